This is an optimization exercise on Yosys and OpenROAD, whose aim is small area, not a production implementation.
Only simulation tests tie the RTL to the original design; equivalence was not proved.
The runs stand in the order in which they began. Some may have run side by side, so a run need not build on the results above it, and the first need not be the original design.
The series may have gaps, and a smaller design here may also do less where the tests do not look.

===== flow/config.mk =====
export PLATFORM = sky130hd
export DESIGN_NAME = Neuron
export DESIGN_NICKNAME = Neuron
export VERILOG_FILES = /design/flow/design.v
export SDC_FILE = /design/flow/constraint.sdc
export NUM_CORES = 4
export LEC_CHECK = 0
export CAP_MARGIN = 20
export CORE_MARGIN = 2
export CORE_UTILIZATION = 40
export SLEW_MARGIN = 20

===== flow/constraint.sdc =====
create_clock -name core_clock -period 22.0 [get_ports {CLOCK_50}]
set_input_delay 4.4000 -clock core_clock [delete_from_list [all_inputs] [get_ports {CLOCK_50}]]
set_output_delay 4.4000 -clock core_clock [all_outputs]
set_load 0.01 [all_outputs]

===== flow/design.v =====
module Neuron(
	input CLOCK_50, 
	input [1:0] KEY, 
	input [3:0] SW,  
	input [3:0] GPIO_0, 
	output [7:0] LED,
	output [3:0] GPIO_1,
	output [17:0] V_OUT,
	output [17:0] W_OUT,
	output [17:0] SPIKE_COUNT
);
	reg signed [17:0] v1, v2;  
	reg [5:0] count; 
	reg signed [17:0] w1,w2,c1, c2, c3, c4; 
	reg signed [17:0] v1new, w1new,w2new,v2new,v12,v13,v22,v23; 
	reg signed	[35:0]	temp_mult_out_v12,temp_mult_out_v22; 
	reg signed	[35:0]	temp_mult_out_v13,temp_mult_out_v23; 
	reg [17:0] spike_counter;  
	reg v2_active;
	reg [3:0] led_sw;
	reg [1:0] led_lo;
	reg gpio1_r;
	assign V_OUT = v1;
	assign W_OUT = w1;
	assign SPIKE_COUNT = spike_counter;
	assign LED = {1'b0, led_sw, 1'b0, led_lo};
	assign GPIO_1 = {3'b000, gpio1_r};
always @ (posedge CLOCK_50) 
begin 
	count <= count + 1; 
	if (KEY[0]==0)  
		begin 
			count <= 1;
			led_sw <= SW[3:0];
			spike_counter <= 0;
			v1 = 18'h3_2148 ;  
			w1 = 18'h3_C9BB ;  
			v2 = 0 ;  
			v1new=0;
			w1new=0;
			v2new=0;
			v12=0;
			v13=0;
			v22=0;
			v23=0;
			if(SW[0]==1)
				begin
					c1<=18'h0_1000;
				end
			else
				begin
					c1<=0;
				end
			if(SW[1]==1)
				begin
					c2<=18'h0_1000;
				end
			else
				begin
					c2<=0;
				end
			if(SW[2]==1)
				begin
					c3<=18'h0_2000;
				end
			else
				begin
					c3<=0;
				end
			if(SW[3]==1)
				begin
					c4<=18'h0_2000;
				end
			else
				begin
					c4<=0;
				end
		end
	else if(count==0) 
		begin
		if(GPIO_0[0]==1) 
			begin
				v2=18'h0_1000;
				led_lo[1] <= 1;
			end
		else 
			begin
					v2=0;	
					led_lo[1] <= 0;	
			end
		temp_mult_out_v12=v1*(v1>>>1); 
		v12 = {temp_mult_out_v12[35], temp_mult_out_v12[32:16]}; 
		temp_mult_out_v13=v12*(v1>>>1); 
		v13 = {temp_mult_out_v13[35], temp_mult_out_v13[32:16]}; 
		v1new = v1 + (((v1>>>2)-v13-(w1>>>2)+(c1>>>2)-(c2>>>2)+(c3>>>2)+(c4>>>2)-(v2>>>2))>>>4);  
		w1new = w1 + (((v1>>>1)-(w1>>>1)) >>>9);  
		v1 = v1new ;
		w1 = w1new ;
		led_lo[0] <= spike_counter[17];
		if(v1[17]==0 & v1[16]==0 & v1[15]==1)
			begin
			 spike_counter <= spike_counter+1;
			gpio1_r <= 1;
			end
		else
			begin
			gpio1_r <= 0;
			end
		end
end
endmodule

===== flow/run.sh =====
#!/bin/bash
# synth_recipe.tcl (not shown) runs the flow's synth.tcl, then flattens the netlist and writes it again
# the make line also repeats each setting of config.mk as NAME=value (left out here)
make -C /OpenROAD-flow-scripts/flow DESIGN_CONFIG=/design/flow/config.mk WORK_HOME=/design/flow/orfs CLKGATE_MAP_FILE= SYNTH_SCRIPT=/design/flow/synth_recipe.tcl finish

==> summary.txt, run 1 <==
DRT Wirelength=62710 µm; H-Tree Depth=3; CTS max path bufs=2; Post-CTS Resized=0; Slew Viols, Final=0; Synth Area in Adders=59.01%; share of cells above drive strength 1=3.491%; drt first pass iters=5; antenna violations before repair=0; Crit-path slowest cell=a2111oi_0; register bit total from synthesis=67; largest net degree at the start of global routing=51; worst slew pin tran=1057 ps; Worst Hold Class=flip-flop to flip-flop; mux share of post-synthesis cell area=0.3462%; TritonCTS Buffers=9; Die Width=264.3 µm; Synth cell types=74; # hold bufs at CTS=0; Ant. Diodes=0; Critical Path Most Common Cell=fa_1; simple-gate share of the synthesized area=13.00%; Most used DFF post-synth=dfxtp_1; Critical Path Start Type=flip-flop; clk sink count=67; site row count=95; Setup crit end kind=flip-flop; Synth Instances=2953; drt first-iter violations=789; Synth Area per Inst=9.178 µm²; Post-synth EDFFs=7; main combinational cell family by area after synthesis=adder cells; All-Layer GR Usage=19.09%; clk root buf=clkbuf_16; setup TNS=0 ps; postcts setup bufs=0; Reg clk slew, reported paths=70 ps; synth warn=1; WL per Instance=16.28 µm; sequential area share after synthesis=5.207%; clk_skew=11.86 ps; max incr delay on CP=730 ps; PnR worst setup slack=1997 ps; CP Max Fanout=22; DRC errors left=0; r2r startpoint=v1[3]; fin nets=3884; Final Cycle Share=90.92%; first-pass GRT wire length=106400 µm; area leader, netlist=fa_1; WP data required=22250 ps; Crit path buffers/inverters=9; share of the synthesized area in the top cell type=46.68%; Initial Util=40.36%; Post-DP HPWL=52010 µm; Critical path origin=v1[3]; CTS tree=done; final hold vios=0; core area=67160 µm²; XOR/XNOR Fraction of Synth Area=3.933%; RD Place Congestion=0.8128; pre-CTS setup slack=1880 ps; Die Y-Extent=264.3 µm; final setup vio count=0; complex-gate fraction of the synthesized area=6.241%; GRT overflow=0; Max Cap Viol=0; Max Clk Rate=49.99 MHz; port buffer count=67; top post-synthesis cells by area=fa_1 (47%), ha_1 (12%), inv_1 (11%), and2_1 (4.6%), dfxtp_1 (4.4%); ANT nets after route=0; critical path class=flip-flop to flip-flop; I/O pins=77; Final Critical Period=20000 ps; Die ar.=69860 µm²; status=timing/DRC/antenna clean; Vias/cell=4.834; Area growth syn-to-layout=7.511%; Max-slew headroom=29.29%; vias=18620; Post-Syn Area=27100 µm²; later-pin clock latency in the skew report=340 ps; Critical Path AT=20250 ps; Async SR Flop Fraction=0%; vias in the first global route=20010; crit-path leading delay family=adder cells; worst hold start=count[0]; RSZ-0062 raised after global routing=false
==> layout make-up <==
| cell class | instances | area (µm²) |
|---|---|---|
| Fill cell | 6615 | 38020 |
| Multi-Input combinational cell | 2014 | 22420 |
| Inverter | 769 | 2887 |
| Sequential cell | 67 | 1428 |
| Tap cell | 873 | 1092 |
| Timing Repair Buffer | 113 | 1016 |
| Clock buffer | 9 | 225.2 |
| Clock inverter | 7 | 76.32 |
==> layer usage <==
metal | up-vias | wire, µm | global-route usage [%]
li1 | 8810 | - | -
met1 | 9522 | 28750 | 26.55
met2 | 244 | 31550 | 33.51
met3 | 46 | 1726 | 1.398
met4 | 0 | 690 | 2.457
met5 | - | 0 | 0
==> Yosys cell counts, drive strengths merged (27+ instances only) <==
cell type / instances
fa: 632
nand2: 291
nand3: 28
xnor2: 78
nor3: 27
inv: 767
o21ai: 41
dfxtp: 60
clkbuf: 98
and2: 200
ha: 267
xor2: 38
a21oi: 82
a21o: 41
nor2: 111
==> kinds of logic after synthesis <==
kind of cell,count (synthesis)
xor gates and xnor gates,117
and+or+nand+nor,730
DFF,67
other,1
muxes,9
AOI/OAI and AO/OA,254
buffers and inverters,876
adders and majority gates,899
==> state kept, by name, summed over array words and instances, names as in the netlist <==
name           cells
gpio1_r            1
led_sw             4
led_lo             2
count              6
v1                18
spike_counter     18
w1                18
==> cell usage in the layout (no fill, tap or decap), types with 11 or more instances in the layout <==
cell             Yosys  layout
a21o_1              41      41
a21oi_1             82      82
o21ai_0             35      35
nor2b_1             11      11
o21a_1              15      15
and2_1             200     200
fa_1               632     632
dfxtp_2              0      13
buf_4                6      46
nand2b_1            15      15
o211ai_1            11      11
dfxtp_1             60      47
o21bai_1            11      11
nand3_1             27      26
or3_1               19      19
xor2_1              38      36
xnor2_1             76      75
clkdlybuf4s50_1      0      67
ha_1               267     267
nand2_1            291     291
nor3_1              26      26
nor2_1             111     111
inv_1              767     767
==> per-stage QoR <==
stage	hold slack (ps)	instances	instance area, µm²	util [%]
floorplan	388.2	2957	27120	-
global placement	408.0	3836	28840	42.94
detailed placement	410.6	3836	28840	42.94
CTS	427.6	3852	29140	43.39
global route	463.3	3852	29140	43.39
finish	429.6	3852	29140	43.39
==> final timing paths <==
check | to | slack, ps | cells after the start
setup / recovery | spike_counter[10] | 2000 | 67
hold / removal | count[0] | 430 | 1
setup reg to reg | spike_counter[10] | 2000 | 67
hold reg to reg | count[0] | 430 | 1
Power of run 1 is left out: the tool's default activity adds up to more than one toggle a clock period on the data nets, which glitch-free logic cannot reach.
==> run 2, diff against run 1 <==
==> flow/design.v (replaced) <==
module Neuron(
	input CLOCK_50,
	input [1:0] KEY,
	input [3:0] SW,
	input [3:0] GPIO_0,
	output [7:0] LED,
	output [3:0] GPIO_1,
	output [17:0] V_OUT,
	output [17:0] W_OUT,
	output [17:0] SPIKE_COUNT
);
	reg signed [17:0] v, w;
	reg [17:0] spike_counter;
	reg [5:0] count;
	reg [3:0] led_sw;
	reg [1:0] led_lo;
	reg gpio1_r;
	reg [17:0] acc;      
	reg [16:0] qr;       
	reg wrap;            
	assign V_OUT = v;
	assign W_OUT = w;
	assign SPIKE_COUNT = spike_counter;
	assign LED = {1'b0, led_sw, 1'b0, led_lo};
	assign GPIO_1 = {3'b000, gpio1_r};
	wire rst = ~KEY[0];
	wire g = GPIO_0[0];
	wire [17:0] h = {v[17], v[17:1]};           
	wire signed [17:0] I = (led_sw[0] ? 18'sh00400 : 18'sh0) - (led_sw[1] ? 18'sh00400 : 18'sh0)
	                     + (led_sw[2] ? 18'sh00800 : 18'sh0) + (led_sw[3] ? 18'sh00800 : 18'sh0);
	reg b1;
	always @* begin
		case (count[4:0])
			5'd1: b1 = v[0];   5'd2: b1 = v[1];   5'd3: b1 = v[2];   5'd4: b1 = v[3];
			5'd5: b1 = v[4];   5'd6: b1 = v[5];   5'd7: b1 = v[6];   5'd8: b1 = v[7];
			5'd9: b1 = v[8];   5'd10: b1 = v[9];  5'd11: b1 = v[10]; 5'd12: b1 = v[11];
			5'd13: b1 = v[12]; 5'd14: b1 = v[13]; 5'd15: b1 = v[14]; 5'd16: b1 = v[15];
			5'd17: b1 = v[16];
			default: b1 = v[17];
		endcase
	end
	reg [1:0] bsel;    
	reg m;             
	reg m0mask;        
	reg inv, cin, shift;
	always @* begin
		bsel = 2'd0; m = 1'b0; m0mask = 1'b0; inv = 1'b0; cin = 1'b0; shift = 1'b0;
		if (count >= 6'd1 && count <= 6'd16) begin
			m = b1; shift = 1'b1;
		end else if (count == 6'd17) begin
			m = b1;
		end else if (count == 6'd18 || count == 6'd19) begin
			m = b1; inv = 1'b1; cin = 1'b1;
		end else if (count >= 6'd20 && count <= 6'd34) begin
			m = qr[0]; inv = 1'b1; cin = 1'b1; shift = 1'b1;
		end else if (count == 6'd35) begin
			m = ~qr[0]; m0mask = 1'b1; inv = qr[0]; cin = qr[0] & ~v[1]; shift = 1'b1;
		end else if (count == 6'd36) begin
			m = qr[0]; inv = 1'b1; cin = 1'b1;
		end else if (count == 6'd37) begin
			bsel = 2'd1; inv = 1'b1; cin = 1'b1;
		end else if (count == 6'd38) begin
			bsel = 2'd2;
		end else if (count >= 6'd39 && count <= 6'd42) begin
			shift = 1'b1;
		end else if (count == 6'd43) begin
			bsel = 2'd3;
		end
	end
	reg [17:0] bsrc;
	always @* begin
		case (bsel)
			2'd0: bsrc = {h[17:1] & {17{m}}, h[0] & m & ~m0mask};
			2'd1: bsrc = {{2{w[17]}}, w[17:2]};
			2'd2: bsrc = I;
			default: bsrc = v;
		endcase
	end
	wire [17:0] bx = bsrc ^ {18{inv}};
	wire [18:0] S = {acc[17], acc} + {bx[17], bx} + {18'd0, cin};
	wire [17:0] vnew = acc + ({18{g}} & (wrap ? 18'h03FC0 : 18'h3FFC0));
	wire [17:0] dw = h - {w[17], w[17:1]};
	wire [17:0] wnew = w + {{9{dw[17]}}, dw[17:9]};
	wire spk = (vnew[17:15] == 3'b001);
	always @(posedge CLOCK_50) begin
		count <= count + 6'd1;
		if (rst) begin
			count <= 6'd1;
			led_sw <= SW;
			spike_counter <= 18'd0;
			v <= 18'h32148;
			w <= 18'h3C9BB;
		end else if (count == 6'd0) begin
			v <= vnew;
			w <= wnew;
			led_lo[1] <= g;
			led_lo[0] <= spike_counter[17];
			gpio1_r <= spk;
			if (spk) spike_counter <= spike_counter + 18'd1;
		end
	end
	always @(posedge CLOCK_50) begin
		if (rst || count == 6'd0)
			acc <= 18'd0;
		else if (count == 6'd19)
			acc <= 18'h0FFFF;
		else if (shift)
			acc <= S[18:1];
		else
			acc <= S[17:0];
		if (count == 6'd19)
			qr <= S[16:0];
		else
			qr <= {1'b0, qr[16:1]};
		if (count == 6'd43)
			wrap <= (acc[13:6] == 8'h80);
	end
endmodule
==> run 2 against run 1 <==
  * Maximum frequency increased to 2.6 times the previous value
  * First-iteration DRC count down 48%
  * Clock skew shrank 1.7 ps
  * Wire length decreased by 67%
  * Core utilization is 3.0 points higher
  * Sequential share of layout area grew 19 points
  * Register-to-register slack better by 14000 ps
  * Design area fell by 69%
  * Still clean on timing, DRC and antenna
  * Synthesized cell count decreased by 67%
  * Cell count shrank 67%
  * Critical endpoint is now spike_counter[4]
==> summary.txt, run 2 <==
first-pass GRT wire length=33700 µm; WL per Instance=16.49 µm; Slew Viols, Final=0; Reg clk slew, reported paths=80 ps; max incr delay on CP=770 ps; Post-synth top cells=nand2_1 (117), dfxtp_1 (95), a21oi_1 (83); Synth cell types=79; largest net degree at the start of global routing=61; RSZ-0062 raised after global routing=false; clk sink count=103; All-Layer GR Usage=20.50%; Die ar.=20600 µm²; most common cell after layout, fill and taps aside=nand2_1; ANT nets after route=0; Final Critical Period=7800 ps; clk root buf=clkbuf_16; register bit total from synthesis=103; Most used DFF post-synth=dfxtp_1; top sig layer=met4; synth warn=1; RD Place Congestion=0.8555; vias=7123; core area=19270 µm²; CP Cell Sequence=clkdlybuf4s50_1 -> ha_1 -> inv_1 -> fa_1 -> nor2b_1 -> o21ai_1 -> a31oi_1 -> o2111a_1 -> o31ai_1 -> a21o_1 -> or4_1 -> a21oi_1; Area growth syn-to-layout=14.83%; Max Clk Rate=128.2 MHz; Synth Area per Inst=8.112 µm²; area leader, netlist=dfxtp_1; DRC errors left=0; antenna violations before repair=0; Synth Instances=960; # hold bufs at CTS=0; Critical Path Start Type=input port; status=timing/DRC/antenna clean; Worst Hold Class=flip-flop to flip-flop; met3 routed WL=869 µm; I/O pins=77; M1 WL=10500 µm; Vias/cell=5.600; share of cells above drive strength 1=5.462%; top post-synthesis cells by area=dfxtp_1 (24%), ha_1 (11%), nand2_1 (5.6%), a21oi_1 (5.3%), xnor2_1 (4.4%); DRT Wirelength=20980 µm; WP data required=22290 ps; Max-slew headroom=37.77%; site row count=51; Ant. Diodes=0; WL met2=9328 µm; most frequent cells in the layout=nand2_1 (117), dfxtp_1 (95), a21oi_1 (83); sequential area share after synthesis=27.51%; Async SR Flop Fraction=0%; later-pin clock latency in the skew report=360 ps; H-Tree Depth=3; drt first-iter violations=407; Post-CTS Resized=0; CTS tree=done; critical path class=input port to flip-flop; Post-DP HPWL=14950 µm; GRT overflow=0; TritonCTS Buffers=9; drt first pass iters=5; CP Max Fanout=27; Post-synth EDFFs=8; worst slew pin tran=920.5 ps; Die Y-Extent=143.5 µm; final instance area=8942 µm²; most numerous cell in the Yosys netlist=nand2_1; Initial Util=40.41%; clk_skew=10.17 ps; postcts setup bufs=0; final setup vio count=0; port buffer count=67; Placed Area=8652 µm²; vias in the first global route=6387; Critical Path AT=8090 ps; share of the synthesized area in the top cell type=24.42%; Die Width=143.5 µm; CTS max path bufs=2; setup TNS=0 ps; Final Cycle Share=35.45%; Max Cap Viol=0; final hold vios=0; Setup crit end kind=flip-flop; fin nets=1089; Crit-path slowest cell=clkdlybuf4s50_1; Post-Syn Area=7787 µm²
## run 2: cell count changes after synthesis, sizes merged, moves of 39 or more
| cell | previous run | this run |
|---|---|---|
| inv | 767 | 47 |
| fa | 632 | 5 |
| ha | 267 | 71 |
| and2 | 200 | 6 |
| nand2 | 291 | 117 |
| clkbuf | 98 | 30 |
| nor2 | 111 | 59 |
| xnor2 | 78 | 39 |
## run 2: path summary, 6_finish.rpt
kind	start	to	slack [ps]	cells after the start
worst min-delay path	qr[1]	qr[0]	440	2
worst max register to register	count[0]	acc[16]	15980	20
worst min register to register	qr[1]	qr[0]	440	2
worst max-delay path	GPIO_0[0]	spike_counter[4]	14200	12
## run 2: area by class of cell
| cell class | count | area (µm²) |
|---|---|---|
| Clock buffer | 10 | 239.0 |
| Fill cell | 1973 | 10330 |
| Clock inverter | 6 | 51.30 |
| Inverter | 48 | 180.2 |
| Multi-Input combinational cell | 764 | 5260 |
| Sequential cell | 103 | 2142 |
| Timing Repair Buffer | 76 | 738.2 |
| Tap cell | 265 | 331.6 |
## run 2: critical path, delay by kind of cell
kind / cells / cell delay, ps
buffers and inverters: 2 / 820
adder cells (fa/ha/maj): 2 / 630
AND/OR/NAND/NOR: 2 / 740
AO/OA/AOI/OAI: 6 / 1470
## run 2: per-layer routing
| metal | vias up | global-route usage (%) |
|---|---|---|
| met5 | - | 0 |
| met4 | 0 | 4.283 |
| met3 | 17 | 2.832 |
| met2 | 171 | 32.43 |
| met1 | 3354 | 29.78 |
| li1 | 3581 | - |
## run 2: stage by stage
stage	hold WS, ps	utilization, %	setup slack (ps)	instances
after floorplan	401.4	-	15260	964
after global placement	414.5	44.90	13850	1256
after detailed placement	417.6	44.90	13850	1256
after CTS	444.1	46.40	14200	1272
after global routing	469.8	46.40	13850	1272
final	436.0	46.40	14200	1272
## run 2: cell families (layout without fill, tap and decap cells)
group | count (synthesis) | after routing | synth area share, %
fa+ha+maj | 76 | 76 | 12.69
compound gates | 290 | 290 | 25.06
buf+inv | 97 | 140 | 5.206
simple gates | 316 | 316 | 20.36
mux | 18 | 18 | 2.490
xor+xnor | 59 | 59 | 6.636
flops | 103 | 103 | 27.51
other cells | 1 | 5 | 0.04815
Power of run 2 is not shown: the default activity estimate is doubtful for this run.
==> run 3, diff against run 2 <==
==> flow/design.v (replaced) <==
module Neuron(
	input CLOCK_50,
	input [1:0] KEY,
	input [3:0] SW,
	input [3:0] GPIO_0,
	output [7:0] LED,
	output [3:0] GPIO_1,
	output [17:0] V_OUT,
	output [17:0] W_OUT,
	output [17:0] SPIKE_COUNT
);
	reg [17:0] v, w;
	reg [17:0] spike_counter;
	reg [5:0] count;
	reg [3:0] led_sw;
	reg [1:0] led_lo;
	reg gpio1_r;
	reg [17:0] acc;      
	reg [17:0] qr;       
	reg wrap;            
	assign V_OUT = v;
	assign W_OUT = w;
	assign SPIKE_COUNT = spike_counter;
	assign LED = {1'b0, led_sw, 1'b0, led_lo};
	assign GPIO_1 = {3'b000, gpio1_r};
	wire rst = ~KEY[0];
	wire upd = (count == 6'd0);
	wire g = GPIO_0[0];
	wire [17:0] h = {v[17], v[17:1]};           
	wire [17:0] I = (led_sw[0] ? 18'h00400 : 18'h0) - (led_sw[1] ? 18'h00400 : 18'h0)
	              + (led_sw[2] ? 18'h00800 : 18'h0) + (led_sw[3] ? 18'h00800 : 18'h0);
	reg b1;
	always @* begin
		case (count[4:0])
			5'd1: b1 = v[0];   5'd2: b1 = v[1];   5'd3: b1 = v[2];   5'd4: b1 = v[3];
			5'd5: b1 = v[4];   5'd6: b1 = v[5];   5'd7: b1 = v[6];   5'd8: b1 = v[7];
			5'd9: b1 = v[8];   5'd10: b1 = v[9];  5'd11: b1 = v[10]; 5'd12: b1 = v[11];
			5'd13: b1 = v[12]; 5'd14: b1 = v[13]; 5'd15: b1 = v[14]; 5'd16: b1 = v[15];
			5'd17: b1 = v[16];
			default: b1 = v[17];
		endcase
	end
	wire q15 = qr[17];
	reg [1:0] bsel;    
	reg m;             
	reg m0mask;        
	reg inv, cin, shift;
	always @* begin
		bsel = 2'd0; m = 1'b0; m0mask = 1'b0; inv = 1'b0; cin = 1'b0; shift = 1'b0;
		case (count)
			6'd1, 6'd2, 6'd3, 6'd4, 6'd5, 6'd6, 6'd7, 6'd8,
			6'd9, 6'd10, 6'd11, 6'd12, 6'd13, 6'd14, 6'd15, 6'd16: begin
				m = b1; shift = 1'b1;
			end
			6'd17: m = b1;
			6'd18, 6'd19: begin m = b1; inv = 1'b1; cin = 1'b1; end
			6'd20, 6'd21, 6'd22, 6'd23, 6'd24, 6'd25, 6'd26,
			6'd27, 6'd28, 6'd29, 6'd30, 6'd31, 6'd32, 6'd33: begin
				m = qr[0]; inv = 1'b1; cin = 1'b1; shift = 1'b1;
			end
			6'd34: begin m = qr[0]; inv = 1'b1; cin = 1'b1; end
			6'd35: begin bsel = 2'd1; m0mask = 1'b1; inv = 1'b1; cin = 1'b1; shift = 1'b1; end
			6'd36: begin
				m = ~q15; m0mask = 1'b1; inv = q15 & v[1] & ~w[1];
				cin = w[1] & ~(q15 & v[1]); shift = 1'b1;
			end
			6'd37: begin m = q15; inv = 1'b1; cin = 1'b1; end
			6'd38: bsel = 2'd2;
			6'd39, 6'd40, 6'd41, 6'd42: shift = 1'b1;
			6'd44: begin m = 1'b1; cin = v[0]; end
			6'd45: m = 1'b1;
			6'd46, 6'd47: m = 1'b1;
			6'd48: begin bsel = 2'd1; m0mask = 1'b1; inv = 1'b1; cin = 1'b1; shift = 1'b1; end
			6'd49, 6'd50, 6'd51, 6'd52, 6'd53, 6'd54, 6'd55, 6'd56, 6'd57: shift = 1'b1;
			6'd58: bsel = 2'd1;
			default: ;
		endcase
	end
	reg [17:0] bsrc;
	always @* begin
		case (bsel)
			2'd0: bsrc = {h[17:1] & {17{m}}, h[0] & m & ~m0mask};
			2'd1: bsrc = {w[17:1], w[0] & ~m0mask};
			default: bsrc = I;
		endcase
	end
	wire [17:0] bx = bsrc ^ {18{inv}};
	wire [18:0] S;
	wire [18:0] cy;
	genvar gi;
	generate for (gi = 0; gi < 18; gi = gi + 1) begin : add
		wire ci = (gi == 0) ? cin : cy[gi-1];
		assign S[gi] = acc[gi] ^ bx[gi] ^ ci;
		assign cy[gi] = (acc[gi] & bx[gi]) | (ci & (acc[gi] ^ bx[gi]));
	end endgenerate
	assign S[18] = acc[17] ^ bx[17] ^ cy[17];
	function [17:0] inc18(input [17:0] a, input c);
		integer i;
		reg cc;
		begin
			cc = c;
			for (i = 0; i < 18; i = i + 1) begin
				inc18[i] = a[i] ^ cc;
				cc = a[i] & cc;
			end
		end
	endfunction
	wire [7:0] lo = qr[13:6];
	wire [7:0] lo_new;
	wire [8:0] bw;
	assign bw[0] = g;
	generate for (gi = 0; gi < 8; gi = gi + 1) begin : dec
		assign lo_new[gi] = lo[gi] ^ bw[gi];
		assign bw[gi+1] = bw[gi] & ~lo[gi];
	end endgenerate
	wire up = g & wrap & ~bw[8];
	wire dn = bw[8] & ~(g & wrap);
	wire [3:0] hi = qr[17:14];
	wire [3:0] hi_new = hi + {{3{dn}}, up | dn};
	wire [17:0] vnew = {hi_new, lo_new, qr[5:0]};
	wire spk = (vnew[17:15] == 3'b001);
	wire [17:0] count_inc = inc18({12'd0, count}, 1'b1);
	always @(posedge CLOCK_50) begin
		count <= count_inc[5:0];
		spike_counter <= inc18(spike_counter, upd & spk) & {18{~rst}};
		if (rst) begin
			count <= 6'd1;
			led_sw <= SW;
			v <= 18'h32148;
			w <= 18'h3C9BB;
		end else if (upd) begin
			v <= vnew;
			w <= acc;
			led_lo[1] <= g;
			led_lo[0] <= spike_counter[17];
			gpio1_r <= spk;
		end
	end
	always @(posedge CLOCK_50) begin
		if (rst || upd || count == 6'd45)
			acc <= 18'd0;
		else if (count == 6'd19)
			acc <= 18'h0FFFF;
		else if (shift)
			acc <= S[18:1];
		else
			acc <= S[17:0];
		if (count == 6'd19 || count == 6'd45)
			qr <= S[17:0];
		else
			qr <= {qr[0], qr[17:1]};
		if (count == 6'd44)
			wrap <= (acc[13:6] == 8'h80);
	end
endmodule
==> run 3 against run 2 <==
  * Still clean
  * Clock skew up 1.1 ps
  * Maximum frequency down 28%
  * Cell count is 33% lower
  * Synthesized cell count decreased by 35%
  * Design area down 24%
  * Setup slack lost 3100 ps
  * First-iteration DRC count is 11% lower
  * Sequential cell count increased by 1
  * Critical endpoint is now spike_counter[16]
  * Largest cell class unchanged
==> summary.txt, run 3 <==
CP Max Fanout=3; hold path endpoint=count[0]; Ant. Diodes=0; met2 Resource Use GR=32.66%; Hold Path Cell Cnt=1; Vias/cell=5.590; setup TNS=0 ps; drt first pass iters=6; GRT overflow=0; DRC errors left=0; Slew Viols, Final=0; register bit total from synthesis=104; r2r startpoint=count[0]; Post-CTS Resized=0; Post-synth top cells=dfxtp_1 (96), nand2_1 (63), a21oi_1 (55); Critical Path Most Common Cell=ha_1; final hold vios=0; share of cells above drive strength 1=5.232%; Most used DFF post-synth=dfxtp_1; DRT Wirelength=15340 µm; top post-synthesis cells by area=dfxtp_1 (33%), ha_1 (8.2%), fa_1 (7.2%), a21oi_1 (4.7%), edfxtp_1 (4.1%); M3 GR Usage=3.737%; clk sink count=104; CTS tree=done; core area=14370 µm²; most numerous cell in the Yosys netlist=dfxtp_1; multi-input logic area=3269 µm²; Post-Syn Area=5802 µm²; Final Cycle Share=49.45%; TritonCTS Buffers=9; Crit-path slowest cell=clkdlybuf4s50_1; Final Critical Period=10880 ps; drt first-iter violations=361; area leader, netlist=dfxtp_1; later-pin clock latency in the skew report=360 ps; Critical Path AT=11130 ps; All-Layer GR Usage=20.06%; Critical Path Start Type=input port; sequential area share after synthesis=37.27%; ANT nets after route=0; fin nets=734; Synth Area per Inst=9.313 µm²; FF/Latch Area=2162 µm²; site row count=44; Max Clk Rate=91.92 MHz; Async SR Flop Fraction=0%; largest net degree at the start of global routing=49; RSZ-0062 raised after global routing=false; R2R setup slack=11450 ps; synth warn=1; share of the synthesized area in the top cell type=33.12%; I/O pins=77; met1 Use GR=25.83%; WL per Instance=17.98 µm; H-Tree Depth=3; critical path class=input port to flip-flop; Worst R2R End=acc[16]; Reg2Reg Depth=30; WP data required=22250 ps; Post-DP HPWL=10630 µm; Setup crit end kind=flip-flop; Initial Util=40.38%; Die ar.=15480 µm²; most common cell after layout, fill and taps aside=dfxtp_1; Reg clk slew, reported paths=70 ps; first-pass GRT wire length=24670 µm; port buffer count=67; postcts setup bufs=0; number of fill cells=1375; Area growth syn-to-layout=17.73%; most frequent cells in the layout=dfxtp_1 (96), clkdlybuf4s50_1 (67), nand2_1 (63); worst slew pin tran=1078 ps; Post-synth EDFFs=8; final setup vio count=0; max incr delay on CP=550 ps; RD Place Congestion=0.9492; status=timing/DRC/antenna clean; Max-slew headroom=27.95%; Synth Instances=623; gr busiest metal=met2; clk_skew=11.30 ps; Die Y-Extent=124.4 µm; Max Cap Viol=0; antenna violations before repair=0; Worst Hold Class=flip-flop to flip-flop; Critical path origin=GPIO_0[0]; Die Width=124.4 µm; vias in the first global route=4654; clk root buf=clkbuf_16; vias=4768; worst hold start=count[0]; CTS max path bufs=2; Synth cell types=68; # hold bufs at CTS=0
==> run 3: worst max path at each step <==
stage | to | slack, ps | cells past startpoint
3_3_place_gp | spike_counter[16] | 10800 | 34
3_5_place_dp | spike_counter[16] | 10700 | 34
2_1_floorplan | spike_counter[16] | 11790 | 33
6_report | spike_counter[16] | 11120 | 34
4_1_cts | spike_counter[16] | 11080 | 34
5_1_grt | spike_counter[16] | 10790 | 34
==> run 3: cell families (layout without fill, tap and decap cells) <==
logic type	after synthesis	count (layout)	synth area share, %
simple gates	186	186	16.17
fa+ha+maj	59	59	15.44
compound gates	139	139	16.71
flops	104	104	37.27
other cells	1	5	0.06463
buf+inv	89	131	6.750
xor+xnor	24	24	3.623
mux	21	21	3.968
==> run 3: per-layer routing <==
| metal | up-vias | routed length (µm) |
|---|---|---|
| li1 | 2242 | - |
| met1 | 2312 | 6494 |
| met2 | 178 | 7380 |
| met3 | 36 | 915 |
| met4 | 0 | 544 |
| met5 | - | 0 |
==> run 3: layout make-up <==
cell class / instances / share of cell area (%)
Clock buffer: 12 / 3.920
Multi-Input combinational cell: 434 / 47.87
Timing Repair Buffer: 73 / 10.48
Clock inverter: 4 / 0.4030
Inverter: 42 / 2.308
Tap cell: 184 / 3.371
Sequential cell: 104 / 31.65
==> run 3: critical path, delay by kind of cell <==
| kind | cells | cell delay (ps) |
|---|---|---|
| buf+inv | 3 | 670 |
| fa+ha+maj | 28 | 5590 |
| xor+xnor | 1 | 250 |
| simple gates | 2 | 250 |
==> run 3: metrics by stage <==
stage               util [%]  area (µm²)  hold slack [ps]  worst slack (ps)  instances
CTS                    47.53        6829            438.0             11080        853
detailed placement     45.47        6534            424.8             10700        837
floorplan                  -        5817            391.8             11790        627
global placement       45.47        6534            398.4             10800        837
global route           47.54        6830            477.4             10790        853
finish                 47.54        6830            431.6             11120        853
Power of run 3 is not shown: the default activity estimate is doubtful for this run.
==> run 4, diff against run 3 <==
--- a/flow/design.v
+++ b/flow/design.v
@@ -30,16 +30,6 @@
 	wire [17:0] I = (led_sw[0] ? 18'h00400 : 18'h0) - (led_sw[1] ? 18'h00400 : 18'h0)
 	              + (led_sw[2] ? 18'h00800 : 18'h0) + (led_sw[3] ? 18'h00800 : 18'h0);
-	reg b1;
-	always @* begin
-		case (count[4:0])
-			5'd1: b1 = v[0];   5'd2: b1 = v[1];   5'd3: b1 = v[2];   5'd4: b1 = v[3];
-			5'd5: b1 = v[4];   5'd6: b1 = v[5];   5'd7: b1 = v[6];   5'd8: b1 = v[7];
-			5'd9: b1 = v[8];   5'd10: b1 = v[9];  5'd11: b1 = v[10]; 5'd12: b1 = v[11];
-			5'd13: b1 = v[12]; 5'd14: b1 = v[13]; 5'd15: b1 = v[14]; 5'd16: b1 = v[15];
-			5'd17: b1 = v[16];
-			default: b1 = v[17];
-		endcase
-	end
 	wire q15 = qr[17];
+	wire b1 = (count == 6'd19) ? qr[17] : qr[0];    
 	reg [1:0] bsel;    
 	reg m;             
@@ -68,10 +58,11 @@
 			6'd38: bsel = 2'd2;
 			6'd39, 6'd40, 6'd41, 6'd42: shift = 1'b1;
-			6'd44: begin m = 1'b1; cin = v[0]; end
-			6'd45: m = 1'b1;
-			6'd46, 6'd47: m = 1'b1;
-			6'd48: begin bsel = 2'd1; m0mask = 1'b1; inv = 1'b1; cin = 1'b1; shift = 1'b1; end
-			6'd49, 6'd50, 6'd51, 6'd52, 6'd53, 6'd54, 6'd55, 6'd56, 6'd57: shift = 1'b1;
-			6'd58: bsel = 2'd1;
+			6'd43: begin m = 1'b1; cin = v[0]; end
+			6'd44: m = 1'b1;
+			6'd45, 6'd46: m = 1'b1;
+			6'd47: begin bsel = 2'd1; m0mask = 1'b1; inv = 1'b1; cin = 1'b1; shift = 1'b1; end
+			6'd48, 6'd49, 6'd50, 6'd51, 6'd52, 6'd53, 6'd54, 6'd55, 6'd56: shift = 1'b1;
+			6'd57: bsel = 2'd1;
+			6'd0: bsel = 2'd3;
 			default: ;
 		endcase
@@ -82,5 +73,6 @@
 			2'd0: bsrc = {h[17:1] & {17{m}}, h[0] & m & ~m0mask};
 			2'd1: bsrc = {w[17:1], w[0] & ~m0mask};
-			default: bsrc = I;
+			2'd2: bsrc = I;
+			default: bsrc = {{4{g & ~wrap}}, {8{g}}, 6'd0};
 		endcase
 	end
@@ -106,17 +98,5 @@
 		end
 	endfunction
-	wire [7:0] lo = qr[13:6];
-	wire [7:0] lo_new;
-	wire [8:0] bw;
-	assign bw[0] = g;
-	generate for (gi = 0; gi < 8; gi = gi + 1) begin : dec
-		assign lo_new[gi] = lo[gi] ^ bw[gi];
-		assign bw[gi+1] = bw[gi] & ~lo[gi];
-	end endgenerate
-	wire up = g & wrap & ~bw[8];
-	wire dn = bw[8] & ~(g & wrap);
-	wire [3:0] hi = qr[17:14];
-	wire [3:0] hi_new = hi + {{3{dn}}, up | dn};
-	wire [17:0] vnew = {hi_new, lo_new, qr[5:0]};
+	wire [17:0] vnew = S[17:0];
 	wire spk = (vnew[17:15] == 3'b001);
 	wire [17:0] count_inc = inc18({12'd0, count}, 1'b1);
@@ -131,5 +111,5 @@
 		end else if (upd) begin
 			v <= vnew;
-			w <= acc;
+			w <= qr;
 			led_lo[1] <= g;
 			led_lo[0] <= spike_counter[17];
@@ -138,6 +118,8 @@
 	end
 	always @(posedge CLOCK_50) begin
-		if (rst || upd || count == 6'd45)
+		if (rst || upd || count == 6'd44)
 			acc <= 18'd0;
+		else if (count == 6'd63)
+			acc <= qr;
 		else if (count == 6'd19)
 			acc <= 18'h0FFFF;
@@ -146,9 +128,11 @@
 		else
 			acc <= S[17:0];
-		if (count == 6'd19 || count == 6'd45)
+		if (rst)
+			qr <= 18'h32148;
+		else if (upd || count == 6'd19 || count == 6'd44 || count == 6'd63)
 			qr <= S[17:0];
 		else
 			qr <= {qr[0], qr[17:1]};
-		if (count == 6'd44)
+		if (count == 6'd43)
 			wrap <= (acc[13:6] == 8'h80);
 	end
==> flow/flow/run.sh (new file) <==
#!/bin/bash
# Standard ORFS layout (standard.sh, standard synthesis unchanged), with
# two placement/CTS options changed:
#  - port buffers use sky130_fd_sc_hd__buf_1 instead of the resizer's default pick
#    (every input and output port still gets its own buffer);
#  - clock tree built from clkbuf_8 cells, without dummy loads.
set -euo pipefail
export BUFFER_PORTS_ARGS="-buffer_cell sky130_fd_sc_hd__buf_1"
export CTS_ARGS="-sink_clustering_enable -repair_clock_nets -dont_use_dummy_load -buf_list sky130_fd_sc_hd__clkbuf_8"
bash standard.sh finish > flow_make.log 2>&1
==> flow/standard.sh (new file) <==
#!/bin/bash
# synth_recipe.tcl (not shown) runs the flow's synth.tcl, then flattens the netlist and writes it again
# the make line also repeats each setting of config.mk as NAME=value (left out here)
make -C /OpenROAD-flow-scripts/flow DESIGN_CONFIG=/design/flow/config.mk WORK_HOME=/design/flow/orfs CLKGATE_MAP_FILE= SYNTH_SCRIPT=/design/flow/synth_recipe.tcl "${@:-finish}"
removed: flow/run.sh
==> run 4 against run 3 <==
  * Sequential share of layout area increased by 5.0 points
  * Design area decreased by 14%
  * Clock skew increased by 9.8 ps
  * Sequential cell count unchanged
  * Synthesized cell count decreased by 7.1%
  * Critical path depth increased by 14
  * Via count decreased by 9.9%
  * Area after synthesis decreased by 5.7%
  * Die area decreased by 5.5%
  * Non-clock buffer count increased by 2
  * Cell count decreased by 7.0%
  * Hold slack improved by 11 ps
  * Critical endpoint is now spike_counter[17]
  * Highest routed layer unchanged
==> summary.txt, run 4 <==
synth warn=1; # hold bufs at CTS=0; CTS max path bufs=2; critical path class=flip-flop to flip-flop; clk root buf=clkbuf_8; antenna violations before repair=0; clk_skew=21.11 ps; share of cells above drive strength 1=7.618%; WP data required=22270 ps; Max-slew headroom=30.13%; M3 GR Usage=3.148%; largest net degree at the start of global routing=53; Crit-path slowest cell=or4b_2; share of the synthesized area in the top cell type=35.12%; Crit path buffers/inverters=3; most frequent cells in the layout=dfxtp_1 (96), nand2_1 (69), buf_1 (66); Initial Util=41.16%; Async SR Flop Fraction=0%; Vias/cell=5.417; fin nets=676; clk sink count=104; Synth Instances=579; Die ar.=14630 µm²; ANT nets after route=0; number of fill cells=1336; Max Cap Viol=0; multi-input logic area=2945 µm²; vias in the first global route=4119; Worst Hold Class=flip-flop to flip-flop; final hold vios=0; Die Width=121.0 µm; area leader, netlist=dfxtp_1; most numerous cell in the Yosys netlist=dfxtp_1; first-pass GRT wire length=21700 µm; drt first pass iters=5; FF/Latch Area=2162 µm²; met1 Use GR=26.24%; top post-synthesis cells by area=dfxtp_1 (35%), fa_1 (7.3%), ha_1 (5.9%), nand2_1 (4.7%), edfxtp_1 (4.4%); setup TNS=0 ps; DRC errors left=0; gr busiest metal=met2; CP Max Fanout=20; max incr delay on CP=650 ps; drt first-iter violations=357; Post-Syn Area=5473 µm²; Max Clk Rate=72.72 MHz; port buffer count=67; Reg clk slew, reported paths=90 ps; Final Critical Period=13750 ps; Die Y-Extent=121.0 µm; Synth cell types=62; Most used DFF post-synth=dfxtp_1; GRT overflow=0; Post-DP HPWL=8766 µm; Critical Path Start Type=flip-flop; RD Place Congestion=0.8638; I/O pins=77; Worst R2R End=spike_counter[17]; All-Layer GR Usage=19.13%; Critical Path AT=14020 ps; sequential area share after synthesis=39.51%; final setup vio count=0; R2R setup slack=8250 ps; status=timing/DRC/antenna clean; Synth Area per Inst=9.452 µm²; Hold Path Cell Cnt=1; Post-CTS Resized=0; worst hold start=count[0]; hold path endpoint=count[0]; Post-synth top cells=dfxtp_1 (96), nand2_1 (69), inv_1 (33); later-pin clock latency in the skew report=390 ps; RSZ-0062 raised after global routing=false; Ant. Diodes=0; TritonCTS Buffers=9; met2 Resource Use GR=29.95%; postcts setup bufs=0; H-Tree Depth=3; most common cell after layout, fill and taps aside=dfxtp_1; r2r startpoint=count[0]; DRT Wirelength=13390 µm; Final Cycle Share=62.51%; register bit total from synthesis=104; vias=4296; WL per Instance=16.89 µm; site row count=42; Slew Viols, Final=0; Setup crit end kind=flip-flop; Area growth syn-to-layout=7.659%; CTS tree=done; crit-path leading delay family=adder cells; worst slew pin tran=1048 ps; Post-synth EDFFs=8; core area=13300 µm²; Reg2Reg Depth=48
-- run 4: cell types whose count changed in the layout (fill, tap and decap cells not counted), sizes merged, moves of 10 or more --
cell | previous run | this run
a211oi | 9 | 25
a21oi | 56 | 27
buf | 6 | 74
clkdlybuf4s50 | 67 | 0
ha | 38 | 26
nor2 | 42 | 32
o21ai | 11 | 21
xnor2 | 6 | 19
xor2 | 18 | 2
-- run 4: worst max path at each step --
stage | depth (start not counted) | startpoint | to
6_report | 48 | count[0] | spike_counter[17]
5_1_grt | 48 | count[0] | spike_counter[17]
4_1_cts | 48 | count[0] | spike_counter[17]
3_5_place_dp | 38 | GPIO_0[0] | spike_counter[17]
3_3_place_gp | 38 | GPIO_0[0] | spike_counter[17]
2_1_floorplan | 36 | GPIO_0[0] | spike_counter[16]
-- run 4: kinds of logic (layout without fill, tap and decap cells) --
group	after synthesis	count (layout)	synth area share, %
simple gates	172	172	15.04
compound gates	130	130	16.92
flops	104	104	39.51
buf+inv	84	118	7.270
fa+ha+maj	46	46	13.26
xor+xnor	21	21	3.361
mux	21	21	4.573
other cells	1	5	0.06852
-- run 4: layout make-up --
type | instances | area share, %
Timing Repair Buffer | 75 | 5.309
Inverter | 34 | 2.166
Sequential cell | 104 | 36.70
Clock buffer | 9 | 2.102
Multi-Input combinational cell | 395 | 49.99
Tap cell | 176 | 3.738
-- run 4: metrics by stage --
stage / instance area (µm²) / hold WS [ps] / setup slack, ps / instances / utilization [%]
4_1_cts: 5892 / 451.7 / 8242 / 793 / 44.32
3_5_place_dp: 5768 / 430.8 / 8056 / 784 / 43.38
2_1_floorplan: 5488 / 400.4 / 8961 / 583 / -
5_1_grt: 5892 / 466.1 / 7656 / 793 / 44.32
3_3_place_gp: 5768 / 409.7 / 8099 / 784 / 43.38
6_report: 5892 / 442.7 / 8248 / 793 / 44.32
-- run 4: routing by layer --
layer,share of wire (%),up-vias
li1,-,2064
met1,46,2105
met3,5.1,16
met5,0,-
met2,47,111
met4,1.6,0
Power of run 4 is not shown: the default activity estimate is doubtful for this run.
==> run 5, diff against run 4 <==
--- a/flow/flow/run.sh
+++ b/flow/flow/run.sh
@@ -7,4 +7,4 @@
 set -euo pipefail
 export BUFFER_PORTS_ARGS="-buffer_cell sky130_fd_sc_hd__buf_1"
-export CTS_ARGS="-sink_clustering_enable -repair_clock_nets -dont_use_dummy_load -buf_list sky130_fd_sc_hd__clkbuf_8"
+export CTS_ARGS="-sink_clustering_enable -sink_clustering_size 40 -sink_clustering_max_diameter 300 -repair_clock_nets -dont_use_dummy_load -buf_list sky130_fd_sc_hd__clkbuf_8"
 bash standard.sh finish > flow_make.log 2>&1
==> run 5 against run 4 <==
  * Sequential cell count is the same
  * Setup slack stayed put
  * Register-to-register slack barely moved
  * Maximum frequency is the same
  * Die area is the same
  * Critical path depth stayed put
  * Clock skew stayed put
  * Cell count unchanged
  * Count of clock-buffer cells in the layout did not move
  * Hold slack unchanged
  * Via count unchanged
  * Core utilization unchanged
  * Largest cell class unchanged
==> summary.txt, run 5 <==
first-pass GRT wire length=21700 µm; RSZ-0062 raised after global routing=false; Crit path buffers/inverters=3; Post-CTS Resized=0; Reg clk slew, reported paths=90 ps; Vias/cell=5.417; Die Width=121.0 µm; CP Max Fanout=20; Post-Syn Area=5473 µm²; Hold Path Cell Cnt=1; fin nets=676; most common cell after layout, fill and taps aside=dfxtp_1; drt first pass iters=5; GRT overflow=0; setup TNS=0 ps; final hold slack=442.7 ps; CTS tree=done; top post-synthesis cells by area=dfxtp_1 (35%), fa_1 (7.3%), ha_1 (5.9%), nand2_1 (4.7%), edfxtp_1 (4.4%); final hold vios=0; WL per Instance=16.89 µm; Worst Hold Class=flip-flop to flip-flop; clk sink count=104; vias=4296; synth warn=1; share of cells above drive strength 1=7.618%; Die Y-Extent=121.0 µm; clk_skew=21.11 ps; drt first-iter violations=357; Initial Util=41.16%; DRT Wirelength=13390 µm; All-Layer GR Usage=19.13%; Synth cell types=62; Async SR Flop Fraction=0%; Die ar.=14630 µm²; Max-slew headroom=30.13%; final setup vio count=0; later-pin clock latency in the skew report=390 ps; postcts setup bufs=0; Levels on crit path=48; register bit total from synthesis=104; share of the synthesized area in the top cell type=35.12%; CTS max path bufs=2; core area=13300 µm²; worst slew pin tran=1048 ps; I/O pins=77; crit-path leading delay family=adder cells; Post-synth top cells=dfxtp_1 (96), nand2_1 (69), inv_1 (33); clk root buf=clkbuf_8; RD Place Congestion=0.8638; Max Cap Viol=0; Area growth syn-to-layout=7.659%; TritonCTS Buffers=9; Reg2Reg Depth=48; critical path class=flip-flop to flip-flop; vias in the first global route=4119; Post-synth EDFFs=8; Synth Area per Inst=9.452 µm²; number of fill cells=1336; site row count=42; WP data required=22270 ps; # hold bufs at CTS=0; Max Clk Rate=72.72 MHz; most frequent cells in the layout=dfxtp_1 (96), nand2_1 (69), buf_1 (66); ANT nets after route=0; Critical Path Start Type=flip-flop; Slew Viols, Final=0; H-Tree Depth=3; max incr delay on CP=650 ps; Final Cycle Share=62.51%; most numerous cell in the Yosys netlist=dfxtp_1; Setup crit end kind=flip-flop; Crit-path slowest cell=or4b_2; status=timing/DRC/antenna clean; Final Critical Period=13750 ps; largest net degree at the start of global routing=53; sequential area share after synthesis=39.51%; Critical Path AT=14020 ps; Post-DP HPWL=8766 µm; Synth Instances=579; area leader, netlist=dfxtp_1; Ant. Diodes=0; Most used DFF post-synth=dfxtp_1; port buffer count=67; DRC errors left=0; antenna violations before repair=0
[run 5: cell counts after synthesis]
No cell type changed its count.
[run 5: worst paths after layout]
path | startpoint | to | slack, ps
worst min register to register | count[0] | count[0] | 440
worst min-delay path | count[0] | count[0] | 440
worst max register to register | count[0] | spike_counter[17] | 8250
worst max-delay path | count[0] | spike_counter[17] | 8250
[run 5: kinds of logic after synthesis]
logic type,Yosys count,share of synthesized area [%]
adders and majority gates,46,13.26
DFF,104,39.51
buffers and inverters,84,7.270
muxes,21,4.573
AOI/OAI and AO/OA,130,16.92
and+or+nand+nor,172,15.04
other,1,0.06852
xor gates and xnor gates,21,3.361
[run 5: per-layer routing]
metal,share of wire [%],GRT usage (%)
met5,0,0
met2,47,29.95
met4,1.6,7.849
met3,5.1,3.148
met1,46,26.24
[run 5: per-stage QoR]
stage               worst slack (ps)  area, µm²  cells  utilization (%)
finish                          8248       5892    793            44.32
global placement                8099       5768    784            43.38
floorplan                       8961       5488    583                -
detailed placement              8056       5768    784            43.38
CTS                             8242       5892    793            44.32
global route                    7656       5892    793            44.32
[run 5: cell type report]
type                    instances  area (µm²)  share of cell area [%]
multi-input cells             395        2945                   49.99
well taps                     176       220.2                   3.738
flip-flops and latches        104        2162                   36.70
inverters                      34       127.6                   2.166
clock buffers                   9       123.9                   2.102
repair buffers                 75       312.8                   5.309
Power of run 5 is not shown: the default activity estimate is doubtful for this run.
==> run 6, diff against run 5 <==
--- a/flow/design.v
+++ b/flow/design.v
@@ -25,5 +25,5 @@
 	assign GPIO_1 = {3'b000, gpio1_r};
 	wire rst = ~KEY[0];
-	wire upd = (count == 6'd0);
+	wire upd = (count == 6'd63);
 	wire g = GPIO_0[0];
 	wire [17:0] h = {v[17], v[17:1]};           
@@ -31,5 +31,5 @@
 	              + (led_sw[2] ? 18'h00800 : 18'h0) + (led_sw[3] ? 18'h00800 : 18'h0);
 	wire q15 = qr[17];
-	wire b1 = (count == 6'd19) ? qr[17] : qr[0];    
+	wire b1 = (count == 6'd18) ? qr[17] : qr[0];    
 	reg [1:0] bsel;    
 	reg m;             
@@ -39,30 +39,30 @@
 		bsel = 2'd0; m = 1'b0; m0mask = 1'b0; inv = 1'b0; cin = 1'b0; shift = 1'b0;
 		case (count)
-			6'd1, 6'd2, 6'd3, 6'd4, 6'd5, 6'd6, 6'd7, 6'd8,
-			6'd9, 6'd10, 6'd11, 6'd12, 6'd13, 6'd14, 6'd15, 6'd16: begin
+			6'd0, 6'd1, 6'd2, 6'd3, 6'd4, 6'd5, 6'd6, 6'd7,
+			6'd8, 6'd9, 6'd10, 6'd11, 6'd12, 6'd13, 6'd14, 6'd15: begin
 				m = b1; shift = 1'b1;
 			end
-			6'd17: m = b1;
-			6'd18, 6'd19: begin m = b1; inv = 1'b1; cin = 1'b1; end
-			6'd20, 6'd21, 6'd22, 6'd23, 6'd24, 6'd25, 6'd26,
-			6'd27, 6'd28, 6'd29, 6'd30, 6'd31, 6'd32, 6'd33: begin
+			6'd16: m = b1;
+			6'd17, 6'd18: begin m = b1; inv = 1'b1; cin = 1'b1; end
+			6'd19, 6'd20, 6'd21, 6'd22, 6'd23, 6'd24, 6'd25,
+			6'd26, 6'd27, 6'd28, 6'd29, 6'd30, 6'd31, 6'd32: begin
 				m = qr[0]; inv = 1'b1; cin = 1'b1; shift = 1'b1;
 			end
-			6'd34: begin m = qr[0]; inv = 1'b1; cin = 1'b1; end
-			6'd35: begin bsel = 2'd1; m0mask = 1'b1; inv = 1'b1; cin = 1'b1; shift = 1'b1; end
-			6'd36: begin
+			6'd33: begin m = qr[0]; inv = 1'b1; cin = 1'b1; end
+			6'd34: begin bsel = 2'd1; m0mask = 1'b1; inv = 1'b1; cin = 1'b1; shift = 1'b1; end
+			6'd35: begin
 				m = ~q15; m0mask = 1'b1; inv = q15 & v[1] & ~w[1];
 				cin = w[1] & ~(q15 & v[1]); shift = 1'b1;
 			end
-			6'd37: begin m = q15; inv = 1'b1; cin = 1'b1; end
-			6'd38: bsel = 2'd2;
-			6'd39, 6'd40, 6'd41, 6'd42: shift = 1'b1;
-			6'd43: begin m = 1'b1; cin = v[0]; end
-			6'd44: m = 1'b1;
-			6'd45, 6'd46: m = 1'b1;
-			6'd47: begin bsel = 2'd1; m0mask = 1'b1; inv = 1'b1; cin = 1'b1; shift = 1'b1; end
-			6'd48, 6'd49, 6'd50, 6'd51, 6'd52, 6'd53, 6'd54, 6'd55, 6'd56: shift = 1'b1;
-			6'd57: bsel = 2'd1;
-			6'd0: bsel = 2'd3;
+			6'd36: begin m = q15; inv = 1'b1; cin = 1'b1; end
+			6'd37: bsel = 2'd2;
+			6'd38, 6'd39, 6'd40, 6'd41: shift = 1'b1;
+			6'd42: begin m = 1'b1; cin = v[0]; end
+			6'd43: m = 1'b1;
+			6'd44, 6'd45: m = 1'b1;
+			6'd46: begin bsel = 2'd1; m0mask = 1'b1; inv = 1'b1; cin = 1'b1; shift = 1'b1; end
+			6'd47, 6'd48, 6'd49, 6'd50, 6'd51, 6'd52, 6'd53, 6'd54, 6'd55: shift = 1'b1;
+			6'd56: bsel = 2'd1;
+			6'd63: bsel = 2'd3;
 			default: ;
 		endcase
@@ -105,5 +105,5 @@
 		spike_counter <= inc18(spike_counter, upd & spk) & {18{~rst}};
 		if (rst) begin
-			count <= 6'd1;
+			count <= 6'd0;
 			led_sw <= SW;
 			v <= 18'h32148;
@@ -118,9 +118,9 @@
 	end
 	always @(posedge CLOCK_50) begin
-		if (rst || upd || count == 6'd44)
+		if (rst || upd || count == 6'd43)
 			acc <= 18'd0;
-		else if (count == 6'd63)
+		else if (count == 6'd62)
 			acc <= qr;
-		else if (count == 6'd19)
+		else if (count == 6'd18)
 			acc <= 18'h0FFFF;
 		else if (shift)
@@ -130,9 +130,9 @@
 		if (rst)
 			qr <= 18'h32148;
-		else if (upd || count == 6'd19 || count == 6'd44 || count == 6'd63)
+		else if (upd || count == 6'd18 || count == 6'd43 || count == 6'd62)
 			qr <= S[17:0];
 		else
 			qr <= {qr[0], qr[17:1]};
-		if (count == 6'd43)
+		if (count == 6'd42)
 			wrap <= (acc[13:6] == 8'h80);
 	end
--- a/flow/flow/run.sh
+++ b/flow/flow/run.sh
@@ -7,4 +7,4 @@
 set -euo pipefail
 export BUFFER_PORTS_ARGS="-buffer_cell sky130_fd_sc_hd__buf_1"
-export CTS_ARGS="-sink_clustering_enable -sink_clustering_size 40 -sink_clustering_max_diameter 300 -repair_clock_nets -dont_use_dummy_load -buf_list sky130_fd_sc_hd__clkbuf_8"
+export CTS_ARGS="-sink_clustering_enable -repair_clock_nets -dont_use_dummy_load -buf_list sky130_fd_sc_hd__clkbuf_8"
 bash standard.sh finish > flow_make.log 2>&1
==> run 6 against run 5 <==
  * Via count fell by 3.0%
  * Largest cell class unchanged
  * Register-to-register slack worse by 40 ps
  * Synthesized cell count down 3.5%
  * Highest routed layer unchanged
  * Critical path depth unchanged
  * Still clean
  * Setup slack got worse by 40 ps
==> summary.txt, run 6 <==
Critical Path Start Type=flip-flop; Async SR Flop Fraction=0%; vias in the first global route=4120; GRT overflow=0; Cells after DPL=766; worst slew pin tran=949.6 ps; Die Y-Extent=119.9 µm; postcts setup bufs=0; Initial Util=40.75%; top post-synthesis cells by area=dfxtp_1 (36%), fa_1 (7.4%), ha_1 (6.1%), nand2_1 (4.8%), edfxtp_1 (4.5%); first-pass GRT wire length=20820 µm; most common cell after layout, fill and taps aside=dfxtp_1; Vias/cell=5.374; Worst Hold Class=flip-flop to flip-flop; Critical Path AT=14030 ps; All-Layer GR Usage=18.37%; pre-CTS setup slack=8170 ps; most numerous cell in the Yosys netlist=dfxtp_1; DRT Wirelength=12860 µm; clk sink count=104; Post-Syn Area=5375 µm²; Die ar.=14380 µm²; DRC errors left=0; final setup vio count=0; clk_skew=15.97 ps; site row count=42; Reg clk slew, reported paths=90 ps; drt first-iter violations=435; core area=13190 µm²; final instance area=5824 µm²; Placed Area=5700 µm²; most frequent cells in the layout=dfxtp_1 (96), nand2_1 (69), buf_1 (66); worst hold start=count[0]; I/O pins=77; setup TNS=0 ps; Critical path origin=count[0]; Post-synth EDFFs=8; Max Cap Viol=0; Final Cycle Share=62.69%; WP data required=22240 ps; Finished Layout Cells=775; WL per Instance=16.59 µm; CTS tree=done; sequential area share after synthesis=40.22%; critical path class=flip-flop to flip-flop; Crit-path slowest cell=or2_2; max incr delay on CP=590 ps; status=timing/DRC/antenna clean; final hold vios=0; r2r startpoint=count[0]; RD Place Congestion=0.8573; CTS max path bufs=2; synth warn=1; Hold Path Cell Cnt=1; H-Tree Depth=3; Ant. Diodes=0; Reg2Reg Depth=48; Most used DFF post-synth=dfxtp_1; largest net degree at the start of global routing=49; TritonCTS Buffers=9; Post-CTS Resized=0; Final Critical Period=13790 ps; share of cells above drive strength 1=7.846%; ANT nets after route=0; RSZ-0062 raised after global routing=false; Synth Instances=559; later-pin clock latency in the skew report=370 ps; Post-synth top cells=dfxtp_1 (96), nand2_1 (69), nor2_1 (36); # hold bufs at CTS=0; area leader, netlist=dfxtp_1; port buffer count=67; number of fill cells=1299; Area growth syn-to-layout=8.357%; Max-slew headroom=36.69%; PnR worst setup slack=8208 ps; Die Width=119.9 µm; Slew Viols, Final=0; Synth Area per Inst=9.616 µm²; Post-DP HPWL=8553 µm; Max Clk Rate=72.51 MHz; Synth cell types=59; register bit total from synthesis=104; fin nets=658; vias=4165; clk root buf=clkbuf_8; antenna violations before repair=0; drt first pass iters=6; Setup crit end kind=flip-flop; share of the synthesized area in the top cell type=35.75%; CP Max Fanout=19
run 6: cell types whose count changed in the layout (fill, tap and decap cells not counted), sizes merged, moves of 3 or more:
cell / delta
o21ai: -8
nor2: +4
mux2: -13
a21o: -7
a221oi: +3
xnor2: -11
a21oi: -12
o211ai: -7
o221a: +15
a22oi: -5
xor2: +12
nand4b: -3
mux2i: +13
run 6: final timing paths:
path                                          end  slack [ps]
worst min register to register           count[0]         460
worst max register to register  spike_counter[17]        8210
worst min-delay path                     count[0]         460
worst max-delay path            spike_counter[17]        8210
run 6: per-stage QoR:
step | utilization, % | hold WS, ps
after floorplan | - | 417.8
after global routing | 44.16 | 498.1
after CTS | 44.16 | 465.2
after global placement | 43.22 | 429.7
final | 44.16 | 461.9
after detailed placement | 43.22 | 447.7
run 6: cell type report:
| cell class | count | area [µm²] | share of cell area, % |
|---|---|---|---|
| clock buffer | 9 | 123.9 | 2.127 |
| inverter | 33 | 123.9 | 2.127 |
| multi-input combinational | 380 | 2897 | 49.73 |
| sequential | 104 | 2162 | 37.12 |
| tap | 176 | 220.2 | 3.781 |
| timing repair buffer | 73 | 297.8 | 5.113 |
run 6: critical path, delay by kind of cell, from the launching register on:
kind | cells | cell delay [ps]
buffers and inverters | 3 | 210
adder cells (fa/ha/maj) | 36 | 10660
AND/OR/NAND/NOR | 5 | 1530
XOR/XNOR | 2 | 410
flip-flops | 1 | 390
AO/OA/AOI/OAI | 2 | 500
run 6: cells by family (layout without fill, tap and decap cells):
logic type	after synthesis	in the layout	share of synthesized area, %
simple gates	172	172	14.99
fa+ha+maj	46	46	13.50
buf+inv	79	115	6.518
xor+xnor	22	22	3.585
flops	104	104	40.22
mux	21	21	3.934
other cells	1	5	0.06977
compound gates	114	114	17.18
run 6: metal layers:
layer / vias to the layer above / wire length [µm] / global-route usage [%]
met4: 0 / 170 / 6.029
met1: 2024 / 5616 / 23.77
met2: 116 / 6384 / 31.18
met5: - / 0 / 0
met3: 17 / 688 / 3.042
li1: 2008 / - / -
Power of run 6 is not shown: the default activity estimate is doubtful for this run.
==> run 7, diff against run 6 <==
--- a/flow/flow/run.sh
+++ b/flow/flow/run.sh
@@ -7,4 +7,4 @@
 set -euo pipefail
 export BUFFER_PORTS_ARGS="-buffer_cell sky130_fd_sc_hd__buf_1"
-export CTS_ARGS="-sink_clustering_enable -repair_clock_nets -dont_use_dummy_load -buf_list sky130_fd_sc_hd__clkbuf_8"
+export CTS_ARGS="-sink_clustering_enable -sink_clustering_size 30 -sink_clustering_max_diameter 500 -repair_clock_nets -dont_use_dummy_load -buf_list sky130_fd_sc_hd__clkbuf_16"
 bash standard.sh finish > flow_make.log 2>&1
==> run 7 against run 6 <==
  * Clock skew decreased by 3.7 ps
  * Via count increased by 0.50%
  * Still clean on timing, DRC and antenna
  * Critical path depth unchanged
  * First-iteration DRC count decreased by 12%
  * Sequential share of layout area decreased by 0.63 points
  * Non-clock buffer count unchanged
  * Area after synthesis unchanged
  * Count of clock-buffer cells in the layout unchanged
  * Maximum frequency about the same
  * Die area unchanged
  * Register-to-register slack about the same
==> summary.txt, run 7 <==
# hold bufs at CTS=0; Ant. Diodes=0; Vias/cell=5.401; RSZ-0062 raised after global routing=false; most frequent cells in the layout=dfxtp_1 (96), nand2_1 (69), buf_1 (66); Post-CTS Resized=0; CP Max Fanout=19; core area=13190 µm²; most numerous cell in the Yosys netlist=dfxtp_1; Placed Area=5700 µm²; r2r startpoint=count[0]; GRT overflow=0; Post-synth top cells=dfxtp_1 (96), nand2_1 (69), nor2_1 (36); later-pin clock latency in the skew report=350 ps; final setup vio count=0; All-Layer GR Usage=18.48%; Max Cap Viol=0; area leader, netlist=dfxtp_1; Critical Path AT=14000 ps; postcts setup bufs=0; largest net degree at the start of global routing=49; CTS max path bufs=2; RD Place Congestion=0.8573; vias in the first global route=4109; worst setup path endpoint=spike_counter[17]; Die Width=119.9 µm; DRT Wirelength=12910 µm; Max Clk Rate=72.49 MHz; number of fill cells=1293; Reg clk slew, reported paths=70 ps; Finished Layout Cells=775; drt first pass iters=6; port buffer count=67; Cells after DPL=766; FF/Latch Area=2162 µm²; setup TNS=0 ps; site row count=42; WP data required=22210 ps; max incr delay on CP=600 ps; Die Y-Extent=119.9 µm; Critical path origin=count[0]; register bit total from synthesis=104; share of cells above drive strength 1=7.846%; multi-input logic area=2897 µm²; Max-slew headroom=37.17%; Post-DP HPWL=8553 µm; Post-Syn Area=5375 µm²; Initial Util=40.75%; final hold vios=0; WL per Instance=16.66 µm; Worst R2R End=spike_counter[17]; Synth cell types=59; crit-path leading delay family=adder cells; TritonCTS Buffers=9; Critical Path Start Type=flip-flop; Crit-path slowest cell=or2_2; Async SR Flop Fraction=0%; ANT nets after route=0; share of the synthesized area in the top cell type=35.75%; I/O pins=77; R2R setup slack=8210 ps; Worst Hold Class=flip-flop to flip-flop; synth warn=1; Slew Viols, Final=0; Most used DFF post-synth=dfxtp_1; DRC errors left=0; drt first-iter violations=381; H-Tree Depth=3; fin nets=658; Reg2Reg Depth=48; Final Cycle Share=62.70%; Die ar.=14380 µm²; vias=4186; Levels on crit path=48; most common cell after layout, fill and taps aside=dfxtp_1; final hold slack=468.8 ps; first-pass GRT wire length=20800 µm; worst slew pin tran=942.5 ps; clk root buf=clkbuf_16; Synth Instances=559; antenna violations before repair=0; Final Critical Period=13790 ps; Setup crit end kind=flip-flop; Crit path buffers/inverters=3; Synth Area per Inst=9.616 µm²; critical path class=flip-flop to flip-flop; final instance area=5926 µm²; CTS tree=done; Area growth syn-to-layout=10.24%; clk sink count=104; top post-synthesis cells by area=dfxtp_1 (36%), fa_1 (7.4%), ha_1 (6.1%), nand2_1 (4.8%), edfxtp_1 (4.5%); clk_skew=12.29 ps; status=timing/DRC/antenna clean; Post-synth EDFFs=8; sequential area share after synthesis=40.22%
[run 7: final cells by class]
type                    count  share of cell area, %
well taps                 176                  3.716
inverters                  33                  2.090
multi-input cells         380                  48.88
clock buffers               9                  3.801
flip-flops and latches    104                  36.49
repair buffers             73                  5.025
[run 7: through the flow]
stage | utilization (%) | setup slack, ps
finish | 44.93 | 8205
global route | 44.93 | 7538
CTS | 44.93 | 8227
detailed placement | 43.22 | 8170
global placement | 43.22 | 8229
floorplan | - | 8782
[run 7: worst min path at each step]
stage | endpoint | start | cells after the start | slack (ps)
after CTS | w[13] | qr[13] | 2 | 470
after floorplan | count[0] | count[0] | 1 | 420
after global routing | w[3] | w[3] | 2 | 510
final | w[13] | qr[13] | 2 | 470
after detailed placement | count[0] | count[0] | 1 | 450
after global placement | count[0] | count[0] | 1 | 430
[run 7: cells by family after synthesis]
kind of cell | count (synthesis) | synth area share, %
AO/OA/AOI/OAI | 114 | 17.18
XOR/XNOR | 22 | 3.585
adder cells (fa/ha/maj) | 46 | 13.50
buffers and inverters | 79 | 6.518
flip-flops | 104 | 40.22
multiplexers | 21 | 3.934
other | 1 | 0.06977
AND/OR/NAND/NOR | 172 | 14.99
[run 7: tightest hold or removal path, stage by stage (launching register included)]
cell and delay (ps):
dfxtp_1 320, nand2_1 60, a21oi_1 50
[run 7: layer usage]
metal / global-route usage (%) / share of wire [%]
met5: 0 / 0
met4: 6.029 / 1.3
met3: 3.612 / 4.0
met2: 30.93 / 49
met1: 23.93 / 46
Power of run 7 is not shown: the default activity estimate is doubtful for this run.
==> run 8, diff against run 7 <==
--- a/flow/flow/run.sh
+++ b/flow/flow/run.sh
@@ -7,4 +7,4 @@
 set -euo pipefail
 export BUFFER_PORTS_ARGS="-buffer_cell sky130_fd_sc_hd__buf_1"
-export CTS_ARGS="-sink_clustering_enable -sink_clustering_size 30 -sink_clustering_max_diameter 500 -repair_clock_nets -dont_use_dummy_load -buf_list sky130_fd_sc_hd__clkbuf_16"
+export CTS_ARGS="-repair_clock_nets -dont_use_dummy_load -buf_list sky130_fd_sc_hd__clkbuf_8"
 bash standard.sh finish > flow_make.log 2>&1
==> run 8 against run 7 <==
  * Register-to-register slack hardly changed
  * Maximum frequency hardly changed
  * Non-clock buffer count stayed put
  * Hold slack worse by 6.8 ps
  * Setup slack better by 2.8 ps
  * Sequential share of layout area is 0.63 points higher
  * First-iteration DRC count is 14% higher
  * Sequential cell count stayed put
  * Design area is 1.7% lower
  * Synthesized cell count stayed put
  * Core utilization is 0.77 points lower
  * Area after synthesis stayed put
  * Critical endpoint unchanged
  * Highest routed layer unchanged
==> summary.txt, run 8 <==
Initial Util=40.75%; Final Critical Period=13790 ps; Post-DP HPWL=8553 µm; most frequent cells in the layout=dfxtp_1 (96), nand2_1 (69), buf_1 (66); clk_skew=15.97 ps; Final Cycle Share=62.69%; Critical Path Start Type=flip-flop; Post-CTS Resized=0; Reg clk slew, reported paths=90 ps; antenna violations before repair=0; vias in the first global route=4120; share of the synthesized area in the top cell type=35.75%; worst slew pin tran=949.6 ps; final setup vio count=0; Critical path origin=count[0]; WP data required=22240 ps; CP Max Fanout=19; RD Place Congestion=0.8573; Reg2Reg Depth=48; status=timing/DRC/antenna clean; Worst Hold Class=flip-flop to flip-flop; # hold bufs at CTS=0; Max-slew headroom=36.69%; DRC errors left=0; drt first-iter violations=435; largest net degree at the start of global routing=49; later-pin clock latency in the skew report=370 ps; setup TNS=0 ps; postcts setup bufs=0; Placed Area=5700 µm²; Most used DFF post-synth=dfxtp_1; Ant. Diodes=0; All-Layer GR Usage=18.37%; Critical Path AT=14030 ps; r2r startpoint=count[0]; GRT overflow=0; Post-synth EDFFs=8; H-Tree Depth=3; worst hold start=count[0]; CTS tree=done; Setup crit end kind=flip-flop; Vias/cell=5.374; simple-gate share of the synthesized area=14.99%; I/O pins=77; Area growth syn-to-layout=8.357%; area leader, netlist=dfxtp_1; final instance area=5824 µm²; final hold vios=0; Die ar.=14380 µm²; max incr delay on CP=590 ps; Hold Path Cell Cnt=1; CTS max path bufs=2; share of cells above drive strength 1=7.846%; register bit total from synthesis=104; Synth Area in Adders=13.50%; vias=4165; Synth Instances=559; first-pass GRT wire length=20820 µm; mux share of post-synthesis cell area=3.934%; site row count=42; Async SR Flop Fraction=0%; R2R setup slack=8210 ps; Crit-path slowest cell=or2_2; hold path endpoint=count[0]; Synth Area per Inst=9.616 µm²; top post-synthesis cells by area=dfxtp_1 (36%), fa_1 (7.4%), ha_1 (6.1%), nand2_1 (4.8%), edfxtp_1 (4.5%); Die Width=119.9 µm; synth warn=1; clk sink count=104; Slew Viols, Final=0; WL per Instance=16.59 µm; critical path class=flip-flop to flip-flop; DRT Wirelength=12860 µm; Synth cell types=59; Die Y-Extent=119.9 µm; core area=13190 µm²; drt first pass iters=6; fin nets=658; ANT nets after route=0; sequential area share after synthesis=40.22%; most common cell after layout, fill and taps aside=dfxtp_1; clk root buf=clkbuf_8; final hold slack=461.9 ps; RSZ-0062 raised after global routing=false; TritonCTS Buffers=9; Post-Syn Area=5375 µm²; port buffer count=67; XOR/XNOR Fraction of Synth Area=3.585%; Worst R2R End=spike_counter[17]; main combinational cell family by area after synthesis=compound AO/OA/AOI/OAI gates; Max Clk Rate=72.51 MHz; complex-gate fraction of the synthesized area=17.18%; Post-synth top cells=dfxtp_1 (96), nand2_1 (69), nor2_1 (36); most numerous cell in the Yosys netlist=dfxtp_1; Max Cap Viol=0
-- run 8: kinds of logic (layout without fill, tap and decap cells) --
kind of cell / after synthesis / in the layout
AND/OR/NAND/NOR: 172 / 172
adder cells (fa/ha/maj): 46 / 46
XOR/XNOR: 22 / 22
flip-flops: 104 / 104
AO/OA/AOI/OAI: 114 / 114
other: 1 / 5
multiplexers: 21 / 21
buffers and inverters: 79 / 115
-- run 8: how the worst max path moves through the flow --
stage	to	slack (ps)	depth (start not counted)
2_1_floorplan	spike_counter[16]	8780	37
3_3_place_gp	spike_counter[17]	8230	39
3_5_place_dp	spike_counter[17]	8170	39
4_1_cts	spike_counter[17]	8250	48
5_1_grt	spike_counter[17]	7550	48
6_report	spike_counter[17]	8210	48
-- run 8: critical path: cells and delay by family (launching register included) --
family                   cells  cell delay (ps)
AO/OA/AOI/OAI                2              500
AND/OR/NAND/NOR              5             1530
flip-flops                   1              390
buffers and inverters        3              210
XOR/XNOR                     2              410
adder cells (fa/ha/maj)     36            10660
-- run 8: layer usage --
layer,wire [µm],track usage (%)
met2,6384,31.18
met1,5616,23.77
met5,0,0
met3,688,3.042
met4,170,6.029
-- run 8: layout make-up --
cell class / count / area (µm²)
clock buffer: 9 / 123.9
timing repair buffer: 73 / 297.8
inverter: 33 / 123.9
fill: 1299 / 7366
tap: 176 / 220.2
sequential: 104 / 2162
multi-input combinational: 380 / 2897
-- run 8: through the flow --
step	setup WS, ps	instances	utilization (%)
6_report	8208	775	44.16
5_1_grt	7554	775	44.16
4_1_cts	8247	775	44.16
3_5_place_dp	8170	766	43.22
3_3_place_gp	8229	766	43.22
2_1_floorplan	8782	563	-
Power of run 8 is not shown: the default activity estimate is doubtful for this run.
==> run 9, diff against run 8 <==
--- a/flow/flow/run.sh
+++ b/flow/flow/run.sh
@@ -7,4 +7,4 @@
 set -euo pipefail
 export BUFFER_PORTS_ARGS="-buffer_cell sky130_fd_sc_hd__buf_1"
-export CTS_ARGS="-repair_clock_nets -dont_use_dummy_load -buf_list sky130_fd_sc_hd__clkbuf_8"
+export CTS_ARGS="-sink_clustering_enable -repair_clock_nets -dont_use_dummy_load -root_buf sky130_fd_sc_hd__clkbuf_8 -buf_list sky130_fd_sc_hd__clkbuf_4"
 bash standard.sh finish > flow_make.log 2>&1
--- a/flow/config.mk
+++ b/flow/config.mk
@@ -8,4 +8,5 @@
 export CAP_MARGIN = 20
 export CORE_MARGIN = 2
-export CORE_UTILIZATION = 40
+export CORE_UTILIZATION = 65
+export PLACE_DENSITY = 0.75
 export SLEW_MARGIN = 20
==> run 9 against run 8 <==
  * Synthesized cell count unchanged
  * Largest cell class unchanged
  * Clock skew up 16 ps
  * Count of clock-buffer cells in the layout unchanged
  * Still clean on timing, DRC and antenna
  * Design area down 1.5%
  * Critical path type unchanged
  * Cell count down 9.0%
  * Area after synthesis unchanged
  * Critical endpoint is now spike_counter[16]
  * Core utilization up 26 points
  * Die area down 37%
==> summary.txt, run 9 <==
RSZ-0062 raised after global routing=false; Critical Path AT=13930 ps; most common cell after layout, fill and taps aside=dfxtp_1; DRT Wirelength=12330 µm; core area=8134 µm²; Post-CTS Resized=0; critical path class=flip-flop to flip-flop; TritonCTS Buffers=9; postcts setup bufs=0; main combinational cell family by area after synthesis=compound AO/OA/AOI/OAI gates; Critical path origin=count[0]; largest net degree at the start of global routing=48; pre-CTS setup slack=8172 ps; status=timing/DRC/antenna clean; port buffer count=67; Post-DP HPWL=8223 µm; final hold vios=0; GRT overflow=0; Post-synth top cells=dfxtp_1 (96), nand2_1 (69), nor2_1 (36); PnR worst setup slack=8314 ps; H-Tree Depth=3; All-Layer GR Usage=29.07%; Setup crit end kind=flip-flop; most numerous cell in the Yosys netlist=dfxtp_1; r2r startpoint=count[0]; DRC errors left=0; Post-synth EDFFs=8; Critical Path Most Common Cell=ha_1; CTS tree=done; complex-gate fraction of the synthesized area=17.18%; Slew Viols, Final=0; ANT nets after route=0; register bit total from synthesis=104; Async SR Flop Fraction=0%; Max Clk Rate=73.07 MHz; Synth Area in Adders=13.50%; Worst Hold Class=flip-flop to flip-flop; Critical Path Start Type=flip-flop; Max Cap Viol=0; Crit-path slowest cell=a211oi_4; Final Critical Period=13690 ps; clk_skew=31.64 ps; share of cells above drive strength 1=7.833%; I/O pins=77; fin nets=659; Area growth syn-to-layout=6.774%; antenna violations before repair=0; mux share of post-synthesis cell area=3.934%; WP data required=22240 ps; drt first-iter violations=311; vias=4232; Die ar.=9013 µm²; sequential area share after synthesis=40.22%; Most used DFF post-synth=dfxtp_1; max incr delay on CP=760 ps; # hold bufs at CTS=0; setup TNS=0 ps; CP Max Fanout=36; Max-slew headroom=37.95%; Initial Util=66.08%; simple-gate share of the synthesized area=14.99%; worst hold start=count[0]; site row count=33; Post-Syn Area=5375 µm²; XOR/XNOR Fraction of Synth Area=3.585%; worst slew pin tran=930.7 ps; CTS max path bufs=2; Synth Area per Inst=9.616 µm²; Final Cycle Share=62.21%; Crit path buffers/inverters=2; Die Y-Extent=94.94 µm; share of the synthesized area in the top cell type=35.75%; Ant. Diodes=0; clk sink count=104; area leader, netlist=dfxtp_1; Synth Instances=559; clk root buf=clkbuf_8; most frequent cells in the layout=dfxtp_1 (96), nand2_1 (69), buf_1 (66); drt first pass iters=8; WL per Instance=17.49 µm; Vias/cell=6.003; vias in the first global route=3979; later-pin clock latency in the skew report=370 ps; crit-path leading delay family=adder cells; top post-synthesis cells by area=dfxtp_1 (36%), fa_1 (7.4%), ha_1 (6.1%), nand2_1 (4.8%), edfxtp_1 (4.5%); Die Width=94.94 µm; Reg clk slew, reported paths=70 ps; Synth cell types=59; final setup vio count=0; RD Place Congestion=0.8648; synth warn=1; first-pass GRT wire length=19910 µm
==> run 9: changes by cell type in the layout (fill, tap and decap cells not counted), sizes merged <==
cell | previous run | this run
buf | 72 | 73
==> run 9: area by class of cell <==
type	instances	area [µm²]
multi-input combinational	380	2893
fill	667	2395
sequential	104	2162
timing repair buffer	74	305.3
tap	105	131.4
clock buffer	9	123.9
inverter	33	123.9
==> run 9: worst paths after layout <==
check,endpoint,depth (start not counted),slack (ps)
worst min-delay path,count[0],1,460
worst min register to register,count[0],1,460
worst max register to register,spike_counter[16],46,8310
worst max-delay path,spike_counter[16],46,8310
==> run 9: metal layers <==
layer  track usage, %  share of wire, %  wire, µm  vias up
met5                0                 0         0        -
met3            5.188               6.6       809       14
met4            7.971               1.2       148        0
met2            48.29                49      6066      156
li1                 -                 -         -     2018
met1            39.18                43      5307     2044
==> run 9: metrics by stage <==
step / hold slack (ps) / utilization, % / cells / instance area [µm²]
after floorplan: 417.8 / - / 563 / 5390
final: 456.8 / 70.56 / 705 / 5739
after CTS: 460.7 / 70.56 / 705 / 5739
after detailed placement: 443.2 / 69.04 / 696 / 5615
after global placement: 427.5 / 69.04 / 696 / 5615
after global routing: 492.8 / 70.56 / 705 / 5739
==> run 9: cells by family (layout without fill, tap and decap cells) <==
group                    Yosys count  in the layout
XOR/XNOR                          22             22
AND/OR/NAND/NOR                  172            172
multiplexers                      21             21
buffers and inverters             79            116
other                              1              5
AO/OA/AOI/OAI                    114            114
flip-flops                       104            104
adder cells (fa/ha/maj)           46             46
Power of run 9 is not shown: the default activity estimate is doubtful for this run.
==> run 10, diff against run 9 <==
--- a/flow/flow/run.sh
+++ b/flow/flow/run.sh
@@ -7,4 +7,4 @@
 set -euo pipefail
 export BUFFER_PORTS_ARGS="-buffer_cell sky130_fd_sc_hd__buf_1"
-export CTS_ARGS="-sink_clustering_enable -repair_clock_nets -dont_use_dummy_load -root_buf sky130_fd_sc_hd__clkbuf_8 -buf_list sky130_fd_sc_hd__clkbuf_4"
+export CTS_ARGS="-sink_clustering_enable -repair_clock_nets -dont_use_dummy_load -buf_list sky130_fd_sc_hd__clkbuf_8"
 bash standard.sh finish > flow_make.log 2>&1
==> run 10 against run 9 <==
  * Sequential share of layout area did not move
  * Global-route usage did not move
  * Still clean on timing, DRC and antenna
  * Critical path type unchanged
  * Largest cell class unchanged
  * Clock skew did not move
  * Via count did not move
  * Critical path depth did not move
  * First-iteration DRC count did not move
  * Area after synthesis did not move
  * Wire length did not move
==> summary.txt, run 10 <==
Synth Instances=559; Initial Util=66.08%; All-Layer GR Usage=29.07%; core area=8134 µm²; TritonCTS Buffers=9; synth warn=1; area leader, netlist=dfxtp_1; WL per Instance=17.49 µm; WP data required=22240 ps; Post-Syn Area=5375 µm²; Post-CTS Resized=0; drt first-iter violations=311; Synth Area per Inst=9.616 µm²; Die ar.=9013 µm²; share of the synthesized area in the top cell type=35.75%; first-pass GRT wire length=19910 µm; vias in the first global route=3979; ANT nets after route=0; fin nets=659; Ant. Diodes=0; setup TNS=0 ps; top post-synthesis cells by area=dfxtp_1 (36%), fa_1 (7.4%), ha_1 (6.1%), nand2_1 (4.8%), edfxtp_1 (4.5%); RD Place Congestion=0.8648; Most used DFF post-synth=dfxtp_1; most common cell after layout, fill and taps aside=dfxtp_1; RSZ-0062 raised after global routing=false; largest net degree at the start of global routing=48; Die Width=94.94 µm; Critical Path Start Type=flip-flop; drt first pass iters=8; Critical Path Most Common Cell=ha_1; port buffer count=67; CTS max path bufs=2; postcts setup bufs=0; mux share of post-synthesis cell area=3.934%; Post-synth EDFFs=8; Crit-path slowest cell=a211oi_4; Final Cycle Share=62.21%; # hold bufs at CTS=0; Async SR Flop Fraction=0%; sequential area share after synthesis=40.22%; Setup crit end kind=flip-flop; H-Tree Depth=3; Reg clk slew, reported paths=70 ps; Vias/cell=6.003; most numerous cell in the Yosys netlist=dfxtp_1; Max Clk Rate=73.07 MHz; Slew Viols, Final=0; clk_skew=31.64 ps; main combinational cell family by area after synthesis=compound AO/OA/AOI/OAI gates; Synth Area in Adders=13.50%; Post-DP HPWL=8223 µm; share of cells above drive strength 1=7.833%; status=timing/DRC/antenna clean; final hold vios=0; site row count=33; Max Cap Viol=0; CP Max Fanout=36; Area growth syn-to-layout=6.774%; Synth cell types=59; simple-gate share of the synthesized area=14.99%; antenna violations before repair=0; Max-slew headroom=37.95%; Post-synth top cells=dfxtp_1 (96), nand2_1 (69), nor2_1 (36); CTS tree=done; clk sink count=104; clk root buf=clkbuf_8; Worst Hold Class=flip-flop to flip-flop; later-pin clock latency in the skew report=370 ps; max incr delay on CP=760 ps; Critical Path AT=13930 ps; complex-gate fraction of the synthesized area=17.18%; Die Y-Extent=94.94 µm; critical path class=flip-flop to flip-flop; most frequent cells in the layout=dfxtp_1 (96), nand2_1 (69), buf_1 (66); vias=4232; DRC errors left=0; I/O pins=77; DRT Wirelength=12330 µm; worst slew pin tran=930.7 ps; Final Critical Period=13690 ps; XOR/XNOR Fraction of Synth Area=3.585%; GRT overflow=0; final setup vio count=0; register bit total from synthesis=104
[run 10: layout make-up]
type | count | area [µm²]
Clock buffer | 9 | 123.9
Fill cell | 667 | 2395
Inverter | 33 | 123.9
Multi-Input combinational cell | 380 | 2893
Sequential cell | 104 | 2162
Tap cell | 105 | 131.4
Timing Repair Buffer | 74 | 305.3
[run 10: final timing paths]
check	start	to	slack [ps]	depth (start not counted)
worst max-delay path	count[0]	spike_counter[16]	8310	46
worst min-delay path	count[0]	count[0]	460	1
worst max register to register	count[0]	spike_counter[16]	8310	46
worst min register to register	count[0]	count[0]	460	1
[run 10: worst max-delay path, delay by kind of cell, from the launching register on]
family                   cells  cell delay, ps
buffers and inverters        2             130
flip-flops                   1             340
XOR/XNOR                     1             220
adder cells (fa/ha/maj)     35           10210
AO/OA/AOI/OAI                2             930
AND/OR/NAND/NOR              6            1730
[run 10: layer usage]
layer / wire length [µm] / GRT usage, % / vias up / part of all wire, %
met5: 0 / 0 / - / 0
met4: 148 / 7.971 / 0 / 1.2
met3: 809 / 5.188 / 14 / 6.6
met2: 6066 / 48.29 / 156 / 49
met1: 5307 / 39.18 / 2044 / 43
li1: - / - / 2018 / -
[run 10: cells by family (layout without fill, tap and decap cells)]
logic type / Yosys count / after routing
other: 1 / 5
AOI/OAI and AO/OA: 114 / 114
xor gates and xnor gates: 22 / 22
buffers and inverters: 79 / 116
and+or+nand+nor: 172 / 172
DFF: 104 / 104
adders and majority gates: 46 / 46
muxes: 21 / 21
[run 10: metrics by stage]
| stage | hold slack (ps) | worst slack [ps] | utilization (%) | instances | instance area (µm²) |
|---|---|---|---|---|---|
| 6_report | 456.8 | 8314 | 70.56 | 705 | 5739 |
| 5_1_grt | 492.8 | 7736 | 70.56 | 705 | 5739 |
| 4_1_cts | 460.7 | 8341 | 70.56 | 705 | 5739 |
| 3_5_place_dp | 443.2 | 8172 | 69.04 | 696 | 5615 |
| 3_3_place_gp | 427.5 | 8331 | 69.04 | 696 | 5615 |
| 2_1_floorplan | 417.8 | 8782 | - | 563 | 5390 |
Power of run 10 is not shown: the default activity estimate is doubtful for this run.
==> run 11, diff against run 10 <==
==> flow/flow/run.sh (replaced) <==
#!/bin/bash
# Standard ORFS layout (standard.sh) with three changes in how the
# layout is made:
#  - ABC maps the logic with an area-oriented script (abc_area.script
#    beside this file) instead of ORFS's delay-oriented one; the rest of the
#    standard synthesis (synth_recipe.tcl, registers, flattening) is unchanged;
#  - port buffers use sky130_fd_sc_hd__buf_1 (every port still gets one);
#  - the clock tree is built from clkbuf_8 cells without dummy loads.
set -euo pipefail
here=$(cd "$(dirname "$0")" && pwd)
rm -rf scripts_area
cp -r "$FLOW_HOME/scripts" scripts_area
cp "$here/abc_area.script" scripts_area/abc_speed.script
export BUFFER_PORTS_ARGS="-buffer_cell sky130_fd_sc_hd__buf_1"
export CTS_ARGS="-sink_clustering_enable -repair_clock_nets -dont_use_dummy_load -buf_list sky130_fd_sc_hd__clkbuf_8"
bash standard.sh "SCRIPTS_DIR=$PWD/scripts_area" finish > flow_make.log 2>&1
==> flow/flow/abc_area.script (new file) <==
strash
dch -f
amap
strash
dch -f
amap
topo
--- a/flow/config.mk
+++ b/flow/config.mk
@@ -8,5 +8,4 @@
 export CAP_MARGIN = 20
 export CORE_MARGIN = 2
-export CORE_UTILIZATION = 65
-export PLACE_DENSITY = 0.75
+export CORE_UTILIZATION = 40
 export SLEW_MARGIN = 20
==> run 11 against run 10 <==
  * Area after synthesis down 7.5%
  * Cell count up 15%
  * Highest routed layer unchanged
  * Critical endpoint unchanged
  * Via count up 3.7%
  * Design area down 2.3%
  * Maximum frequency down 4.4%
  * Synthesized cell count down 0.18%
  * First-iteration DRC count down 0.64%
  * Still clean
==> summary.txt, run 11 <==
status=timing/DRC/antenna clean; Critical Path AT=14560 ps; RSZ-0062 raised after global routing=false; Synth Area per Inst=8.906 µm²; Die Y-Extent=115.5 µm; final setup vio count=0; area leader, netlist=dfxtp_1; vias in the first global route=4139; H-Tree Depth=3; # hold bufs at CTS=0; critical path class=flip-flop to flip-flop; final hold vios=0; Area growth syn-to-layout=12.81%; fin nets=700; Async SR Flop Fraction=0%; Slew Viols, Final=0; TritonCTS Buffers=9; Max Clk Rate=69.88 MHz; Worst R2R End=spike_counter[16]; port buffer count=67; clk root buf=clkbuf_8; drt first pass iters=8; final hold slack=469.2 ps; Post-Syn Area=4970 µm²; antenna violations before repair=0; Post-synth EDFFs=8; R2R setup slack=7690 ps; I/O pins=77; Vias/cell=5.423; Setup crit end kind=flip-flop; max incr delay on CP=550 ps; pre-CTS setup slack=7753 ps; Initial Util=41.20%; Synth cell types=31; Critical path origin=count[0]; Post-synth top cells=dfxtp_1 (96), clkinv_1 (71), nor2_1 (63); share of the synthesized area in the top cell type=38.67%; r2r startpoint=count[0]; GRT overflow=0; Reg2Reg Depth=53; clk_skew=18.08 ps; drt first-iter violations=309; vias=4387; Die Width=115.5 µm; worst slew pin tran=907.1 ps; Die ar.=13330 µm²; Worst Hold Class=flip-flop to flip-flop; first-pass GRT wire length=21330 µm; ANT nets after route=0; setup TNS=0 ps; Critical Path Start Type=flip-flop; top post-synthesis cells by area=dfxtp_1 (39%), fa_1 (8.1%), ha_1 (6.5%), clkinv_1 (5.4%), edfxtp_1 (4.8%); Post-CTS Resized=0; Post-DP HPWL=8828 µm; WL per Instance=15.84 µm; PnR worst setup slack=7689 ps; register bit total from synthesis=104; CP Max Fanout=26; sequential area share after synthesis=43.50%; core area=12060 µm²; Final Cycle Share=65.05%; Ant. Diodes=0; most common cell after layout, fill and taps aside=dfxtp_1; Crit-path slowest cell=clkinv_1; later-pin clock latency in the skew report=370 ps; CTS max path bufs=2; Max Cap Viol=0; most frequent cells in the layout=dfxtp_1 (96), clkinv_1 (71), buf_1 (67); DRT Wirelength=12810 µm; CTS tree=done; worst setup path endpoint=spike_counter[16]; Most used DFF post-synth=dfxtp_1; RD Place Congestion=0.8186; share of cells above drive strength 1=3.276%; most numerous cell in the Yosys netlist=dfxtp_1; site row count=40; largest net degree at the start of global routing=43; Final Critical Period=14310 ps; Reg clk slew, reported paths=90 ps; Synth Instances=558; postcts setup bufs=0; synth warn=1; DRC errors left=0; WP data required=22250 ps; Max-slew headroom=39.53%; clk sink count=104; All-Layer GR Usage=20.54%
## run 11: changes by cell type after synthesis, moves of 17 or more
cell and delta:
clkinv_1 +71, inv_1 -32, nor2_1 +27, and2_1 -25
clkbuf_1 -23, o21ai_0 +23, mux2i_1 -20, nor2b_1 +20
nand2_1 -17
## run 11: how the worst min path moves through the flow
stage / start / end / cells after the start
4_1_cts: qr[10] / acc[10] / 2
2_1_floorplan: count[0] / count[0] / 1
3_3_place_gp: count[0] / count[0] / 1
6_report: qr[10] / acc[10] / 2
3_5_place_dp: count[0] / count[0] / 1
5_1_grt: qr[9] / acc[9] / 2
## run 11: cell type report
class,instances,area [µm²]
Fill cell,1189,6455
Multi-Input combinational cell,381,2525
Clock buffer,9,123.9
Inverter,71,266.5
Timing Repair Buffer,76,319.1
Tap cell,168,210.2
Sequential cell,104,2162
## run 11: worst max-delay path, delay by kind of cell (launching register included)
kind	cells	cell delay, ps
simple gates	9	1760
fa+ha+maj	36	10570
compound gates	3	460
buf+inv	5	1020
flops	1	400
## run 11: stage by stage
step | instances | util (%) | cell area, µm²
3_5_place_dp | 800 | 45.44 | 5480
4_1_cts | 809 | 46.46 | 5604
2_1_floorplan | 562 | - | 4985
5_1_grt | 809 | 46.48 | 5607
6_report | 809 | 46.48 | 5607
3_3_place_gp | 800 | 45.44 | 5480
## run 11: cells by family (layout without fill, tap and decap cells)
family	count (synthesis)	in the layout	share of synthesized area, %
other	1	5	0.07546
AND/OR/NAND/NOR	179	179	15.91
AO/OA/AOI/OAI	151	151	19.64
adder cells (fa/ha/maj)	46	46	14.60
buffers and inverters	77	156	6.269
flip-flops	104	104	43.50
## run 11: routing by layer
layer	up-vias	track usage, %	wire length (µm)
li1	2110	-	-
met1	2077	28.55	5812
met2	180	32.20	5790
met5	-	0	0
met4	0	8.434	240
met3	20	3.033	970
Power of run 11 is not shown: the default activity estimate is doubtful for this run.
==> run 12, diff against run 11 <==
==> flow/flow/abc_area.script (replaced) <==
strash
&get -n
&dch -f
&put
amap -m -F 2
strash
dch -f
amap -m -F 2
strash
dch -f
amap -m -F 2
topo
==> run 12 against run 11 <==
  * First-iteration DRC count up 13%
  * Area after synthesis shrank 1.7%
  * Sequential share of layout area is 0.95 points higher
  * Largest cell class unchanged
==> summary.txt, run 12 <==
Max Cap Viol=0; Ant. Diodes=0; final hold vios=0; Die ar.=13110 µm²; I/O pins=77; largest net degree at the start of global routing=44; final setup vio count=0; site row count=40; Die Width=114.5 µm; Critical Path AT=14740 ps; register bit total from synthesis=104; Die Y-Extent=114.5 µm; Post-DP HPWL=9185 µm; critical path class=flip-flop to flip-flop; Initial Util=40.83%; post-layout util=45.74%; ANT nets after route=0; status=timing/DRC/antenna clean; most frequent cells in the layout=dfxtp_1 (96), clkinv_1 (70), nor2_1 (67), buf_1 (67), o22ai_1 (45); vias=4219; Async SR Flop Fraction=0%; Setup crit end kind=flip-flop; # hold bufs at CTS=0; fin nets=671; CP Max Fanout=4; GRT overflow=0; most numerous cell in the Yosys netlist=dfxtp_1; CTS max path bufs=2; Area growth syn-to-layout=12.04%; Post-synth top cells=dfxtp_1 (96), clkinv_1 (70), nor2_1 (67); WP data required=22240 ps; antenna violations before repair=0; first-pass GRT wire length=21920 µm; Final Cycle Share=65.92%; later-pin clock latency in the skew report=370 ps; Synth cell types=32; setup TNS=0 ps; All-Layer GR Usage=21.32%; CTS tree=done; RSZ-0062 raised after global routing=false; DRC errors left=0; area leader, netlist=dfxtp_1; vias in the first global route=4245; clk_skew=25.24 ps; Final Critical Period=14500 ps; most common cell after layout, fill and taps aside=dfxtp_1; worst slew pin tran=952.3 ps; max incr delay on CP=740 ps; synth warn=1; Post-Syn Area=4883 µm²; DRT Wirelength=13290 µm; Reg clk slew, reported paths=90 ps; drt first-iter violations=349; RD Place Congestion=0.8620; Worst Hold Class=flip-flop to flip-flop; share of cells above drive strength 1=2.941%; H-Tree Depth=3; Slew Viols, Final=0; port buffer count=67; postcts setup bufs=0; Synth Instances=532; Post-synth EDFFs=8; Max Clk Rate=68.96 MHz; clk root buf=clkbuf_8; top post-synthesis cells by area=dfxtp_1 (39%), fa_1 (8.2%), ha_1 (6.7%), o22ai_1 (5.8%), clkinv_1 (5.4%); Synth Area per Inst=9.179 µm²; Most used DFF post-synth=dfxtp_1; clk sink count=104; Vias/cell=5.559; core area=11960 µm²; number of fill cells=1163; drt first pass iters=5; Crit-path slowest cell=a2111oi_0; TritonCTS Buffers=9; sequential area share after synthesis=44.27%; Critical Path Start Type=flip-flop; share of the synthesized area in the top cell type=39.35%; WL per Instance=17.51 µm; Max-slew headroom=36.33%; Post-CTS Resized=0
## run 12: cell count changes after synthesis, sizes merged, moves of 9 or more
cell | before | now
a211oi | 24 | 10
a31oi | 12 | 3
o22ai | 12 | 45
nor3 | 21 | 7
a21oi | 31 | 22
nand2 | 52 | 31
## run 12: path summary, 6_finish.rpt
path | startpoint | end | slack, ps | depth (start not counted)
min | qr[14] | w[14] | 470 | 2
min reg2reg | qr[14] | w[14] | 470 | 2
max reg2reg | count[0] | spike_counter[16] | 7500 | 55
max | count[0] | spike_counter[16] | 7500 | 55
## run 12: cells by family (layout without fill, tap and decap cells)
| logic type | after synthesis | in the layout | synth area share [%] |
|---|---|---|---|
| AOI/OAI and AO/OA | 165 | 165 | 21.86 |
| and+or+nand+nor | 140 | 140 | 12.63 |
| other | 1 | 5 | 0.07679 |
| buffers and inverters | 76 | 152 | 6.303 |
| DFF | 104 | 104 | 44.27 |
| adders and majority gates | 46 | 46 | 14.86 |
## run 12: layer usage
| layer | vias to the layer above | global-route usage [%] | wire, µm |
|---|---|---|---|
| met2 | 151 | 32.98 | 6102 |
| met4 | 0 | 7.967 | 310 |
| li1 | 2040 | - | - |
| met1 | 2007 | 29.73 | 6028 |
| met3 | 21 | 3.864 | 848 |
| met5 | - | 0 | 0 |
## run 12: final cells by class
| cell class | instances | area (µm²) | share of cell area [%] |
|---|---|---|---|
| well taps | 147 | 183.9 | 3.362 |
| inverters | 70 | 262.8 | 4.802 |
| clock buffers | 9 | 123.9 | 2.264 |
| flip-flops and latches | 104 | 2162 | 39.52 |
| multi-input cells | 356 | 2442 | 44.64 |
| repair buffers | 73 | 296.5 | 5.420 |
## run 12: metrics by stage
stage               hold WS, ps  cells  instance area [µm²]  setup WS (ps)
floorplan                 421.4    536                 4898           8196
global placement          435.2    750                 5345           7851
detailed placement        461.4    750                 5348           7705
CTS                       475.6    759                 5472           7582
global route              500.5    759                 5472           6817
finish                    472.0    759                 5472           7499
## run 12: critical path, delay by kind of cell, from the launching register on
family	cells	cell delay [ps]
buf+inv	5	460
fa+ha+maj	36	10740
flops	1	400
compound gates	7	1990
simple gates	7	780
Power of run 12 is not shown: the default activity estimate is doubtful for this run.
==> run 13, diff against run 12 <==
==> flow/flow/abc_area.script (replaced) <==
strash
&get -n
&deepsyn -T 60
&put
dch -f
amap -m -F 2
strash
dch -f
amap -m -F 2
strash
dch -f
amap -m -F 2
topo
==> run 13 against run 12 <==
  * Global-route usage is 1.8 points lower
  * Still clean
  * Via count is 6.2% lower
  * Non-clock buffer count stayed put
  * Sequential cell count unchanged
  * Die area decreased by 3.5%
  * First-iteration DRC count fell by 7.4%
  * Count of clock-buffer cells in the layout did not move
  * Cell count down 3.8%
  * Design area is 3.6% lower
==> summary.txt, run 13 <==
drt first pass iters=7; max incr delay on CP=490 ps; share of the synthesized area in the top cell type=40.83%; most numerous cell in the Yosys netlist=dfxtp_1; largest net degree at the start of global routing=31; critical path class=flip-flop to flip-flop; Critical Path AT=14200 ps; clk sink count=104; site row count=39; synth warn=1; worst slew pin tran=923.9 ps; Final Critical Period=13970 ps; Synth Area per Inst=9.284 µm²; vias=3956; RD Place Congestion=0.9687; Crit-path slowest cell=dfxtp_1; I/O pins=77; gr busiest metal=met2; Max Cap Viol=0; Area growth syn-to-layout=12.09%; Post-synth EDFFs=8; setup TNS=0 ps; Setup crit end kind=flip-flop; DRT Wirelength=11960 µm; share of cells above drive strength 1=2.555%; first-pass GRT wire length=19380 µm; port buffer count=67; later-pin clock latency in the skew report=370 ps; status=timing/DRC/antenna clean; WL per Instance=16.38 µm; final setup vio count=0; DRC errors left=0; Post-Syn Area=4707 µm²; CTS max path bufs=2; M3 GR Usage=4.482%; met1 Use GR=25.91%; postcts setup bufs=0; Reg clk slew, reported paths=80 ps; sequential area share after synthesis=45.93%; met2 Resource Use GR=31.12%; TritonCTS Buffers=9; antenna violations before repair=0; H-Tree Depth=3; Synth cell types=29; most frequent cells in the layout=dfxtp_1 (96), clkinv_1 (82), buf_1 (67); Synth Instances=507; WP data required=22230 ps; most common cell after layout, fill and taps aside=dfxtp_1; RSZ-0062 raised after global routing=false; Slew Viols, Final=0; CTS tree=done; Post-CTS Resized=0; clk root buf=clkbuf_8; R2R setup slack=8030 ps; Critical Path Most Common Cell=fa_1; Post-synth top cells=dfxtp_1 (96), clkinv_1 (82), nor2_1 (63); Critical Path Start Type=flip-flop; final instance area=5276 µm²; Die Y-Extent=112.5 µm; ANT nets after route=0; Final Cycle Share=63.50%; Vias/cell=5.419; Placed Area=5152 µm²; area leader, netlist=dfxtp_1; Worst Hold Class=flip-flop to flip-flop; Max Clk Rate=71.58 MHz; # hold bufs at CTS=0; Post-DP HPWL=8425 µm; Most used DFF post-synth=dfxtp_1; core area=11470 µm²; Initial Util=41.05%; GRT overflow=0; top post-synthesis cells by area=dfxtp_1 (41%), fa_1 (8.5%), ha_1 (6.9%), clkinv_1 (6.5%), edfxtp_1 (5.1%); register bit total from synthesis=104; Die ar.=12650 µm²; Max-slew headroom=38.03%; final hold vios=0; Die Width=112.5 µm; CP Max Fanout=13; fin nets=646; vias in the first global route=3824; All-Layer GR Usage=19.55%; drt first-iter violations=323; Async SR Flop Fraction=0%; Ant. Diodes=0; clk_skew=13.31 ps
-- run 13: metal layers --
metal | share of wire [%] | vias up | wire length, µm
met5 | 0 | - | 0
met4 | 1.9 | 0 | 225
met3 | 5.5 | 19 | 656
met2 | 47 | 124 | 5611
met1 | 46 | 1903 | 5468
li1 | - | 1910 | -
-- run 13: worst max-delay path, delay by kind of cell (launching register included) --
kind            cells  cell delay [ps]
fa+ha+maj          35            10250
simple gates        7             1320
buf+inv             6             1080
compound gates      7              680
flops               1              490
-- run 13: worst paths after layout --
check	from	end	depth (start not counted)
worst max-delay path	count[2]	spike_counter[16]	55
worst min-delay path	count[0]	count[0]	1
worst max register to register	count[2]	spike_counter[16]	55
worst min register to register	count[0]	count[0]	1
-- run 13: cell type report --
| class | count | area [µm²] |
|---|---|---|
| clock buffer | 9 | 123.9 |
| fill | 1145 | 6191 |
| inverter | 82 | 307.8 |
| multi-input combinational | 319 | 2207 |
| sequential | 104 | 2162 |
| tap | 143 | 178.9 |
| timing repair buffer | 73 | 296.5 |
-- run 13: cells by family (layout without fill, tap and decap cells) --
group                    count (synthesis)  count (layout)  synth area share [%]
AND/OR/NAND/NOR                        127             127                 11.86
other                                    1               5               0.07967
buffers and inverters                   88             164                 7.496
AO/OA/AOI/OAI                          141             141                 19.22
flip-flops                             104             104                 45.93
adder cells (fa/ha/maj)                 46              46                 15.42
-- run 13: through the flow --
step	utilization, %	hold slack, ps	cells	worst slack [ps]
floorplan	-	421.4	511	8499
global placement	44.93	441.3	721	8169
detailed placement	44.93	451.0	721	8066
CTS	46.01	469.7	730	8113
global route	46.01	503.1	730	7203
finish	46.01	465.6	730	8030
Power of run 13 is not shown: the default activity estimate is doubtful for this run.
==> run 14, diff against run 13 <==
==> flow/flow/run.sh (replaced) <==
#!/bin/bash
set -euo pipefail
here=$(cd "$(dirname "$0")" && pwd)
rm -rf scripts_area
cp -r "$FLOW_HOME/scripts" scripts_area
cp "$here/abc_area.script" scripts_area/abc_speed.script
export BUFFER_PORTS_ARGS="-buffer_cell sky130_fd_sc_hd__buf_1"
export CTS_ARGS="-sink_clustering_enable -repair_clock_nets -dont_use_dummy_load -buf_list sky130_fd_sc_hd__clkbuf_8"
bash standard.sh "SCRIPTS_DIR=$PWD/scripts_area" finish > flow_make.log 2>&1
==> run 14 against run 13 <==
  * Setup slack stayed put
  * Critical path depth stayed put
  * Non-clock buffer count stayed put
  * Sequential cell count stayed put
  * Critical endpoint unchanged
==> summary.txt, run 14 <==
status=timing/DRC/antenna clean; fin nets=646; port buffer count=67; Final Cycle Share=63.50%; met1 Use GR=25.91%; share of cells above drive strength 1=2.555%; RSZ-0062 raised after global routing=false; TritonCTS Buffers=9; Slew Viols, Final=0; first-pass GRT wire length=19380 µm; postcts setup bufs=0; drt first pass iters=7; max incr delay on CP=490 ps; later-pin clock latency in the skew report=370 ps; Crit-path slowest cell=dfxtp_1; area leader, netlist=dfxtp_1; Post-DP HPWL=8425 µm; worst slew pin tran=923.9 ps; Post-synth EDFFs=8; Setup crit end kind=flip-flop; synth warn=1; Die Y-Extent=112.5 µm; Die Width=112.5 µm; top post-synthesis cells by area=dfxtp_1 (41%), fa_1 (8.5%), ha_1 (6.9%), clkinv_1 (6.5%), edfxtp_1 (5.1%); number of fill cells=1145; Critical Path Start Type=flip-flop; site row count=39; Max Clk Rate=71.58 MHz; Max Cap Viol=0; Async SR Flop Fraction=0%; worst hold start=count[0]; most frequent cells in the layout=dfxtp_1 (96), clkinv_1 (82), buf_1 (67); GRT overflow=0; r2r startpoint=count[2]; vias=3956; antenna violations before repair=0; multi-input logic area=2207 µm²; Hold Path Cell Cnt=1; gr busiest metal=met2; Ant. Diodes=0; most common cell after layout, fill and taps aside=dfxtp_1; Critical path origin=count[2]; vias in the first global route=3824; final hold vios=0; M3 GR Usage=4.482%; R2R setup slack=8030 ps; RD Place Congestion=0.9687; CP Max Fanout=13; Synth cell types=29; All-Layer GR Usage=19.55%; ANT nets after route=0; clk sink count=104; most numerous cell in the Yosys netlist=dfxtp_1; CTS max path bufs=2; clk_skew=13.31 ps; Max-slew headroom=38.03%; Worst Hold Class=flip-flop to flip-flop; setup TNS=0 ps; Initial Util=41.05%; FF/Latch Area=2162 µm²; DRT Wirelength=11960 µm; I/O pins=77; Post-synth top cells=dfxtp_1 (96), clkinv_1 (82), nor2_1 (63); critical path class=flip-flop to flip-flop; pre-CTS setup slack=8066 ps; Post-Syn Area=4707 µm²; H-Tree Depth=3; final hold slack=465.6 ps; Critical Path Most Common Cell=fa_1; Reg2Reg Depth=55; CTS tree=done; Vias/cell=5.419; Synth Area per Inst=9.284 µm²; post-layout util=46.01%; share of the synthesized area in the top cell type=40.83%; Reg clk slew, reported paths=80 ps; Synth Instances=507; WL per Instance=16.38 µm; Post-CTS Resized=0; WP data required=22230 ps; Critical Path AT=14200 ps; Die ar.=12650 µm²; Most used DFF post-synth=dfxtp_1; register bit total from synthesis=104; PnR worst setup slack=8030 ps; Final Critical Period=13970 ps; largest net degree at the start of global routing=31; core area=11470 µm²; sequential area share after synthesis=45.93%; # hold bufs at CTS=0; clk root buf=clkbuf_8; met2 Resource Use GR=31.12%; final setup vio count=0; DRC errors left=0; drt first-iter violations=323; Area growth syn-to-layout=12.09%
-- run 14: final timing paths --
kind / end
worst max-delay path: spike_counter[16]
worst min-delay path: count[0]
worst max register to register: spike_counter[16]
worst min register to register: count[0]
-- run 14: area by class of cell --
class                   instances  share of cell area, %
clock buffers                   9                  2.348
inverters                      82                  5.834
multi-input cells             319                  41.83
flip-flops and latches        104                  40.98
well taps                     143                  3.391
repair buffers                 73                  5.620
-- run 14: cell families after synthesis --
kind of cell / share of synthesized area (%)
compound gates: 19.22
fa+ha+maj: 15.42
buf+inv: 7.496
flops: 45.93
other cells: 0.07967
simple gates: 11.86
-- run 14: layer usage --
metal,routed length (µm),up-vias
met3,656,19
met5,0,-
met1,5468,1903
met2,5611,124
met4,225,0
li1,-,1910
-- run 14: worst max-delay path, delay by kind of cell, from the launching register on --
kind	cells	cell delay, ps
adders and majority gates	35	10250
and+or+nand+nor	7	1320
buffers and inverters	6	1080
AOI/OAI and AO/OA	7	680
DFF	1	490
-- run 14: metrics by stage --
step | instance area [µm²] | std cells
floorplan | 4722 | 511
global placement | 5152 | 721
detailed placement | 5152 | 721
CTS | 5276 | 730
global route | 5276 | 730
finish | 5276 | 730
Power of run 14 is not shown: the default activity estimate is doubtful for this run.
==> run 15, diff against run 14 <==
--- a/flow/flow/run.sh
+++ b/flow/flow/run.sh
@@ -7,3 +7,3 @@
 export BUFFER_PORTS_ARGS="-buffer_cell sky130_fd_sc_hd__buf_1"
 export CTS_ARGS="-sink_clustering_enable -repair_clock_nets -dont_use_dummy_load -buf_list sky130_fd_sc_hd__clkbuf_8"
-bash standard.sh "SCRIPTS_DIR=$PWD/scripts_area" finish > flow_make.log 2>&1
+bash standard.sh "SCRIPTS_DIR=$PWD/scripts_area" "ADDER_MAP_FILE=" finish > flow_make.log 2>&1
==> run 15 against run 14 <==
  * Still clean on timing, DRC and antenna
  * Hold slack worse by 5.9 ps
  * Wire length increased by 2.4%
  * Sequential cell count stayed put
  * Synthesized cell count is 14% higher
  * Global-route usage increased by 1.1 points
  * First-iteration DRC count up 15%
  * Sequential share of layout area up 1.3 points
  * Cell count increased by 8.9%
  * Die area decreased by 3.0%
  * Largest cell class is now sequential cells
==> summary.txt, run 15 <==
status=timing/DRC/antenna clean; Vias/cell=5.436; max incr delay on CP=670 ps; Setup crit end kind=flip-flop; Max-slew headroom=34.89%; CTS tree=done; Synth Instances=577; core area=10980 µm²; postcts setup bufs=0; Synth Area per Inst=7.906 µm²; Post-Syn Area=4562 µm²; CP Max Fanout=15; Die Width=110.8 µm; RSZ-0062 raised after global routing=false; Critical Path Start Type=flip-flop; Critical Path AT=12110 ps; ANT nets after route=0; Reg clk slew, reported paths=90 ps; Critical Path Most Common Cell=nor2_1; first-pass GRT wire length=20360 µm; Synth cell types=32; Final Critical Period=11800 ps; drt first pass iters=5; FF/Latch Area=2162 µm²; Die ar.=12270 µm²; final hold slack=459.7 ps; port buffer count=67; critical path class=flip-flop to flip-flop; TritonCTS Buffers=9; Max Cap Viol=0; I/O pins=77; Die Y-Extent=110.8 µm; top post-synthesis cells by area=dfxtp_1 (42%), nor2_1 (9.8%), a21oi_1 (5.8%), edfxtp_1 (5.3%), clkinv_1 (5.2%); DRT Wirelength=12250 µm; DRC errors left=0; final hold vios=0; clk root buf=clkbuf_8; # hold bufs at CTS=0; register bit total from synthesis=104; WL per Instance=15.41 µm; largest net degree at the start of global routing=32; Most used DFF post-synth=dfxtp_1; R2R setup slack=10200 ps; Post-synth EDFFs=8; CTS max path bufs=2; multi-input logic area=2137 µm²; Post-CTS Resized=0; clk_skew=17.25 ps; Final Cycle Share=53.63%; later-pin clock latency in the skew report=380 ps; Post-DP HPWL=8674 µm; most numerous cell in the Yosys netlist=nor2_1; Area growth syn-to-layout=12.15%; sequential area share after synthesis=47.39%; Max Clk Rate=84.75 MHz; Crit-path slowest cell=nor2_1; synth warn=1; vias in the first global route=4029; Slew Viols, Final=0; share of the synthesized area in the top cell type=42.13%; fin nets=668; Worst Hold Class=flip-flop to flip-flop; worst slew pin tran=976.7 ps; drt first-iter violations=373; H-Tree Depth=3; All-Layer GR Usage=20.61%; vias=4322; number of fill cells=1116; Ant. Diodes=0; GRT overflow=0; WP data required=22310 ps; most common cell after layout, fill and taps aside=nor2_1; antenna violations before repair=0; Async SR Flop Fraction=0%; setup TNS=0 ps; area leader, netlist=dfxtp_1; Post-synth top cells=nor2_1 (119), dfxtp_1 (96), clkinv_1 (63); Initial Util=41.54%; clk sink count=104; site row count=38; share of cells above drive strength 1=2.137%; final setup vio count=0; most frequent cells in the layout=nor2_1 (119), dfxtp_1 (96), buf_1 (67); RD Place Congestion=0.8836
## run 15: cell types whose count changed in the layout (fill, tap and decap cells not counted), sizes merged, moves of 7 or more
cell,previous run,this run
nand2,26,38
a22oi,9,1
clkinv,82,63
o21ai,35,42
fa,20,0
nor3,7,24
nor2,63,119
ha,26,0
a21oi,30,53
nor2b,21,1
and3,0,15
a21o,0,16
## run 15: final timing paths
kind,end,cells past startpoint,start
worst max-delay path,spike_counter[17],69,count[0]
worst min-delay path,acc[2],2,qr[2]
worst max register to register,spike_counter[17],69,count[0]
worst min register to register,acc[2],2,qr[2]
## run 15: critical path, delay by kind of cell (launching register included)
family	cells	cell delay (ps)
AO/OA/AOI/OAI	17	2360
AND/OR/NAND/NOR	48	7710
buffers and inverters	4	1170
flip-flops	1	470
## run 15: kinds of logic (layout without fill, tap and decap cells)
family	count (synthesis)	after routing	synth area share, %
flops	104	104	47.39
compound gates	195	195	27.10
simple gates	208	208	19.25
buf+inv	69	143	6.171
other cells	1	5	0.08220
## run 15: per-layer routing
metal	vias to the layer above	GRT usage, %	wire length [µm]
li1	2217	-	-
met1	1953	28.25	5880
met2	132	31.29	5425
met3	20	4.757	722
met4	0	8.500	221
met5	-	0	0
## run 15: cell type report
type                    count  area share, %
multi-input cells         408          41.77
repair buffers             71          5.503
clock buffers               9          2.421
flip-flops and latches    104          42.26
inverters                  63          4.622
well taps                 140          3.424
## run 15: stage by stage
step	setup WS, ps	area, µm²	std cells	util [%]
5_1_grt	8769	5116	795	46.58
3_3_place_gp	10730	4989	786	45.42
6_report	10200	5116	795	46.58
3_5_place_dp	10550	4989	786	45.42
4_1_cts	10460	5112	795	46.55
2_1_floorplan	12440	4577	581	-
Power of run 15 is not shown: the default activity estimate is doubtful for this run.
==> run 16, diff against run 15 <==
--- a/flow/flow/run.sh
+++ b/flow/flow/run.sh
@@ -1,3 +1,9 @@
 #!/bin/bash
+# Standard ORFS layout (standard.sh) with these changes in how the
+# layout is made:
+#  - no ADDER_MAP_FILE, so full/half adders are not pre-mapped to fa/ha
+#    cells and ABC maps that logic together with the rest;
+#  - port buffers use sky130_fd_sc_hd__buf_1 (every port still gets one);
+#  - the clock tree is built from clkbuf_8 cells without dummy loads.
 set -euo pipefail
 here=$(cd "$(dirname "$0")" && pwd)
==> run 16 against run 15 <==
  * Maximum frequency did not move
  * Hold slack stayed put
  * Core utilization unchanged
  * Design area unchanged
  * Clock skew stayed put
  * Non-clock buffer count did not move
  * Setup slack unchanged
  * Count of clock-buffer cells in the layout unchanged
  * Wire length unchanged
==> summary.txt, run 16 <==
register bit total from synthesis=104; first-pass GRT wire length=20360 µm; Die ar.=12270 µm²; Post-synth top cells=nor2_1 (119), dfxtp_1 (96), clkinv_1 (63); setup TNS=0 ps; I/O pins=77; final instance area=5116 µm²; Worst R2R End=spike_counter[17]; final setup vio count=0; later-pin clock latency in the skew report=380 ps; Synth cell types=32; Die Width=110.8 µm; Post-synth EDFFs=8; top post-synthesis cells by area=dfxtp_1 (42%), nor2_1 (9.8%), a21oi_1 (5.8%), edfxtp_1 (5.3%), clkinv_1 (5.2%); Post-CTS Resized=0; Critical Path Start Type=flip-flop; clk sink count=104; CP Max Fanout=15; Most used DFF post-synth=dfxtp_1; Final Critical Period=11800 ps; GRT overflow=0; Critical Path AT=12110 ps; hold path endpoint=acc[2]; antenna violations before repair=0; Area growth syn-to-layout=12.15%; R2R setup slack=10200 ps; Setup crit end kind=flip-flop; Async SR Flop Fraction=0%; core area=10980 µm²; worst slew pin tran=976.7 ps; DRC errors left=0; postcts setup bufs=0; # hold bufs at CTS=0; most numerous cell in the Yosys netlist=nor2_1; Slew Viols, Final=0; number of fill cells=1116; Synth Area per Inst=7.906 µm²; drt first-iter violations=373; RSZ-0062 raised after global routing=false; Max Clk Rate=84.75 MHz; sequential area share after synthesis=47.39%; area leader, netlist=dfxtp_1; clk_skew=17.25 ps; Crit-path slowest cell=nor2_1; Critical Path Most Common Cell=nor2_1; vias in the first global route=4029; Initial Util=41.54%; final hold vios=0; status=timing/DRC/antenna clean; Worst Hold Class=flip-flop to flip-flop; RD Place Congestion=0.8836; WP data required=22310 ps; Post-Syn Area=4562 µm²; H-Tree Depth=3; Reg2Reg Depth=69; CTS max path bufs=2; max incr delay on CP=670 ps; WL per Instance=15.41 µm; TritonCTS Buffers=9; Reg clk slew, reported paths=90 ps; synth warn=1; All-Layer GR Usage=20.61%; largest net degree at the start of global routing=32; clk root buf=clkbuf_8; fin nets=668; DRT Wirelength=12250 µm; Placed Area=4989 µm²; r2r startpoint=count[0]; final hold slack=459.7 ps; Max Cap Viol=0; Vias/cell=5.436; share of the synthesized area in the top cell type=42.13%; port buffer count=67; Hold Path Cell Cnt=2; vias=4322; most frequent cells in the layout=nor2_1 (119), dfxtp_1 (96), buf_1 (67); CTS tree=done; share of cells above drive strength 1=2.137%; drt first pass iters=5; Max-slew headroom=34.89%; critical path class=flip-flop to flip-flop; Die Y-Extent=110.8 µm; ANT nets after route=0; most common cell after layout, fill and taps aside=nor2_1; Synth Instances=577; site row count=38; Ant. Diodes=0; Final Cycle Share=53.63%; Post-DP HPWL=8674 µm; worst hold start=qr[2]
## run 16: worst max-delay path by stage
stage / from / cells after the start / slack (ps) / endpoint
after global placement: count[0] / 69 / 10730 / spike_counter[17]
after global routing: count[0] / 69 / 8770 / spike_counter[17]
final: count[0] / 69 / 10200 / spike_counter[17]
after detailed placement: count[0] / 69 / 10550 / spike_counter[17]
after CTS: count[0] / 69 / 10460 / spike_counter[17]
after floorplan: GPIO_0[0] / 41 / 12440 / spike_counter[17]
## run 16: kinds of logic (layout without fill, tap and decap cells)
logic type / after synthesis / count (layout) / synth area share, %
flip-flops: 104 / 104 / 47.39
other: 1 / 5 / 0.08220
buffers and inverters: 69 / 143 / 6.171
AND/OR/NAND/NOR: 208 / 208 / 19.25
AO/OA/AOI/OAI: 195 / 195 / 27.10
## run 16: critical path: cells and delay by family (launching register included)
| kind | cells | cell delay [ps] |
|---|---|---|
| compound gates | 17 | 2360 |
| buf+inv | 4 | 1170 |
| simple gates | 48 | 7710 |
| flops | 1 | 470 |
## run 16: layout make-up
| type | instances | area, µm² | share of cell area, % |
|---|---|---|---|
| clock buffer | 9 | 123.9 | 2.421 |
| inverter | 63 | 236.5 | 4.622 |
| multi-input combinational | 408 | 2137 | 41.77 |
| timing repair buffer | 71 | 281.5 | 5.503 |
| sequential | 104 | 2162 | 42.26 |
| tap | 140 | 175.2 | 3.424 |
## run 16: through the flow
stage / std cells / utilization (%) / worst slack (ps)
floorplan: 581 / - / 12440
global placement: 786 / 45.42 / 10730
detailed placement: 786 / 45.42 / 10550
CTS: 795 / 46.55 / 10460
global route: 795 / 46.58 / 8769
finish: 795 / 46.58 / 10200
## run 16: layer usage
| metal | track usage [%] | vias up | wire (µm) |
|---|---|---|---|
| met3 | 4.757 | 20 | 722 |
| li1 | - | 2217 | - |
| met5 | 0 | - | 0 |
| met4 | 8.500 | 0 | 221 |
| met2 | 31.29 | 132 | 5425 |
| met1 | 28.25 | 1953 | 5880 |
Power of run 16 is not shown: the default activity estimate is doubtful for this run.
==> run 17, diff against run 16 <==
--- a/flow/design.v
+++ b/flow/design.v
@@ -45,5 +45,6 @@
 			6'd16: m = b1;
 			6'd17, 6'd18: begin m = b1; inv = 1'b1; cin = 1'b1; end
-			6'd19, 6'd20, 6'd21, 6'd22, 6'd23, 6'd24, 6'd25,
+			6'd19: begin m = qr[0]; inv = 1'b1; shift = 1'b1; end
+			6'd20, 6'd21, 6'd22, 6'd23, 6'd24, 6'd25,
 			6'd26, 6'd27, 6'd28, 6'd29, 6'd30, 6'd31, 6'd32: begin
 				m = qr[0]; inv = 1'b1; cin = 1'b1; shift = 1'b1;
@@ -56,5 +57,5 @@
 			end
 			6'd36: begin m = q15; inv = 1'b1; cin = 1'b1; end
-			6'd37: bsel = 2'd2;
+			6'd37: begin bsel = 2'd2; cin = 1'b1; end
 			6'd38, 6'd39, 6'd40, 6'd41: shift = 1'b1;
 			6'd42: begin m = 1'b1; cin = v[0]; end
@@ -118,10 +119,8 @@
 	end
 	always @(posedge CLOCK_50) begin
-		if (rst || upd || count == 6'd43)
+		if (rst || upd || count == 6'd18 || count == 6'd43)
 			acc <= 18'd0;
 		else if (count == 6'd62)
 			acc <= qr;
-		else if (count == 6'd18)
-			acc <= 18'h0FFFF;
 		else if (shift)
 			acc <= S[18:1];
==> run 17 against run 16 <==
  * Critical path type unchanged
  * Setup slack improved by 1500 ps
  * Core utilization decreased by 0.061 points
  * Area after synthesis decreased by 0.82%
  * Global-route usage increased by 1.5 points
==> summary.txt, run 17 <==
status=timing/DRC/antenna clean; Worst R2R End=spike_counter[17]; drt first-iter violations=255; share of the synthesized area in the top cell type=42.48%; Crit-path slowest cell=dfxtp_1; I/O pins=77; Post-synth top cells=dfxtp_1 (96), nor2_1 (81), clkinv_1 (74); Ant. Diodes=0; DRT Wirelength=12580 µm; clk root buf=clkbuf_8; sequential area share after synthesis=47.79%; Critical Path Start Type=flip-flop; port buffer count=67; Die Width=110.4 µm; Max Clk Rate=96.75 MHz; Hold Path Cell Cnt=2; simple-gate share of the synthesized area=18.69%; CTS tree=done; Critical Path Most Common Cell=nor2_1; M1 WL=5721 µm; worst hold start=qr[11]; Synth Instances=571; r2r startpoint=count[1]; share of cells above drive strength 1=2.308%; critical path class=flip-flop to flip-flop; ANT nets after route=0; TritonCTS Buffers=9; Initial Util=41.37%; Async SR Flop Fraction=0%; Post-Syn Area=4524 µm²; Die Y-Extent=110.4 µm; Max-slew headroom=30.23%; R2R setup slack=11660 ps; area leader, netlist=dfxtp_1; WP data required=22270 ps; crit-path leading delay family=simple AND/OR/NAND/NOR gates; DRC errors left=0; vias in the first global route=4041; Post-synth EDFFs=8; clk_skew=19.59 ps; Post-DP HPWL=8706 µm; H-Tree Depth=3; Slew Viols, Final=0; first-pass GRT wire length=20310 µm; worst slew pin tran=1043 ps; Vias/cell=5.489; mux share of post-synthesis cell area=0%; WL met2=5674 µm; Area growth syn-to-layout=12.44%; top sig layer=met4; Post-CTS Resized=0; fin nets=663; postcts setup bufs=0; final setup vio count=0; RD Place Congestion=0.8965; Setup crit end kind=flip-flop; final hold vios=0; complex-gate fraction of the synthesized area=26.30%; final instance area=5087 µm²; largest net degree at the start of global routing=31; main combinational cell family by area after synthesis=compound AO/OA/AOI/OAI gates; core area=10940 µm²; Critical Path AT=10610 ps; most common cell after layout, fill and taps aside=dfxtp_1; Synth Area per Inst=7.924 µm²; Most used DFF post-synth=dfxtp_1; top post-synthesis cells by area=dfxtp_1 (42%), nor2_1 (6.7%), o21ai_0 (6.4%), clkinv_1 (6.1%), edfxtp_1 (5.3%); Synth cell types=34; Final Critical Period=10340 ps; CP Max Fanout=6; Worst Hold Class=flip-flop to flip-flop; site row count=38; most frequent cells in the layout=dfxtp_1 (96), nor2_1 (81), clkinv_1 (74); Max Cap Viol=0; drt first pass iters=5; Critical path origin=count[1]; Final Cycle Share=46.98%; later-pin clock latency in the skew report=380 ps; clk sink count=104; vias=4336; Synth Area in Adders=0%; synth warn=1; Die ar.=12180 µm²; Reg clk slew, reported paths=80 ps; # hold bufs at CTS=0; register bit total from synthesis=104; XOR/XNOR Fraction of Synth Area=0%; Placed Area=4964 µm²; met3 routed WL=888 µm; RSZ-0062 raised after global routing=false; All-Layer GR Usage=22.09%; Crit path buffers/inverters=4; most numerous cell in the Yosys netlist=dfxtp_1; max incr delay on CP=410 ps; CTS max path bufs=2; GRT overflow=0; hold path endpoint=w[11]; WL per Instance=15.92 µm; setup TNS=0 ps; antenna violations before repair=0; Reg2Reg Depth=56
## run 17: changes by cell type after synthesis, sizes merged, moves of 4 or more
cell and delta:
nand2 +22, nand3 +4, a21oi -20, a221oi -5, o21ai +16, a22oi +13
a32oi -4, nor2 -38, o22ai +7, a31oi -4, a2111oi -7, a21o -13
clkinv +11
## run 17: layout make-up
cell class              count  area [µm²]
repair buffers             72       289.0
multi-input cells         391        2059
clock buffers               9       123.9
fillers                  1123        5848
flip-flops and latches    104        2162
inverters                  74       277.8
well taps                 140       175.2
## run 17: cell families (layout without fill, tap and decap cells)
| group | after synthesis | after routing |
|---|---|---|
| buffers and inverters | 80 | 155 |
| and+or+nand+nor | 198 | 198 |
| other | 1 | 5 |
| AOI/OAI and AO/OA | 188 | 188 |
| DFF | 104 | 104 |
## run 17: worst max-delay path by stage
stage                              endpoint  cells after the start
after floorplan           spike_counter[17]                     35
after global placement    spike_counter[17]                     36
after detailed placement  spike_counter[17]                     36
after CTS                 spike_counter[17]                     56
after global routing      spike_counter[17]                     57
final                     spike_counter[17]                     56
## run 17: per-layer routing
| metal | up-vias | global-route usage [%] |
|---|---|---|
| met5 | - | 0 |
| met4 | 0 | 9.464 |
| met3 | 23 | 4.703 |
| met2 | 156 | 36.06 |
| met1 | 1961 | 28.23 |
| li1 | 2196 | - |
## run 17: worst reg2reg max path, delay by kind of cell, from the launching register on
family          cells  cell delay [ps]
flops               1              410
buf+inv             4              780
compound gates     23             4000
simple gates       29             5020
## run 17: per-stage QoR
| step | instances | worst slack, ps | util, % | hold slack, ps |
|---|---|---|---|---|
| after floorplan | 575 | 12580 | - | 432.6 |
| after global placement | 781 | 11710 | 45.39 | 457.8 |
| after detailed placement | 781 | 11520 | 45.39 | 453.8 |
| after CTS | 790 | 11780 | 46.52 | 464.7 |
| after global routing | 790 | 10260 | 46.52 | 486.5 |
| final | 790 | 11660 | 46.52 | 461.0 |
Power of run 17 is not shown: the default activity estimate is doubtful for this run.
==> run 18, diff against run 17 <==
==> flow/flow/run.sh (replaced) <==
#!/bin/bash
# Standard ORFS layout (standard.sh) with these changes in how the
# layout is made:
#  - synthesis is run with three &deepsyn random seeds, each in its own work
#    folder, and the layout continues from the one with the smallest cell area;
#  - no ADDER_MAP_FILE, so full/half adders are not pre-mapped to fa/ha
#    cells and ABC maps that logic together with the rest;
#  - port buffers use sky130_fd_sc_hd__buf_1 (every port still gets one);
#  - the clock tree is built from clkbuf_8 cells without dummy loads.
# Logs: synth_s<seed>.log (each synthesis run), synth_seeds.log (areas and the
# pick), flow_make.log (the rest of the flow), and ORFS's own logs under orfs/.
set -euo pipefail
here=$(cd "$(dirname "$0")" && pwd)
best=""
best_area=""
for s in 0 1 2; do
  d="$PWD/scripts_s$s"
  rm -rf "$d" "orfs_s$s"
  cp -r "$FLOW_HOME/scripts" "$d"
  sed "s/&deepsyn -T 60/\&deepsyn -T 60 -S $s/" "$here/abc_area.script" > "$d/abc_speed.script"
  bash standard.sh "SCRIPTS_DIR=$d" "ADDER_MAP_FILE=" "WORK_HOME=$PWD/orfs_s$s" synth > "synth_s$s.log" 2>&1
  area=$(awk '/Chip area for module/ {a = $NF} END {print a}' "orfs_s$s/reports/$FLOW_PLATFORM/Neuron/base/synth_stat.txt")
  echo "seed $s: synthesis cell area $area" >> synth_seeds.log
  if [[ -z "$best" ]] || awk -v a="$area" -v b="$best_area" 'BEGIN { exit !(a < b) }'; then
    best=$s
    best_area=$area
  fi
done
echo "continuing with seed $best" >> synth_seeds.log
rm -rf orfs
cp -rp "orfs_s$best" orfs
bash standard.sh "SCRIPTS_DIR=$PWD/scripts_s$best" "ADDER_MAP_FILE=" finish > flow_make.log 2>&1
==> run 18 against run 17 <==
  * Area after synthesis is 1.5% lower
  * Sequential cell count stayed put
  * Non-clock buffer count is 2 higher
  * Still clean on timing, DRC and antenna
==> summary.txt, run 18 <==
status=timing/DRC/antenna clean; Critical path origin=GPIO_0[0]; I/O pins=77; Reg2Reg Depth=49; R2R setup slack=13000 ps; DRT Wirelength=12530 µm; Most used DFF post-synth=dfxtp_1; Die Width=109.6 µm; Post-CTS Resized=0; Vias/cell=5.457; Post-synth EDFFs=8; Post-synth top cells=dfxtp_1 (96), nor2_1 (76), clkinv_1 (62), nand2_1 (62), o21ai_0 (62); later-pin clock latency in the skew report=380 ps; Max Cap Viol=0; gr busiest metal=met2; Critical Path Start Type=input port; most common cell after layout, fill and taps aside=dfxtp_1; RSZ-0062 raised after global routing=false; Die ar.=12010 µm²; Finished Layout Cells=785; WL per Instance=15.96 µm; Post-DP HPWL=8630 µm; Synth Instances=557; critical path class=input port to flip-flop; ANT nets after route=0; Area growth syn-to-layout=23.77%; largest net degree at the start of global routing=29; clk sink count=104; final instance area=5518 µm²; synth warn=1; H-Tree Depth=3; vias in the first global route=4024; setup TNS=0 ps; core area=10840 µm²; Setup crit end kind=flip-flop; Cells after DPL=769; GRT overflow=0; worst setup path endpoint=spike_counter[17]; Final Critical Period=10710 ps; r2r startpoint=count[0]; met2 Resource Use GR=36.20%; drt first-iter violations=260; RD Place Congestion=0.8577; Async SR Flop Fraction=0%; # hold bufs at CTS=0; Crit-path slowest cell=clkdlybuf4s50_1; TritonCTS Buffers=9; M3 GR Usage=4.268%; final hold vios=0; Worst R2R End=spike_counter[17]; Die Y-Extent=109.6 µm; Critical Path AT=11030 ps; Final Cycle Share=48.69%; Ant. Diodes=0; share of the synthesized area in the top cell type=43.11%; Worst Hold Class=flip-flop to flip-flop; drt first pass iters=5; most numerous cell in the Yosys netlist=dfxtp_1; CP Max Fanout=8; max incr delay on CP=410 ps; site row count=38; Post-Syn Area=4458 µm²; clk_skew=13.67 ps; All-Layer GR Usage=21.93%; final setup vio count=0; worst slew pin tran=846.6 ps; vias=4284; WP data required=22310 ps; postcts setup bufs=0; Placed Area=5326 µm²; clk root buf=clkbuf_8; register bit total from synthesis=104; share of cells above drive strength 1=3.101%; Initial Util=41.12%; fin nets=651; port buffer count=67; Reg clk slew, reported paths=100 ps; first-pass GRT wire length=20070 µm; sequential area share after synthesis=48.50%; Slew Viols, Final=0; Synth cell types=32; DRC errors left=0; Synth Area per Inst=8.004 µm²; Max-slew headroom=43.21%; met1 Use GR=28.28%; top post-synthesis cells by area=dfxtp_1 (43%), o21ai_0 (7.0%), nor2_1 (6.4%), edfxtp_1 (5.4%), clkinv_1 (5.2%); area leader, netlist=dfxtp_1; CTS tree=done; antenna violations before repair=0; Max Clk Rate=93.36 MHz; CTS max path bufs=2; most frequent cells in the layout=dfxtp_1 (96), nor2_1 (76), clkdlybuf4s50_1 (67)
run 18: cell types whose count changed in the layout (fill, tap and decap cells not counted), moves of 5 or more:
cell,delta
nand3_1,-5
nor2_1,-5
o22ai_1,-8
a21oi_1,+8
clkdlybuf4s50_1,+67
buf_1,-67
clkinv_1,-12
run 18: per-layer routing:
metal,part of all wire [%],vias up
met5,0,-
met4,2.9,0
met3,5.8,28
met2,47,127
met1,44,1974
li1,-,2155
run 18: worst min-delay path by stage:
stage	from	endpoint	slack (ps)	cells past startpoint
final	v[16]	v[16]	470	2
after global routing	spike_counter[17]	led_lo[0]	500	0
after CTS	v[16]	v[16]	470	2
after detailed placement	v[16]	v[16]	450	2
after global placement	v[16]	v[16]	450	2
after floorplan	qr[5]	w[5]	430	2
run 18: final cells by class:
type	instances	area [µm²]
tap	140	175.2
sequential	104	2162
multi-input combinational	389	2033
clock buffer	13	148.9
timing repair buffer	74	723.2
inverter	62	232.7
clock inverter	3	42.54
fill	1072	5323
run 18: worst max-delay path, delay by kind of cell:
kind            cells  cell delay (ps)
compound gates     15             2550
simple gates       20             3660
buf+inv             1              410
run 18: logic make-up after synthesis:
family	after synthesis	share of synthesized area, %
compound gates	195	27.14
buf+inv	68	6.231
flops	104	48.50
other cells	1	0.08412
simple gates	189	18.05
run 18: through the flow:
step | util (%) | worst slack, ps | hold WS, ps
3_5_place_dp | 49.13 | 10990 | 453.8
3_3_place_gp | 49.13 | 11150 | 449.4
2_1_floorplan | - | 12450 | 432.6
5_1_grt | 50.90 | 10560 | 495.1
6_report | 50.90 | 11290 | 467.6
4_1_cts | 50.90 | 11360 | 471.1
Power of run 18 is not shown: the default activity estimate is doubtful for this run.
==> run 19, diff against run 18 <==
--- a/flow/flow/run.sh
+++ b/flow/flow/run.sh
@@ -12,4 +12,6 @@
 set -euo pipefail
 here=$(cd "$(dirname "$0")" && pwd)
+export BUFFER_PORTS_ARGS="-buffer_cell sky130_fd_sc_hd__buf_1"
+export CTS_ARGS="-sink_clustering_enable -repair_clock_nets -dont_use_dummy_load -buf_list sky130_fd_sc_hd__clkbuf_8"
 best=""
 best_area=""
==> run 19 against run 18 <==
  * Still clean
  * Non-clock buffer count unchanged
  * Critical path depth unchanged
  * Sequential share of layout area grew 3.8 points
  * First-iteration DRC count down 9.6%
  * Maximum frequency up 4.2%
  * Global-route usage down 0.58 points
  * Largest cell class unchanged
==> summary.txt, run 19 <==
ANT nets after route=0; Final Critical Period=10280 ps; DRT Wirelength=12300 µm; Setup crit end kind=flip-flop; Slew Viols, Final=0; synth warn=1; vias in the first global route=3926; PnR worst setup slack=11720 ps; final instance area=5034 µm²; RSZ-0062 raised after global routing=false; clk_skew=13.45 ps; Final Cycle Share=46.73%; Reg2Reg Depth=49; worst hold start=v[16]; Post-DP HPWL=8501 µm; Post-synth top cells=dfxtp_1 (96), nor2_1 (76), clkinv_1 (62), nand2_1 (62), o21ai_0 (62); Max-slew headroom=43.04%; CP Max Fanout=8; Synth Area per Inst=8.004 µm²; I/O pins=77; Placed Area=4910 µm²; drt first pass iters=5; Critical Path AT=10600 ps; CTS tree=done; Die ar.=12010 µm²; Initial Util=41.12%; All-Layer GR Usage=21.36%; CTS max path bufs=2; top post-synthesis cells by area=dfxtp_1 (43%), o21ai_0 (7.0%), nor2_1 (6.4%), edfxtp_1 (5.4%), clkinv_1 (5.2%); TritonCTS Buffers=9; r2r startpoint=count[0]; Vias/cell=5.452; port buffer count=67; DRC errors left=0; Synth Instances=557; Hold Path Cell Cnt=2; H-Tree Depth=3; Ant. Diodes=0; Die Width=109.6 µm; Worst R2R End=spike_counter[17]; sequential area share after synthesis=48.50%; register bit total from synthesis=104; Area growth syn-to-layout=12.91%; Async SR Flop Fraction=0%; RD Place Congestion=0.8444; Most used DFF post-synth=dfxtp_1; Post-synth EDFFs=8; status=timing/DRC/antenna clean; first-pass GRT wire length=19460 µm; setup TNS=0 ps; Critical Path Start Type=input port; area leader, netlist=dfxtp_1; critical path class=input port to flip-flop; Crit-path slowest cell=nor2_1; drt first-iter violations=235; WP data required=22320 ps; GRT overflow=0; max incr delay on CP=420 ps; core area=10840 µm²; fin nets=651; Max Clk Rate=97.27 MHz; Synth cell types=32; final hold vios=0; R2R setup slack=13120 ps; later-pin clock latency in the skew report=370 ps; largest net degree at the start of global routing=29; Max Cap Viol=0; Worst Hold Class=flip-flop to flip-flop; Post-CTS Resized=0; share of the synthesized area in the top cell type=43.11%; # hold bufs at CTS=0; postcts setup bufs=0; final setup vio count=0; vias=4242; worst slew pin tran=849.2 ps; WL per Instance=15.81 µm; pre-CTS setup slack=11360 ps; hold path endpoint=v[16]; clk sink count=104; Reg clk slew, reported paths=90 ps; post-layout util=46.43%; Die Y-Extent=109.6 µm; clk root buf=clkbuf_8; share of cells above drive strength 1=2.665%; antenna violations before repair=0; Post-Syn Area=4458 µm²; site row count=38; most numerous cell in the Yosys netlist=dfxtp_1; most frequent cells in the layout=dfxtp_1 (96), nor2_1 (75), buf_1 (67); most common cell after layout, fill and taps aside=dfxtp_1
[run 19: cell counts after synthesis]
Identical to the previous run, type by type.
[run 19: worst max-delay path, delay by kind of cell]
| family | cells | cell delay, ps |
|---|---|---|
| compound gates | 15 | 2470 |
| buf+inv | 1 | 80 |
| simple gates | 20 | 3620 |
[run 19: cell type report]
type | count | area (µm²)
fillers | 1124 | 5807
well taps | 140 | 175.2
multi-input cells | 389 | 2036
inverters | 62 | 232.7
clock buffers | 9 | 123.9
repair buffers | 74 | 304.0
flip-flops and latches | 104 | 2162
[run 19: metal layers]
| metal | track usage [%] | wire length [µm] |
|---|---|---|
| met1 | 27.42 | 5707 |
| met2 | 35.49 | 5735 |
| met3 | 4.209 | 594 |
| met4 | 7.957 | 263 |
| met5 | 0 | 0 |
[run 19: cell families after synthesis]
family                 after synthesis  share of synthesized area (%)
AO/OA/AOI/OAI                      195                          27.14
AND/OR/NAND/NOR                    189                          18.05
flip-flops                         104                          48.50
buffers and inverters               68                          6.231
other                                1                        0.08412
[run 19: worst max-delay path by stage]
| stage | slack, ps | end | startpoint |
|---|---|---|---|
| 6_report | 11720 | spike_counter[17] | GPIO_0[0] |
| 5_1_grt | 10890 | spike_counter[17] | GPIO_0[0] |
| 4_1_cts | 11740 | spike_counter[17] | GPIO_0[0] |
| 3_5_place_dp | 11360 | spike_counter[17] | GPIO_0[0] |
| 3_3_place_gp | 11470 | spike_counter[17] | GPIO_0[0] |
| 2_1_floorplan | 12450 | spike_counter[17] | GPIO_0[0] |
[run 19: metrics by stage]
step / hold slack [ps] / std cells
global placement: 448.0 / 769
detailed placement: 454.3 / 769
finish: 464.5 / 778
global route: 497.7 / 778
floorplan: 432.6 / 561
CTS: 470.5 / 778
Power of run 19 is not shown: the default activity estimate is doubtful for this run.

==> separate check: timing with driven ports <==
How much do the figures lean on ideal ports? The routed layouts below were timed once more, with nothing changed but the port constraints. Step 1: set_driving_cell puts a clkbuf_16 on CLOCK_50 and a buf_2 on each other input, an assumption about the parent block. Step 2 moves the port delays by t, midway between the first and last clock arrival at a register: inputs arrive t later, outputs are due t later. That takes back most of the time a late clock gives input paths. Three values: no drivers, after step 1, after step 2; two values: the first two.
run | t, ns | setup slack, ns | worst setup path after step 2
run 1 | 0.373 | 1.997 / 1.997 / 1.997 | register to register
run 2 | 0.397 | 14.200 / 14.220 / 13.823 | input to register
run 3 | 0.393 | 11.121 / 11.142 / 10.749 | input to register
run 4 | 0.414 | 8.248 / 8.248 / 8.044 | input to register
run 5 | 0.414 | 8.248 / 8.248 / 8.044 | input to register
run 6 | 0.400 | 8.208 / 8.208 / 8.098 | input to register
run 7 | 0.379 | 8.205 / 8.205 / 8.070 | input to register
run 8 | 0.400 | 8.208 / 8.208 / 8.098 | input to register
run 9 | 0.390 | 8.314 / 8.314 / 8.110 | input to register
run 10 | 0.390 | 8.314 / 8.314 / 8.110 | input to register
run 11 | 0.392 | 7.689 / 7.689 / 7.689 | register to register
run 12 | 0.392 | 7.499 / 7.499 / 7.499 | register to register
run 13 | 0.399 | 8.030 / 8.030 / 8.030 | register to register
run 14 | 0.399 | 8.030 / 8.030 / 8.030 | register to register
run 15 | 0.406 | 10.201 / 10.201 / 10.201 | register to register
run 16 | 0.406 | 10.201 / 10.201 / 10.201 | register to register
run 17 | 0.406 | 11.664 / 11.664 / 11.454 | input to register
run 18 | 0.405 | 11.288 / 11.292 / 10.887 | input to register
run 19 | 0.401 | 11.719 / 11.725 / 11.324 | input to register
After both steps every run listed still meets setup and hold. For run 18, which loses most, drivers alone change the setup slack by +0.004 ns; drivers and shift together by -0.401 ns.
